Context: an optimization exercise on an open-source flow, tuned for small area and few clock cycles. The choices shown serve that exercise and are no tape-out recipe.
The RTL was checked by simulation tests, not by an equivalence proof against the original design.
Runs are listed by start time; runs that overlapped did not see each other's results, and the first one shown may already differ from the original design.
The series may have gaps, and a smaller design here may also do less where the tests do not look.

### config.mk
export PLATFORM = sky130hd
export DESIGN_NAME = QR_Engine
export DESIGN_NICKNAME = QR_Engine
export VERILOG_FILES = /design/flow/design.v
export SDC_FILE = /design/flow/constraint.sdc
export NUM_CORES = 4
export LEC_CHECK = 0
export CAP_MARGIN = 20
export CORE_MARGIN = 10
export CORE_UTILIZATION = 30
export PLACE_DENSITY = 0.45
export SLEW_MARGIN = 20
### constraint.sdc
create_clock -name core_clock -period 10.0 [get_ports {i_clk}]
set_input_delay 2.0000 -clock core_clock [delete_from_list [all_inputs] [get_ports {i_clk}]]
set_output_delay 2.0000 -clock core_clock [all_outputs]
set_load 0.01 [all_outputs]
### design.v
module cordic_pass (
    input              clk,
    input      [11:0]  i_x,
    input      [11:0]  i_y,
    input              i_vec,
    input      [6:0]   i_dir,
    output reg [11:0]  o_x,
    output reg [11:0]  o_y,
    output reg [6:0]   o_dir
);
    wire        c0 = i_vec ? i_x[11] : i_dir[6];
    wire [11:0] x0 = (i_x ^ {12{c0}}) + {11'd0, c0};
    wire [11:0] y0 = (i_y ^ {12{c0}}) + {11'd0, c0};
    wire        d0 = i_vec ? y0[11] : i_dir[0];
    wire [11:0] x1 = x0 + (y0 ^ {12{d0}}) + {11'd0, d0};
    wire [11:0] y1 = y0 + (x0 ^ {12{~d0}}) + {11'd0, ~d0};
    wire        d1 = i_vec ? y1[11] : i_dir[1];
    wire [11:0] y1s = {y1[11], y1[11:1]};
    wire [11:0] x1s = {x1[11], x1[11:1]};
    wire [11:0] x2 = x1 + (y1s ^ {12{d1}}) + {11'd0, d1};
    wire [11:0] y2 = y1 + (x1s ^ {12{~d1}}) + {11'd0, ~d1};
    wire        d2 = i_vec ? y2[11] : i_dir[2];
    wire [11:0] y2s = {{2{y2[11]}}, y2[11:2]};
    wire [11:0] x2s = {{2{x2[11]}}, x2[11:2]};
    wire [11:0] x3 = x2 + (y2s ^ {12{d2}}) + {11'd0, d2};
    wire [11:0] y3 = y2 + (x2s ^ {12{~d2}}) + {11'd0, ~d2};
    reg  [11:0] m_x, m_y;
    reg         m_vec;
    reg  [2:0]  m_rdir;    
    reg  [3:0]  m_dir;     
    always @(posedge clk) begin
        m_x    <= x3;
        m_y    <= y3;
        m_vec  <= i_vec;
        m_rdir <= i_dir[5:3];
        m_dir  <= {c0, d2, d1, d0};
    end
    wire        d3 = m_vec ? m_y[11] : m_rdir[0];
    wire [11:0] y3s = {{3{m_y[11]}}, m_y[11:3]};
    wire [11:0] x3s = {{3{m_x[11]}}, m_x[11:3]};
    wire [11:0] x4 = m_x + (y3s ^ {12{d3}}) + {11'd0, d3};
    wire [11:0] y4 = m_y + (x3s ^ {12{~d3}}) + {11'd0, ~d3};
    wire        d4 = m_vec ? y4[11] : m_rdir[1];
    wire [11:0] y4s = {{4{y4[11]}}, y4[11:4]};
    wire [11:0] x4s = {{4{x4[11]}}, x4[11:4]};
    wire [11:0] x5 = x4 + (y4s ^ {12{d4}}) + {11'd0, d4};
    wire [11:0] y5 = y4 + (x4s ^ {12{~d4}}) + {11'd0, ~d4};
    wire        d5 = m_vec ? y5[11] : m_rdir[2];
    wire [11:0] y5s = {{5{y5[11]}}, y5[11:5]};
    wire [11:0] x5s = {{5{x5[11]}}, x5[11:5]};
    wire [11:0] x6 = x5 + (y5s ^ {12{d5}}) + {11'd0, d5};
    wire [11:0] y6 = y5 + (x5s ^ {12{~d5}}) + {11'd0, ~d5};
    wire [11:0] kx = {x6[11], x6[11:1]} + {{3{x6[11]}}, x6[11:3]};
    wire [11:0] ky = {y6[11], y6[11:1]} + {{3{y6[11]}}, y6[11:3]};
    always @(posedge clk) begin
        o_x   <= kx;
        o_y   <= ky;
        o_dir <= {m_dir[3], d5, d4, d3, m_dir[2:0]};
    end
endmodule
module pe_core #(
    parameter VPOS = 0
) (
    input             clk,
    input             rst,
    input      [1:0]  slot_n,   
    input             cv,       
    input      [2:0]  ck,
    input             pv,       
    input      [2:0]  pk,
    input      [11:0] xr, xi,   
    input      [11:0] yr, yi,   
    input             ovr,      
    input      [11:0] ovx, ovy,
    input             ovvec,
    input      [6:0]  ovdir,
    output reg [11:0] hxr, hyr, hyi,
    output reg        hvec,
    output     [11:0] uox, uoy,
    output     [6:0]  udir
);
    reg [3:0] sh;
    always @(posedge clk or posedge rst) begin
        if (rst) sh <= 4'b1000;
        else     sh <= 4'b0001 << slot_n;
    end
    wire cvec = cv & (ck == VPOS);
    wire pvec = pv & (pk == VPOS);
    reg [6:0]  t0x, t0y, t1;
    reg [11:0] h1xx, h1xy, h1yy;
    wire [11:0] ix = ({12{sh[0]}} & (ovr ? ovx : xr)) | ({12{sh[1]}} & yr)
                   | ({12{sh[2]}} & h1xy) | ({12{sh[3]}} & h1xx);
    wire [11:0] iy = ({12{sh[0]}} & (ovr ? ovy : xi)) | ({12{sh[1]}} & yi)
                   | ({12{sh[2]}} & h1yy) | ({12{sh[3]}} & uox);
    wire        ivec = (sh[0] & (ovr ? ovvec : cvec)) | ((sh[1] | sh[3]) & cvec);
    wire [6:0]  idir = ({7{sh[0]}} & (ovr ? ovdir : t0x)) | ({7{sh[1]}} & t0y)
                     | ({7{sh[2] | sh[3]}} & t1);
    cordic_pass u (.clk(clk), .i_x(ix), .i_y(iy), .i_vec(ivec), .i_dir(idir),
                   .o_x(uox), .o_y(uoy), .o_dir(udir));
    always @(posedge clk) begin
        h1xx <= uox;    
        hyi  <= uoy;    
    end
    always @(posedge clk) begin
        case (1'b1)
            sh[2]: begin
                h1xy <= uoy;
                if (cvec) t0x <= udir;
            end
            sh[3]: begin
                h1yy <= uoy;
                if (cvec) t0y <= udir;
            end
            sh[1]: begin
                hxr  <= uox;
                hyr  <= uoy;
                hvec <= pvec;
                if (pvec) t1 <= udir;
            end
            default: ;
        endcase
    end
endmodule
module QR_Engine (
    i_clk,
    i_rst,
    i_trig,
    i_data,
    o_rd_vld,
    o_last_data,
    o_y_hat,
    o_r
);
    input          i_clk;
    input          i_rst;
    input          i_trig;
    input  [ 47:0] i_data;
    output         o_rd_vld;
    output         o_last_data;
    output [159:0] o_y_hat;
    output [319:0] o_r;
    localparam [7:0] TAIL = 8'h96;
    localparam NT = 11;
    integer i;
    reg  [1:0] slot;
    reg  [4:0] wcnt;         
    reg        ld;
    reg        vld;
    reg        tv [0:NT-1];  
    reg  [2:0] tk [0:NT-1];
    wire busy  = tv[0] & (tk[0] != 3'd4);
    wire start = i_trig & (wcnt == 5'd4);
    reg  inflight;
    always @(*) begin
        inflight = 1'b0;
        for (i = 0; i < NT; i = i + 1) inflight = inflight | tv[i];
    end
    wire idle = ~inflight & ~i_trig;
    wire [1:0] slot_n = idle ? 2'd3 : slot + 2'd1;
    always @(posedge i_clk or posedge i_rst) begin
        if (i_rst) begin
            slot <= 2'd3;
            wcnt <= 5'd0;
            ld   <= 1'b0;
            vld  <= 1'b0;
            for (i = 0; i < NT; i = i + 1) begin
                tv[i] <= 1'b0;
                tk[i] <= 3'd0;
            end
        end else begin
            slot <= slot_n;
            ld   <= ~i_trig & (idle | (slot == 2'd1));
            if (i_trig) begin
                wcnt <= (wcnt == 5'd19) ? 5'd0 : wcnt + 5'd1;
            end else begin
                wcnt <= 5'd0;
            end
            if (slot == 2'd3) begin
                tv[0] <= busy | start;
                tk[0] <= busy ? tk[0] + 3'd1 : 3'd0;
                for (i = 1; i < NT; i = i + 1) begin
                    tv[i] <= tv[i-1];
                    tk[i] <= tk[i-1];
                end
            end
            vld <= (slot == 2'd1) & tv[10] & (tk[10] == 3'd4);
        end
    end
    assign o_last_data = ld;
    assign o_rd_vld    = vld;
    reg [15:0] dl [1:19];
    always @(posedge i_clk) begin
        dl[1] <= {i_data[47:40], i_data[23:16]};
        for (i = 2; i < 20; i = i + 1) dl[i] <= dl[i-1];
    end
    function [11:0] ext;
        input [7:0] b;
        ext = {{2{b[7]}}, b, 2'b01};
    endfunction
    function [15:0] tap;
        input [2:0]  k;
        input [15:0] a0, a1, a2, a3, a4;
        case (k)
            3'd0: tap = a0;
            3'd1: tap = a1;
            3'd2: tap = a2;
            3'd3: tap = a3;
            default: tap = a4;
        endcase
    endfunction
    wire [15:0] row0 = tap(tk[0], dl[5], dl[8],  dl[11], dl[14], dl[17]);
    wire [15:0] row1 = tap(tk[0], dl[1], dl[4],  dl[7],  dl[10], dl[13]);
    wire [15:0] row2 = tap(tk[2], dl[4], dl[7],  dl[10], dl[13], dl[16]);
    wire [15:0] row3 = tap(tk[4], dl[7], dl[10], dl[13], dl[16], dl[19]);
    wire [11:0] p0_hxr, p0_hyr, p0_hyi, p0_ox, p0_oy;
    wire [11:0] p1_hxr, p1_hyr, p1_hyi, p1_ox, p1_oy;
    wire [11:0] p2_hxr, p2_hyr, p2_hyi, p2_ox, p2_oy;
    wire [11:0] p3_hxr, p3_hyr, p3_hyi, p3_ox, p3_oy;
    wire [11:0] p4_hxr, p4_hyr, p4_hyi, p4_ox, p4_oy;
    wire [11:0] p5_hxr, p5_hyr, p5_hyi, p5_ox, p5_oy;
    wire        p0_hv, p1_hv, p2_hv, p3_hv, p4_hv, p5_hv;
    wire [6:0]  p0_d, p1_d, p2_d, p3_d, p4_d, p5_d;
    wire [11:0] p0_xi = p0_hv ? p0_hyr : p0_ox;
    wire [11:0] p1_xi = p1_hv ? p1_hyr : p1_ox;
    wire [11:0] p2_xi = p2_hv ? p2_hyr : p2_ox;
    wire [11:0] p3_xi = p3_hv ? p3_hyr : p3_ox;
    wire [11:0] p4_xi = p4_hv ? p4_hyr : p4_ox;
    wire [11:0] p5_xi = p5_hv ? p5_hyr : p5_ox;
    wire [11:0] p0_yi = p0_hv ? p0_hyr : p0_hyi;
    wire [11:0] p1_yi = p1_hv ? p1_hyr : p1_hyi;
    wire [11:0] p2_yi = p2_hv ? p2_hyr : p2_hyi;
    wire [11:0] p3_yi = p3_hv ? p3_hyr : p3_hyi;
    wire [11:0] p4_yi = p4_hv ? p4_hyr : p4_hyi;
    reg [23:0] du0a, du0b, du1a, du1b;
    always @(posedge i_clk) begin
        if (slot == 2'd1) begin
            du0a <= {p0_yi, p0_hyr};
            du0b <= du0a;
            du1a <= {p3_yi, p3_hyr};
            du1b <= du1a;
        end
    end
    wire       ru_on  = tv[10] & ((tk[10] == 3'd3) | (tk[10] == 3'd4));
    wire       ru_vec = tv[10] & (tk[10] == 3'd3);
    reg  [6:0] t_ru;
    pe_core #(.VPOS(0)) pe0 (.clk(i_clk), .rst(i_rst), .slot_n(slot_n), .cv(tv[0]), .ck(tk[0]), .pv(tv[1]), .pk(tk[1]),
        .xr(ext(row0[7:0])), .xi(ext(row0[15:8])), .yr(ext(row1[7:0])), .yi(ext(row1[15:8])),
        .ovr(1'b0), .ovx(12'd0), .ovy(12'd0), .ovvec(1'b0), .ovdir(7'd0),
        .hxr(p0_hxr), .hyr(p0_hyr), .hyi(p0_hyi), .hvec(p0_hv), .uox(p0_ox), .uoy(p0_oy), .udir(p0_d));
    pe_core #(.VPOS(0)) pe1 (.clk(i_clk), .rst(i_rst), .slot_n(slot_n), .cv(tv[2]), .ck(tk[2]), .pv(tv[3]), .pk(tk[3]),
        .xr(p0_hxr), .xi(p0_xi), .yr(ext(row2[7:0])), .yi(ext(row2[15:8])),
        .ovr(1'b0), .ovx(12'd0), .ovy(12'd0), .ovvec(1'b0), .ovdir(7'd0),
        .hxr(p1_hxr), .hyr(p1_hyr), .hyi(p1_hyi), .hvec(p1_hv), .uox(p1_ox), .uoy(p1_oy), .udir(p1_d));
    pe_core #(.VPOS(0)) pe2 (.clk(i_clk), .rst(i_rst), .slot_n(slot_n), .cv(tv[4]), .ck(tk[4]), .pv(tv[5]), .pk(tk[5]),
        .xr(p1_hxr), .xi(p1_xi), .yr(ext(row3[7:0])), .yi(ext(row3[15:8])),
        .ovr(1'b0), .ovx(12'd0), .ovy(12'd0), .ovvec(1'b0), .ovdir(7'd0),
        .hxr(p2_hxr), .hyr(p2_hyr), .hyi(p2_hyi), .hvec(p2_hv), .uox(p2_ox), .uoy(p2_oy), .udir(p2_d));
    pe_core #(.VPOS(1)) pe3 (.clk(i_clk), .rst(i_rst), .slot_n(slot_n), .cv(tv[4]), .ck(tk[4]), .pv(tv[5]), .pk(tk[5]),
        .xr(du0b[11:0]), .xi(du0b[23:12]), .yr(p1_hyr), .yi(p1_yi),
        .ovr(1'b0), .ovx(12'd0), .ovy(12'd0), .ovvec(1'b0), .ovdir(7'd0),
        .hxr(p3_hxr), .hyr(p3_hyr), .hyi(p3_hyi), .hvec(p3_hv), .uox(p3_ox), .uoy(p3_oy), .udir(p3_d));
    pe_core #(.VPOS(1)) pe4 (.clk(i_clk), .rst(i_rst), .slot_n(slot_n), .cv(tv[6]), .ck(tk[6]), .pv(tv[7]), .pk(tk[7]),
        .xr(p3_hxr), .xi(p3_xi), .yr(p2_hyr), .yi(p2_yi),
        .ovr(1'b0), .ovx(12'd0), .ovy(12'd0), .ovvec(1'b0), .ovdir(7'd0),
        .hxr(p4_hxr), .hyr(p4_hyr), .hyi(p4_hyi), .hvec(p4_hv), .uox(p4_ox), .uoy(p4_oy), .udir(p4_d));
    pe_core #(.VPOS(2)) pe5 (.clk(i_clk), .rst(i_rst), .slot_n(slot_n), .cv(tv[8]), .ck(tk[8]), .pv(tv[9]), .pk(tk[9]),
        .xr(du1b[11:0]), .xi(du1b[23:12]), .yr(p4_hyr), .yi(p4_yi),
        .ovr(ru_on), .ovx(p5_hyr), .ovy(p5_oy), .ovvec(ru_vec), .ovdir(t_ru),
        .hxr(p5_hxr), .hyr(p5_hyr), .hyi(p5_hyi), .hvec(p5_hv), .uox(p5_ox), .uoy(p5_oy), .udir(p5_d));
    reg [11:0] s_r11, s_r22;
    reg [23:0] s_r12, s_r13, s_r14;
    reg [11:0] f_r11, f_r22, f_r33, f_r44;
    reg [23:0] f_r12, f_r13, f_r14, f_r23, f_r24, f_r34;
    reg [23:0] f_y1, f_y2, f_y3;
    always @(posedge i_clk) begin
        if (slot == 2'd0) begin
            if (tv[6]) begin
                case (tk[6])
                    3'd0: s_r11 <= p2_hxr;
                    3'd1: s_r12 <= {p2_xi, p2_hxr};
                    3'd2: s_r13 <= {p2_xi, p2_hxr};
                    3'd3: s_r14 <= {p2_xi, p2_hxr};
                    3'd4: f_y1  <= {p2_xi, p2_hxr};
                    default: ;
                endcase
            end
            if (tv[8]) begin
                case (tk[8])
                    3'd1: s_r22 <= p4_hxr;
                    3'd2: f_r23 <= {p4_xi, p4_hxr};
                    3'd3: f_r24 <= {p4_xi, p4_hxr};
                    3'd4: f_y2  <= {p4_xi, p4_hxr};
                    default: ;
                endcase
            end
            if (tv[10]) begin
                case (tk[10])
                    3'd0: begin
                        f_r11 <= s_r11;
                        f_r12 <= s_r12;
                        f_r13 <= s_r13;
                        f_r14 <= s_r14;
                        f_r22 <= s_r22;
                    end
                    3'd2: f_r33 <= p5_hxr;
                    3'd3: f_r34 <= {p5_xi, p5_hxr};
                    3'd4: f_y3  <= {p5_xi, p5_hxr};
                    default: ;
                endcase
            end
        end
        if (slot == 2'd2 && ru_vec) begin
            t_ru  <= p5_d;
            f_r44 <= p5_ox;
        end
    end
    function [39:0] cpx;
        input [23:0] v;
        cpx = {v[23:12], TAIL, v[11:0], TAIL};
    endfunction
    assign o_r = {f_r44, TAIL, cpx(f_r34), cpx(f_r24), cpx(f_r14), f_r33, TAIL,
                  cpx(f_r23), cpx(f_r13), f_r22, TAIL, cpx(f_r12), f_r11, TAIL};
    assign o_y_hat = {p5_oy, TAIL, p5_ox, TAIL, cpx(f_y3), cpx(f_y2), cpx(f_y1)};
endmodule
### run.sh
#!/bin/bash
# synth_recipe.tcl (not shown) runs the flow's synth.tcl, then flattens the netlist and writes it again
# the make line also repeats each setting of config.mk as NAME=value (left out here)
make -C /OpenROAD-flow-scripts/flow DESIGN_CONFIG=/design/flow/config.mk WORK_HOME=/design/flow/orfs CLKGATE_MAP_FILE= SYNTH_SCRIPT=/design/flow/synth_recipe.tcl finish
==> metrics.md, run 1 <==
| Metric | Value |
|---|---|
| Htree depth | 4 |
| Total Nets Final | roughly 12000 |
| Unrepaired setup endpoints after global routing | true |
| Layout Area Growth over Synthesis | 19.7% |
| GRT Total Usage | 0.171 |
| Drt total wl | 335000 um |
| Vias in the first global route | 76500 |
| Die Wd | 609 um |
| Final worst path period need | between 9 and 10 ns |
| Core Rows | about 220 |
| Period Utilization, post-route | 0.960 |
| CTS Buffer Depth | 4 |
| FMAX | 104 MHz |
| Outcome | complete, no violations |
| Iter 0 DRT Violations | 5312 |
| CTS tree | yes |
| Crit. Startpoint | tk[0][0]$_DFFE_PP0N_ |
| Hold Fails Final Rpt | 0 |
| Avg Cell Area, Syn | approximately 11 sq um |
| Filler Cells Inserted | ~34000 |
| Cell count after synthesis | 9769 |
| Setup WS pre-CTS | -0.365 ns |
| Crit path DAT | roughly 10 ns |
| Worst min-delay path class | reg -> reg |
| Post-Route Utilization | 0.360 |
| Setup Crit Path Kind | reg -> reg |
| # IOs | 533 |
| Remaining global-route overflow | 0 |
| Top FF cell, synth | edfxtp_1 |
| Top reg by flops | dl |
| Post-synth cell types | 131 |
| Post-placement cell count | 15000 |
| CTS Root Cell | clkbuf_16 |
| Largest regs | dl: 304 flops, tk: 33 flops |
| Final setup fails | 0 |
| Per-cell routed wire length | 21.7 um |
| DR pass1 iterations | 7 |
| Max cap viols | 0 |
| TritonCTS buffer count | around 200 |
| Layout Skew | approximately 0.078 ns |
| Worst EP required | 10.74 ns |
| Placer Congestion | between 0.8 and 0.9 |
| Register area share after synthesis | 0.426 |
| Hold Path Origin | dl[3][9]$_DFF_P_ |
| Clk slew on worst S/H paths | 0.07 ns |
| Core area | 0.346 sq mm |
| Most numerous cell on the critical path | a21oi_2 |
| I/O Buffers | between 300 and 400 |
| Worst-Margin Slew | approximately 1.2 ns |
| CP Capture Type | flop |
| Hpwl dp | 266000 um |
| Routed Antenna Nets | 0 |
| RR Startpoint | tk[0][0]$_DFFE_PP0N_ |
| Ys async rst share | 0.0325 |
| Layout cells sized above 1 | 0.136 |
| Max reg flops | 304 |
| CP max stage delay | 0.52 ns |
| Fin cells | ~15000 |
| Number of synthesized flops with an enable pin | 883 |
| Synth warnings | 11 |
| Die height | 609 um |
| Largest net degree at the start of global routing | 94 |
| Worst skew pair latency | 0.90 ns |
| Hold-fix buffers, CTS | 0 |
| Initial Util | 0.301 |
| First-pass GRT wire length | 491000 um |
| Final WS setup | 0.404 ns |
| Register bit total from synthesis | 1754 |
| Die footprint | 0.370 sq mm |
| Crit-path max FO | 8 |
| Clock Sinks | 1754 |
| Slowest cell on crit path | or4_4 |
| Mapped cell area | between 0.1 and 0.15 sq mm |
| Final Max Tran Viols | 0 |
| Vias/cell | between 4 and 5 |
| Slew Limit Headroom | 0.218 |
| Initial antenna violation count | 15 |
| DRC | 0 |
| Vias | 75700 |
| CP startpoint kind | flop |
-- critical path: cells and delay by family (launching register included) --
kind / cells / cell delay [ns]
compound gates: 22 / 3.67
simple gates: 10 / 2.44
fa+ha+maj: 5 / 1.20
buf+inv: 9 / 1.19
xor+xnor: 4 / 0.50
flops: 1 / 0.44
-- cells in the mapped netlist (51+ instances only) --
cell,number,area [sq um]
nand2b_1,130,813
a222oi_1,125,1250
or3_1,59,369
o21ai_0,399,2000
a211oi_1,51,383
nor2_1,487,1830
fa_1,84,1680
o21bai_1,207,1550
o21a_1,66,495
xor2_1,467,4090
nand2_1,407,1530
buf_4,203,1520
a21oi_1,639,3200
nor2b_1,99,619
mux2i_1,116,1160
dfxtp_1,814,16300
dfrtp_1,54,1350
and3_1,76,475
clkbuf_1,113,424
edfxtp_1,883,26500
buf_2,56,280
xnor2_1,1175,10300
nor3_1,142,711
mux2_2,120,1350
inv_1,596,2240
nand3_1,135,676
ha_1,873,10900
a21o_1,264,1980
a22oi_1,98,736
buf_1,54,203
-- final cells by class --
cell class                      instances  area (sq um)  area share
Inverter                              610          2310      0.0186
Antenna cell                            5          12.5    0.000101
Multi-Input combinational cell       7157         56900       0.457
Clock buffer                          253          5400      0.0434
Clock inverter                        106          1110     0.00894
Timing Repair Buffer                  977          8690      0.0699
Tap cell                             4578          5730      0.0460
Sequential cell                      1754         44300       0.356
-- cells in the final DEF (no fill, tap or decap), types with 33 or more instances in the layout --
master / n
dfrtp_1: 48
mux2_2: 118
nor3_1: 137
mux2i_1: 111
buf_12: 33
xnor2_1: 1154
clkbuf_16: 205
o21bai_1: 206
clkbuf_1: 36
a21oi_2: 39
nand2b_1: 129
conb_1: 192
a222oi_1: 125
a211oi_1: 46
edfxtp_1: 883
a21oi_1: 601
nand3_1: 134
a31oi_1: 41
nand4_1: 37
buf_4: 608
clkinv_2: 40
ha_1: 854
clkdlybuf4s50_1: 308
a21o_1: 263
a22oi_1: 97
nor2_1: 480
nand2_1: 401
and2_1: 40
inv_1: 586
and3_1: 74
dfxtp_1: 811
xor2_1: 461
nor2b_1: 96
o21a_1: 64
fa_1: 82
or3_1: 57
o21ai_0: 361
o21ai_1: 47
-- per-stage QoR --
| step | TNS (ns) | instance area, sq um | hold WS (ns) |
|---|---|---|---|
| 2_1_floorplan | -0.0382 | 105000 | 0.310 |
| 3_3_place_gp | -0.690 | 116000 | 0.310 |
| 3_5_place_dp | -1.03 | 116000 | 0.312 |
| 4_1_cts | 0 | 123000 | 0.299 |
| 5_1_grt | -0.553 | 124000 | 0.313 |
| 6_report | 0 | 124000 | 0.302 |
-- path summary, 6_finish.rpt --
check                           cells past startpoint               endpoint  slack, ns
max in group asynchronous                           3    pe4.sh[1]$_DFF_PP0_       7.75
worst min-delay path                                0       dl[4][9]$_DFF_P_       0.30
worst max-delay path                               50  pe0.u.m_x[10]$_DFF_P_       0.40
worst min register to register                      0       dl[4][9]$_DFF_P_       0.30
worst max register to register                     50  pe0.u.m_x[10]$_DFF_P_       0.40
min in group asynchronous                           3   tk[8][0]$_DFFE_PP0N_       1.64
-- logic make-up after synthesis --
logic type / share of synthesized area
AOI/OAI and AO/OA: 0.151
and+or+nand+nor: 0.0848
DFF: 0.426
xor gates and xnor gates: 0.140
buffers and inverters: 0.0467
adders and majority gates: 0.122
muxes: 0.0305
other: 0.0000722
-- repair_timing --
item,4_1_cts,5_1_grt
resized for setup,13,249
buffers inserted,6,65
cloned,0,3
endpoints found under the setup margin,13,109
pin swaps,3,92
-- per-layer routing --
layer / GRT usage / vias up / routed length [um] / share of wire
met5: 0 / - / 0 / 0
met4: 0.0468 / 0 / 9580 / 0.029
met3: 0.0183 / 415 / 13200 / 0.039
met2: 0.305 / 1619 / 166000 / 0.49
met1: 0.219 / 37100 / 147000 / 0.44
li1: - / 36600 / - / -
Testbench counts, summed over its fixed seeds: cycles 10,104.
Power of run 1 is left out: the tool's default activity adds up to more than one toggle a clock period on the data nets, which glitch-free logic cannot reach.
==> inputs of run 2 (changes only) <==
--- a/config.mk
+++ b/config.mk
@@ -7,6 +7,6 @@
 export LEC_CHECK = 0
 export CAP_MARGIN = 20
-export CORE_MARGIN = 10
-export CORE_UTILIZATION = 30
-export PLACE_DENSITY = 0.45
+export CORE_MARGIN = 4
+export CORE_UTILIZATION = 50
+export PLACE_DENSITY = 0.62
 export SLEW_MARGIN = 20
==> run 2 against run 1 <==
  * Synthesized cell count unchanged
  * Routed wire length is 12% lower
  * Global-route usage is 9.0 points higher
  * Largest cell class unchanged
==> metrics.md, run 2 <==
| Metric | Value |
|---|---|
| Outcome | complete, no violations |
| Placer Congestion | 0.918 |
| Vias | 75200 |
| Core Rows | 167 |
| CTS Buffer Depth | 3 |
| CP Buf/Inv Count | 9 |
| RR Startpoint | tk[0][1]$_DFFE_PP0N_ |
| CP endpoint | pe0.u.m_x[10]$_DFF_P_ |
| Final setup fails | 0 |
| Critical path depth | 50 |
| GRT Total Usage | 0.261 |
| Reg2Reg Depth | 50 |
| Synth area leaders | edfxtp_1, dfxtp_1, ha_1 |
| Synth area leader | edfxtp_1 |
| Crit path DAT | 10.33 ns |
| Remaining global-route overflow | 0 |
| Vias/cell | 5.64 |
| Die Wd | about 460 um |
| Post-synth cell types | 131 |
| Setup Crit Path Kind | reg -> reg |
| CTS tree | yes |
| Die footprint | 0.215 sq mm |
| Layout Skew | 0.0746 ns |
| # IOs | 533 |
| Synth cell count leaders | xnor2_1, edfxtp_1, ha_1 |
| Cell count after synthesis | 9769 |
| Initial Util | 0.503 |
| Final WS setup | 0.391 ns |
| Initial antenna violation count | 17 |
| Final Max Tran Viols | 0 |
| CP startpoint kind | flop |
| Max cap viols | 0 |
| Avg Cell Area, Syn | 10.6 sq um |
| Ys async rst share | 0.0325 |
| Mapped cell area | 0.104 sq mm |
| Max reg flops | 304 |
| FMAX | between 100 and 150 MHz |
| Total Nets Final | between 10000 and 15000 |
| Core area | 0.207 sq mm |
| Top FF cell, synth | edfxtp_1 |
| Critical path's top delay family | compound AO/OA/AOI/OAI gates |
| Fin cells | around 13000 |
| Register area share after synthesis | 0.426 |
| Filler Cells Inserted | 17400 |
| Routed Antenna Nets | 0 |
| Worst min-delay path class | reg -> reg |
| Most frequent cell after synthesis | xnor2_1 |
| Hold Path Origin | pe2.u.m_dir[1]$_DFF_P_ |
| Die height | 464 um |
| First-pass GRT wire length | 437000 um |
| TritonCTS buffer count | 181 |
| Crit. Startpoint | tk[0][1]$_DFFE_PP0N_ |
| Layout Area Growth over Synthesis | 15.5% |
| Drt total wl | a little under 300000 um |
| Register bit total from synthesis | 1754 |
| Commonest non-fill, non-tap cell in the layout | xnor2_1 |
| Synth warnings | 11 |
| Worst EP required | approximately 11 ns |
| CP Capture Type | flop |
| Setup WS pre-CTS | -0.310 ns |
| Layout cells sized above 1 | 0.117 |
| FF-to-FF End | pe0.u.m_x[10]$_DFF_P_ |
| Slew Limit Headroom | 0.249 |
| Htree depth | 4 |
| Period Utilization, post-route | 0.961 |
| Vias in the first global route | approximately 74000 |
| Hold Fails Final Rpt | 0 |
| Number of synthesized flops with an enable pin | 883 |
| DRC | 0 |
| CTS Root Cell | clkbuf_16 |
| Largest regs | dl: 304 flops, tk: 33 flops |
| Most frequent cells in the layout | xnor2_1, edfxtp_1, ha_1 |
| DR pass1 iterations | 9 |
| Top reg by flops | dl |
| CP max stage delay | 0.55 ns |
| Hpwl dp | between 200000 and 250000 um |
| Worst-Margin Slew | roughly 1.1 ns |
| Crit-path max FO | 8 |
| Iter 0 DRT Violations | 6124 |
| Clock Sinks | 1754 |
| Synth top area share | 0.255 |
| Worst skew pair latency | about 0.85 ns |
| Final worst path period need | 9.61 ns |
| Reg2reg setup slack | 0.39 ns |
| Largest net degree at the start of global routing | 98 |
| Slowest cell on crit path | or4_4 |
| Clk slew on worst S/H paths | 0.07 ns |
| Per-cell routed wire length | 22.0 um |
| I/O Buffers | 308 |
| Post-placement cell count | ~13000 |
run 2: cells by family after synthesis:
| family | Yosys count | share of synthesized area |
|---|---|---|
| AO/OA/AOI/OAI | 2308 | 0.151 |
| AND/OR/NAND/NOR | 1778 | 0.0848 |
| flip-flops | 1754 | 0.426 |
| XOR/XNOR | 1650 | 0.140 |
| buffers and inverters | 1048 | 0.0467 |
| adder cells (fa/ha/maj) | 961 | 0.122 |
| multiplexers | 268 | 0.0305 |
| other | 2 | 0.0000722 |
run 2: worst min-delay path by stage:
stage                                   to  cells past startpoint
floorplan                dl[10][0]$_DFF_P_                      0
global placement        dl[16][11]$_DFF_P_                      0
detailed placement  pe4.u.o_dir[1]$_DFF_P_                      0
CTS                 pe2.u.o_dir[1]$_DFF_P_                      0
global route        pe2.u.o_dir[1]$_DFF_P_                      0
finish              pe2.u.o_dir[1]$_DFF_P_                      0
run 2: stage by stage:
stage          hold slack [ns]  setup TNS, ns  instance area (sq um)   util
4_1_cts                  0.270              0                 118000  0.572
3_5_place_dp             0.312         -0.787                 112000  0.542
6_report                 0.277              0                 120000  0.580
2_1_floorplan            0.310        -0.0382                 105000      -
5_1_grt                  0.277         -0.242                 120000  0.580
3_3_place_gp             0.309         -0.592                 112000  0.542
run 2: routing by layer:
metal / track usage / part of all wire / wire [um]
met5: 0 / 0.000051 / 15
met4: 0.0815 / 0.029 / 8650
met3: 0.0321 / 0.056 / 16300
met2: 0.457 / 0.50 / 146000
met1: 0.337 / 0.42 / 123000
run 2: layout make-up:
class                      instances  area, sq um  area share
inverter                         610         2310      0.0193
timing repair buffer             776         7050      0.0587
multi-input combinational       7157        56700       0.473
sequential                      1754        44300       0.369
clock inverter                   103         1240      0.0103
clock buffer                     237         5020      0.0419
tap                             2704         3380      0.0282
antenna                            7         17.5    0.000146
run 2: what timing repair did:
action / 4_1_cts / 5_1_grt
cloned: 0 / 4
gates resized for setup: 9 / 203
hold buffers: 0 / 0
pin swaps: 3 / 71
endpoints found under the setup margin: 17 / 108
buffers inserted: 6 / 84
Power of run 2 is left out for the same reason.
==> inputs of run 3 (changes only) <==
--- a/config.mk
+++ b/config.mk
@@ -9,4 +9,6 @@
 export CORE_MARGIN = 4
 export CORE_UTILIZATION = 50
+export CTS_CLUSTER_DIAMETER = 100
+export CTS_CLUSTER_SIZE = 30
 export PLACE_DENSITY = 0.62
 export SLEW_MARGIN = 20
==> run 3 against run 2 <==
  * Still clean on timing, DRC and antenna
  * Synthesized area unchanged
  * Synthesized cell count stayed put
  * Design area decreased by 3.1%
  * Setup slack worse by 0.098 ns
  * Critical endpoint is now pe0.u.m_y[9]$_DFF_P_
  * Largest cell class unchanged
==> metrics.md, run 3 <==
| Metric | Value |
|---|---|
| Layout cells sized above 1 | 0.100 |
| Core Rows | around 170 |
| Post-placement cell area | roughly 0.11 sq mm |
| Cell count after synthesis | 9769 |
| Setup Crit Path Kind | reg -> reg |
| GRT Total Usage | 0.258 |
| Largest net degree at the start of global routing | 98 |
| Hpwl dp | 229000 um |
| Mapped cell area | roughly 0.10 sq mm |
| Most numerous cell on the critical path | ha_1 |
| Max reg flops | 304 |
| Max cap viols | 0 |
| Synth area leader | edfxtp_1 |
| Most frequent cell after synthesis | xnor2_1 |
| Layout Area Growth over Synthesis | 11.9% |
| Initial antenna violation count | 13 |
| CP max stage delay | 0.63 ns |
| DR pass1 iterations | 9 |
| Drt total wl | 291000 um |
| CP startpoint kind | flop |
| CP Capture Type | flop |
| Outcome | complete, no violations |
| Ys async rst share | 0.0325 |
| Initial Util | 0.503 |
| Post-synth cell types | around 130 |
| Clock Sinks | 1754 |
| # IOs | between 500 and 600 |
| TritonCTS buffer count | 78 |
| Top FF cell, synth | edfxtp_1 |
| Vias | around 74000 |
| CTS Root Cell | clkbuf_16 |
| Synth warnings | 11 |
| Unrepaired setup endpoints after global routing | true |
| DRC | 0 |
| Vias/cell | between 5 and 6 |
| Hold-fix buffers, CTS | 0 |
| Core area | 0.207 sq mm |
| Final setup fails | 0 |
| Top reg by flops | dl |
| Total Nets Final | 11400 |
| Slew Limit Headroom | 0.218 |
| Filler Cells Inserted | 17800 |
| Worst-Margin Slew | 1.16 ns |
| Die height | 464 um |
| Synth cell count leaders | xnor2_1, edfxtp_1, ha_1 |
| Largest regs | dl: 304 flops, tk: 33 flops |
| Worst min-delay path class | reg -> reg |
| Layout Skew | 0.0511 ns |
| Final Instance Area | about 0.12 sq mm |
| Hold Fails Final Rpt | 0 |
| Worst skew pair latency | 0.76 ns |
| Die Wd | 464 um |
| Number of synthesized flops with an enable pin | ~880 |
| Routed Antenna Nets | 0 |
| Period Utilization, post-route | 0.971 |
| Post-Route Utilization | 0.562 |
| Worst EP required | 10.63 ns |
| CTS tree | yes |
| Register bit total from synthesis | 1754 |
| Final Max Tran Viols | 0 |
| Clk slew on worst S/H paths | ~0.11 ns |
| Seq. cell area | ~0.044 sq mm |
| Avg Cell Area, Syn | 10.6 sq um |
| I/O Buffers | 308 |
| Per-cell routed wire length | 22.1 um |
| Vias in the first global route | 72300 |
| Htree depth | 3 |
| Synth top area share | 0.255 |
| Remaining global-route overflow | 0 |
| Final worst path period need | 9.71 ns |
| Crit path DAT | 10.34 ns |
| Most frequent cells in the layout | xnor2_1, edfxtp_1, ha_1 |
| Commonest non-fill, non-tap cell in the layout | xnor2_1 |
| CTS Buffer Depth | 3 |
| Iter 0 DRT Violations | 6445 |
| Area of the multi-input gates | 0.0567 sq mm |
| Die footprint | 0.215 sq mm |
| Placer Congestion | 0.918 |
| FMAX | approximately 100 MHz |
| Crit-path max FO | 25 |
| Register area share after synthesis | 0.426 |
| First-pass GRT wire length | 432000 um |
| Synth area leaders | edfxtp_1, dfxtp_1, ha_1 |
| Slowest cell on crit path | a222oi_1 |
[run 3: layer usage]
layer / part of all wire / global-route usage / wire length [um] / vias to the layer above
met5: 0.000045 / 0 / 13 / -
met4: 0.029 / 0.0683 / 8520 / 2
met3: 0.052 / 0.0265 / 15100 / 356
met2: 0.50 / 0.455 / 144000 / 1925
met1: 0.42 / 0.339 / 123000 / 36200
li1: - / - / - / 35900
[run 3: cell families (layout without fill, tap and decap cells)]
logic type	after synthesis	in the layout	share of synthesized area
buf+inv	1048	1519	0.0467
xor+xnor	1650	1650	0.140
simple gates	1778	1778	0.0848
mux	268	268	0.0305
compound gates	2308	2308	0.151
fa+ha+maj	961	961	0.122
flops	1754	1754	0.426
other cells	2	196	0.0000722
[run 3: final cells by class]
class,count,share of cell area
Antenna cell,4,0.0000861
Clock buffer,112,0.0184
Clock inverter,27,0.00408
Inverter,610,0.0199
Multi-Input combinational cell,7157,0.487
Sequential cell,1754,0.381
Tap cell,2704,0.0291
Timing Repair Buffer,770,0.0603
[run 3: final timing paths]
| check | startpoint | end | slack [ns] | cells past startpoint |
|---|---|---|---|---|
| setup / recovery | tk[0][0]$_DFFE_PP0N_ | pe0.u.m_y[9]$_DFF_P_ | 0.29 | 44 |
| hold / removal | dl[6][13]$_DFF_P_ | dl[7][13]$_DFF_P_ | 0.32 | 0 |
| setup reg to reg | tk[0][0]$_DFFE_PP0N_ | pe0.u.m_y[9]$_DFF_P_ | 0.29 | 44 |
| max in group asynchronous | i_rst | pe4.sh[0]$_DFF_PP0_ | 7.63 | 3 |
| min in group asynchronous | i_rst | wcnt[3]$_DFF_PP0_ | 1.77 | 3 |
| hold reg to reg | dl[6][13]$_DFF_P_ | dl[7][13]$_DFF_P_ | 0.32 | 0 |
[run 3: worst max-delay path: cells and delay by family (launching register included)]
kind / cells / cell delay, ns
AO/OA/AOI/OAI: 15 / 3.25
AND/OR/NAND/NOR: 13 / 2.77
adder cells (fa/ha/maj): 5 / 1.39
buffers and inverters: 6 / 0.96
XOR/XNOR: 5 / 0.72
flip-flops: 1 / 0.47
[run 3: timing repair]
item	in CTS	in global routing
endpoints found under the setup margin	15	109
gates cloned	0	3
setup buffers	2	83
pin swaps	2	60
gates resized for setup	8	186
[run 3: metrics by stage]
step / hold WS, ns / TNS (ns) / std cells / setup slack [ns]
2_1_floorplan: 0.310 / -0.0382 / 9959 / -0.0267
3_3_place_gp: 0.309 / -0.592 / 12900 / -0.237
3_5_place_dp: 0.312 / -0.787 / 12900 / -0.310
4_1_cts: 0.327 / 0 / 13000 / 0.00165
5_1_grt: 0.339 / -0.797 / 13100 / -0.118
6_report: 0.323 / 0 / 13100 / 0.294
Power of run 3 is left out for the same reason.
==> inputs of run 4 (changes only) <==
--- a/config.mk
+++ b/config.mk
@@ -10,5 +10,5 @@
 export CORE_UTILIZATION = 50
 export CTS_CLUSTER_DIAMETER = 100
-export CTS_CLUSTER_SIZE = 30
+export CTS_CLUSTER_SIZE = 22
 export PLACE_DENSITY = 0.62
 export SLEW_MARGIN = 20
==> run 4 against run 3 <==
  * Synthesized cell count is the same
  * Still clean
  * Non-clock buffer count shrank 7
  * Fmax up 0.20%
  * Sequential cell count did not move
  * Via count grew 0.23%
  * Worst hold slack better by 0.0015 ns
  * Die area unchanged
  * First-iteration DRC count is 4.9% lower
  * Routed wire length rose by 0.19%
  * Global-route usage is 0.055 points higher
==> metrics.md, run 4 <==
| Metric | Value |
|---|---|
| Initial antenna violation count | 13 |
| Slowest cell on crit path | a222oi_1 |
| Commonest non-fill, non-tap cell in the layout | xnor2_1 |
| Htree depth | 3 |
| Clock Sinks | 1754 |
| Worst-Margin Slew | 1.14 ns |
| Layout Area Growth over Synthesis | 12.1% |
| Largest regs | dl: 304 flops, tk: 33 flops |
| # IOs | 533 |
| Post-placement cell count | roughly 13000 |
| Setup Crit Path Kind | reg -> reg |
| Crit-path max FO | 25 |
| Crit. Startpoint | tk[0][0]$_DFFE_PP0N_ |
| Synth area leader | edfxtp_1 |
| Worst min-delay path class | reg -> reg |
| Iter 0 DRT Violations | 6129 |
| CTS Root Cell | clkbuf_16 |
| Met2 wire len | 144000 um |
| FMAX | 103 MHz |
| Unrepaired setup endpoints after global routing | true |
| Worst EP required | 10.64 ns |
| Post-Route Utilization | 0.563 |
| Routed Antenna Nets | 0 |
| Drt total wl | 291000 um |
| Die Wd | 464 um |
| CTS Buffer Depth | 3 |
| Most frequent cells in the layout | xnor2_1, edfxtp_1, ha_1 |
| Vias/cell | 5.66 |
| Final setup fails | 0 |
| Core Rows | 167 |
| Avg Cell Area, Syn | 10.6 sq um |
| Top FF cell, synth | edfxtp_1 |
| Max reg flops | 304 |
| Total Nets Final | 11400 |
| Final worst path period need | 9.69 ns |
| RR Startpoint | tk[0][0]$_DFFE_PP0N_ |
| Vias in the first global route | 72600 |
| TritonCTS buffer count | 97 |
| Most numerous cell on the critical path | ha_1 |
| CTS tree | yes |
| DRC | 0 |
| I/O Buffers | 308 |
| Cell count after synthesis | 9769 |
| Fin cells | 13200 |
| Vias | 74500 |
| Die height | 464 um |
| Mapped cell area | 0.104 sq mm |
| Slew Limit Headroom | 0.231 |
| Largest net degree at the start of global routing | 98 |
| GRT Total Usage | 0.259 |
| Max cap viols | 0 |
| Die footprint | roughly 0.22 sq mm |
| Initial Util | 0.503 |
| Crit path DAT | 10.33 ns |
| Filler Cells Inserted | 17800 |
| Final hold slack | 0.325 ns |
| Placer Congestion | 0.918 |
| Top reg by flops | dl |
| Worst skew pair latency | 0.77 ns |
| Layout cells sized above 1 | 0.0998 |
| Number of synthesized flops with an enable pin | 883 |
| Per-cell routed wire length | around 22 um |
| Hold Path Origin | dl[15][1]$_DFF_P_ |
| CP startpoint kind | flop |
| Period Utilization, post-route | 0.969 |
| Synth top area share | 0.255 |
| Clk slew on worst S/H paths | 0.09 ns |
| Final Max Tran Viols | 0 |
| Highest routed layer | met5 |
| Layout Skew | 0.0294 ns |
| Ys async rst share | 0.0325 |
| Synth area leaders | edfxtp_1, dfxtp_1, ha_1 |
| Post-synth cell types | ~130 |
| Met3 routed WL | 14200 um |
| Hold Fails Final Rpt | 0 |
| Most frequent cell after synthesis | xnor2_1 |
| Post-Route Setup TNS | 0 ns |
| DR pass1 iterations | 9 |
| Synth cell count leaders | xnor2_1, edfxtp_1, ha_1 |
| CP Capture Type | flop |
| Core area | 0.207 sq mm |
| First-pass GRT wire length | 433000 um |
| CP max stage delay | 0.64 ns |
| Remaining global-route overflow | 0 |
| Outcome | complete, no violations |
| Register bit total from synthesis | about 1800 |
| WL met1 | 124000 um |
| Register area share after synthesis | 0.426 |
| Synth warnings | 11 |
| Hpwl dp | approximately 230000 um |
[run 4: cell counts after synthesis]
No cell type changed its count.
[run 4: metal layers]
| metal | vias up | track usage |
|---|---|---|
| li1 | 35900 | - |
| met3 | 386 | 0.0281 |
| met5 | - | 0 |
| met4 | 2 | 0.0657 |
| met2 | 1897 | 0.458 |
| met1 | 36300 | 0.338 |
[run 4: cells by family after synthesis]
| group | share of synthesized area |
|---|---|
| buffers and inverters | 0.0467 |
| xor gates and xnor gates | 0.140 |
| DFF | 0.426 |
| AOI/OAI and AO/OA | 0.151 |
| muxes | 0.0305 |
| adders and majority gates | 0.122 |
| and+or+nand+nor | 0.0848 |
| other | 0.0000722 |
[run 4: worst max-delay path, delay by kind of cell (launching register included)]
| family | cells | cell delay [ns] |
|---|---|---|
| simple gates | 13 | 2.78 |
| buf+inv | 6 | 0.95 |
| fa+ha+maj | 5 | 1.36 |
| flops | 1 | 0.46 |
| compound gates | 15 | 3.22 |
| xor+xnor | 5 | 0.77 |
[run 4: final cells by class]
cell class                      count  area, sq um  area share
Multi-Input combinational cell   7157        56600       0.486
Sequential cell                  1754        44300       0.380
Timing Repair Buffer              763         6900      0.0592
Tap cell                         2704         3380      0.0290
Clock buffer                      150         2650      0.0227
Inverter                          610         2310      0.0198
Clock inverter                     24          353     0.00303
Antenna cell                        4         10.0   0.0000859
[run 4: per-stage QoR]
stage / area [sq um] / setup WS [ns]
floorplan: 105000 / -0.0267
detailed placement: 112000 / -0.310
CTS: 115000 / 0.0161
global route: 117000 / -0.129
finish: 117000 / 0.313
global placement: 112000 / -0.237
[run 4: path summary, 6_finish.rpt]
| kind | end | slack (ns) | depth (start not counted) |
|---|---|---|---|
| setup reg to reg | pe0.u.m_y[9]$_DFF_P_ | 0.31 | 44 |
| max in group asynchronous | pe4.sh[1]$_DFF_PP0_ | 7.63 | 3 |
| setup / recovery | pe0.u.m_y[9]$_DFF_P_ | 0.31 | 44 |
| hold / removal | dl[16][1]$_DFF_P_ | 0.32 | 0 |
| hold reg to reg | dl[16][1]$_DFF_P_ | 0.32 | 0 |
| min in group asynchronous | wcnt[2]$_DFF_PP0_ | 1.76 | 3 |
[run 4: repair_timing]
item / in CTS / in global routing
endpoints found under the hold margin: 0 / 0
resized for setup: 7 / 172
setup buffers: 2 / 78
setup endpoints to repair: 14 / 107
pin swaps: 2 / 56
cloned: 0 / 2
hold buffers: 0 / 0
Power of run 4 is left out for the same reason.
==> inputs of run 5 (changes only) <==
--- a/design.v
+++ b/design.v
@@ -65,8 +65,6 @@
     input             rst,
     input      [1:0]  slot_n,   
-    input             cv,       
-    input      [2:0]  ck,
-    input             pv,       
-    input      [2:0]  pk,
+    input      [4:0]  cur,      
+    input      [4:0]  prv,      
     input      [11:0] xr, xi,   
     input      [11:0] yr, yi,   
@@ -85,6 +83,6 @@
         else     sh <= 4'b0001 << slot_n;
     end
-    wire cvec = cv & (ck == VPOS);
-    wire pvec = pv & (pk == VPOS);
+    wire cvec = cur[VPOS];
+    wire pvec = prv[VPOS];
     reg [6:0]  t0x, t0y, t1;
     reg [11:0] h1xx, h1xy, h1yy;
@@ -147,12 +145,11 @@
     reg        ld;
     reg        vld;
-    reg        tv [0:NT-1];  
-    reg  [2:0] tk [0:NT-1];
-    wire busy  = tv[0] & (tk[0] != 3'd4);
+    reg  [4:0] to [0:NT-1];  
+    wire busy  = |to[0][3:0];
     wire start = i_trig & (wcnt == 5'd4);
     reg  inflight;
     always @(*) begin
         inflight = 1'b0;
-        for (i = 0; i < NT; i = i + 1) inflight = inflight | tv[i];
+        for (i = 0; i < NT; i = i + 1) inflight = inflight | (|to[i]);
     end
     wire idle = ~inflight & ~i_trig;
@@ -165,6 +162,5 @@
             vld  <= 1'b0;
             for (i = 0; i < NT; i = i + 1) begin
-                tv[i] <= 1'b0;
-                tk[i] <= 3'd0;
+                to[i] <= 5'd0;
             end
         end else begin
@@ -177,12 +173,10 @@
             end
             if (slot == 2'd3) begin
-                tv[0] <= busy | start;
-                tk[0] <= busy ? tk[0] + 3'd1 : 3'd0;
+                to[0] <= busy ? {to[0][3:0], 1'b0} : {4'd0, start};
                 for (i = 1; i < NT; i = i + 1) begin
-                    tv[i] <= tv[i-1];
-                    tk[i] <= tk[i-1];
+                    to[i] <= to[i-1];
                 end
             end
-            vld <= (slot == 2'd1) & tv[10] & (tk[10] == 3'd4);
+            vld <= (slot == 2'd1) & to[10][4];
         end
     end
@@ -199,18 +193,13 @@
     endfunction
     function [15:0] tap;
-        input [2:0]  k;
+        input [4:0]  k;
         input [15:0] a0, a1, a2, a3, a4;
-        case (k)
-            3'd0: tap = a0;
-            3'd1: tap = a1;
-            3'd2: tap = a2;
-            3'd3: tap = a3;
-            default: tap = a4;
-        endcase
+        tap = ({16{k[0]}} & a0) | ({16{k[1]}} & a1) | ({16{k[2]}} & a2)
+            | ({16{k[3]}} & a3) | ({16{k[4]}} & a4);
     endfunction
-    wire [15:0] row0 = tap(tk[0], dl[5], dl[8],  dl[11], dl[14], dl[17]);
-    wire [15:0] row1 = tap(tk[0], dl[1], dl[4],  dl[7],  dl[10], dl[13]);
-    wire [15:0] row2 = tap(tk[2], dl[4], dl[7],  dl[10], dl[13], dl[16]);
-    wire [15:0] row3 = tap(tk[4], dl[7], dl[10], dl[13], dl[16], dl[19]);
+    wire [15:0] row0 = tap(to[0], dl[5], dl[8],  dl[11], dl[14], dl[17]);
+    wire [15:0] row1 = tap(to[0], dl[1], dl[4],  dl[7],  dl[10], dl[13]);
+    wire [15:0] row2 = tap(to[2], dl[4], dl[7],  dl[10], dl[13], dl[16]);
+    wire [15:0] row3 = tap(to[4], dl[7], dl[10], dl[13], dl[16], dl[19]);
     wire [11:0] p0_hxr, p0_hyr, p0_hyi, p0_ox, p0_oy;
     wire [11:0] p1_hxr, p1_hyr, p1_hyi, p1_ox, p1_oy;
@@ -241,28 +230,28 @@
         end
     end
-    wire       ru_on  = tv[10] & ((tk[10] == 3'd3) | (tk[10] == 3'd4));
-    wire       ru_vec = tv[10] & (tk[10] == 3'd3);
+    wire       ru_on  = to[10][3] | to[10][4];
+    wire       ru_vec = to[10][3];
     reg  [6:0] t_ru;
-    pe_core #(.VPOS(0)) pe0 (.clk(i_clk), .rst(i_rst), .slot_n(slot_n), .cv(tv[0]), .ck(tk[0]), .pv(tv[1]), .pk(tk[1]),
+    pe_core #(.VPOS(0)) pe0 (.clk(i_clk), .rst(i_rst), .slot_n(slot_n), .cur(to[0]), .prv(to[1]),
         .xr(ext(row0[7:0])), .xi(ext(row0[15:8])), .yr(ext(row1[7:0])), .yi(ext(row1[15:8])),
         .ovr(1'b0), .ovx(12'd0), .ovy(12'd0), .ovvec(1'b0), .ovdir(7'd0),
         .hxr(p0_hxr), .hyr(p0_hyr), .hyi(p0_hyi), .hvec(p0_hv), .uox(p0_ox), .uoy(p0_oy), .udir(p0_d));
-    pe_core #(.VPOS(0)) pe1 (.clk(i_clk), .rst(i_rst), .slot_n(slot_n), .cv(tv[2]), .ck(tk[2]), .pv(tv[3]), .pk(tk[3]),
+    pe_core #(.VPOS(0)) pe1 (.clk(i_clk), .rst(i_rst), .slot_n(slot_n), .cur(to[2]), .prv(to[3]),
         .xr(p0_hxr), .xi(p0_xi), .yr(ext(row2[7:0])), .yi(ext(row2[15:8])),
         .ovr(1'b0), .ovx(12'd0), .ovy(12'd0), .ovvec(1'b0), .ovdir(7'd0),
         .hxr(p1_hxr), .hyr(p1_hyr), .hyi(p1_hyi), .hvec(p1_hv), .uox(p1_ox), .uoy(p1_oy), .udir(p1_d));
-    pe_core #(.VPOS(0)) pe2 (.clk(i_clk), .rst(i_rst), .slot_n(slot_n), .cv(tv[4]), .ck(tk[4]), .pv(tv[5]), .pk(tk[5]),
+    pe_core #(.VPOS(0)) pe2 (.clk(i_clk), .rst(i_rst), .slot_n(slot_n), .cur(to[4]), .prv(to[5]),
         .xr(p1_hxr), .xi(p1_xi), .yr(ext(row3[7:0])), .yi(ext(row3[15:8])),
         .ovr(1'b0), .ovx(12'd0), .ovy(12'd0), .ovvec(1'b0), .ovdir(7'd0),
         .hxr(p2_hxr), .hyr(p2_hyr), .hyi(p2_hyi), .hvec(p2_hv), .uox(p2_ox), .uoy(p2_oy), .udir(p2_d));
-    pe_core #(.VPOS(1)) pe3 (.clk(i_clk), .rst(i_rst), .slot_n(slot_n), .cv(tv[4]), .ck(tk[4]), .pv(tv[5]), .pk(tk[5]),
+    pe_core #(.VPOS(1)) pe3 (.clk(i_clk), .rst(i_rst), .slot_n(slot_n), .cur(to[4]), .prv(to[5]),
         .xr(du0b[11:0]), .xi(du0b[23:12]), .yr(p1_hyr), .yi(p1_yi),
         .ovr(1'b0), .ovx(12'd0), .ovy(12'd0), .ovvec(1'b0), .ovdir(7'd0),
         .hxr(p3_hxr), .hyr(p3_hyr), .hyi(p3_hyi), .hvec(p3_hv), .uox(p3_ox), .uoy(p3_oy), .udir(p3_d));
-    pe_core #(.VPOS(1)) pe4 (.clk(i_clk), .rst(i_rst), .slot_n(slot_n), .cv(tv[6]), .ck(tk[6]), .pv(tv[7]), .pk(tk[7]),
+    pe_core #(.VPOS(1)) pe4 (.clk(i_clk), .rst(i_rst), .slot_n(slot_n), .cur(to[6]), .prv(to[7]),
         .xr(p3_hxr), .xi(p3_xi), .yr(p2_hyr), .yi(p2_yi),
         .ovr(1'b0), .ovx(12'd0), .ovy(12'd0), .ovvec(1'b0), .ovdir(7'd0),
         .hxr(p4_hxr), .hyr(p4_hyr), .hyi(p4_hyi), .hvec(p4_hv), .uox(p4_ox), .uoy(p4_oy), .udir(p4_d));
-    pe_core #(.VPOS(2)) pe5 (.clk(i_clk), .rst(i_rst), .slot_n(slot_n), .cv(tv[8]), .ck(tk[8]), .pv(tv[9]), .pk(tk[9]),
+    pe_core #(.VPOS(2)) pe5 (.clk(i_clk), .rst(i_rst), .slot_n(slot_n), .cur(to[8]), .prv(to[9]),
         .xr(du1b[11:0]), .xi(du1b[23:12]), .yr(p4_hyr), .yi(p4_yi),
         .ovr(ru_on), .ovx(p5_hyr), .ovy(p5_oy), .ovvec(ru_vec), .ovdir(t_ru),
@@ -275,38 +264,23 @@
     always @(posedge i_clk) begin
         if (slot == 2'd0) begin
-            if (tv[6]) begin
-                case (tk[6])
-                    3'd0: s_r11 <= p2_hxr;
-                    3'd1: s_r12 <= {p2_xi, p2_hxr};
-                    3'd2: s_r13 <= {p2_xi, p2_hxr};
-                    3'd3: s_r14 <= {p2_xi, p2_hxr};
-                    3'd4: f_y1  <= {p2_xi, p2_hxr};
-                    default: ;
-                endcase
-            end
-            if (tv[8]) begin
-                case (tk[8])
-                    3'd1: s_r22 <= p4_hxr;
-                    3'd2: f_r23 <= {p4_xi, p4_hxr};
-                    3'd3: f_r24 <= {p4_xi, p4_hxr};
-                    3'd4: f_y2  <= {p4_xi, p4_hxr};
-                    default: ;
-                endcase
-            end
-            if (tv[10]) begin
-                case (tk[10])
-                    3'd0: begin
-                        f_r11 <= s_r11;
-                        f_r12 <= s_r12;
-                        f_r13 <= s_r13;
-                        f_r14 <= s_r14;
-                        f_r22 <= s_r22;
-                    end
-                    3'd2: f_r33 <= p5_hxr;
-                    3'd3: f_r34 <= {p5_xi, p5_hxr};
-                    3'd4: f_y3  <= {p5_xi, p5_hxr};
-                    default: ;
-                endcase
-            end
+            if (to[6][0]) s_r11 <= p2_hxr;
+            if (to[6][1]) s_r12 <= {p2_xi, p2_hxr};
+            if (to[6][2]) s_r13 <= {p2_xi, p2_hxr};
+            if (to[6][3]) s_r14 <= {p2_xi, p2_hxr};
+            if (to[6][4]) f_y1  <= {p2_xi, p2_hxr};
+            if (to[8][1]) s_r22 <= p4_hxr;
+            if (to[8][2]) f_r23 <= {p4_xi, p4_hxr};
+            if (to[8][3]) f_r24 <= {p4_xi, p4_hxr};
+            if (to[8][4]) f_y2  <= {p4_xi, p4_hxr};
+            if (to[10][0]) begin
+                f_r11 <= s_r11;
+                f_r12 <= s_r12;
+                f_r13 <= s_r13;
+                f_r14 <= s_r14;
+                f_r22 <= s_r22;
+            end
+            if (to[10][2]) f_r33 <= p5_hxr;
+            if (to[10][3]) f_r34 <= {p5_xi, p5_hxr};
+            if (to[10][4]) f_y3  <= {p5_xi, p5_hxr};
         end
         if (slot == 2'd2 && ru_vec) begin
==> run 5 against run 4 <==
  * Clock skew is 0.024 ns higher
  * Die area is 0.65% lower
  * Final cell count fell by 0.68%
  * Non-clock buffer count shrank 6
  * Sequential share of layout area increased by 0.40 points
  * Synthesized cell count decreased by 0.83%
  * Register-to-register slack barely moved
  * Fmax is 0.14% lower
  * Still clean
  * Design area decreased by 0.44%
==> metrics.md, run 5 <==
| Metric | Value |
|---|---|
| Outcome | complete, no violations |
| Core area | about 0.2 sq mm |
| CP endpoint | pe1.u.m_x[11]$_DFF_P_ |
| CP Capture Type | flop |
| Number of synthesized flops with an enable pin | 883 |
| FMAX | 103 MHz |
| CP startpoint kind | flop |
| Per-cell routed wire length | 21.7 um |
| CTS tree | yes |
| TritonCTS buffer count | 99 |
| Register bit total from synthesis | 1765 |
| GRT Total Usage | 0.252 |
| Die height | 462 um |
| Setup WS pre-CTS | -0.0798 ns |
| Commonest non-fill, non-tap cell in the layout | xnor2_1 |
| Layout cells sized above 1 | 0.0984 |
| Most frequent cell after synthesis | xnor2_1 |
| CTS Buffer Depth | 3 |
| Core Rows | 166 |
| Initial Util | 0.504 |
| CP max stage delay | 0.56 ns |
| Crit-path max FO | 24 |
| Worst EP required | 10.63 ns |
| Largest net degree at the start of global routing | 85 |
| DRC | 0 |
| Ys async rst share | 0.0385 |
| Reg2Reg Depth | 46 |
| Unrepaired setup endpoints after global routing | true |
| First-pass GRT wire length | 425000 um |
| Max reg flops | 304 |
| Cell count after synthesis | 9688 |
| CTS Root Cell | clkbuf_16 |
| Hold-fix buffers, CTS | 0 |
| Synth cell count leaders | xnor2_1, edfxtp_1, ha_1 |
| Synth top area share | 0.257 |
| Synth warnings | 9 |
| Placer Congestion | between 0.9 and 1 |
| Worst min-delay path class | reg -> reg |
| Mapped cell area | 0.103 sq mm |
| FF-to-FF End | pe1.u.m_x[11]$_DFF_P_ |
| Avg Cell Area, Syn | 10.7 sq um |
| Most frequent cells in the layout | xnor2_1, edfxtp_1, ha_1 |
| RR Startpoint | pe4.sh[2]$_DFF_PP0_ |
| Register area share after synthesis | 0.431 |
| DR pass1 iterations | 9 |
| Top reg by flops | dl |
| Vias in the first global route | a little over 70000 |
| Remaining global-route overflow | 0 |
| Largest regs | dl: 304 flops, to: 55 flops |
| I/O Buffers | 308 |
| Max cap viols | 0 |
| Layout Skew | 0.0536 ns |
| Initial antenna violation count | 12 |
| Synth area leaders | edfxtp_1, dfxtp_1, ha_1 |
| Final setup fails | 0 |
| Die footprint | between 0.2 and 0.25 sq mm |
| Slowest cell on crit path | dfrtp_4 |
| Synth area leader | edfxtp_1 |
| Final WS setup | about 0.3 ns |
| Slew Limit Headroom | 0.276 |
| Reg2reg setup slack | around 0.3 ns |
| Setup Crit Path Kind | reg -> reg |
| Iter 0 DRT Violations | 6267 |
| Clk slew on worst S/H paths | 0.10 ns |
| Post-synth cell types | 120 |
| Clock Sinks | 1765 |
| Die Wd | ~460 um |
| Crit path DAT | 10.33 ns |
| Vias | 74100 |
| Top FF cell, synth | edfxtp_1 |
| Worst skew pair latency | ~0.78 ns |
| Layout Area Growth over Synthesis | 12.3% |
| Period Utilization, post-route | 0.970 |
| Crit. Startpoint | pe4.sh[2]$_DFF_PP0_ |
| Hold Fails Final Rpt | 0 |
| Hpwl dp | 223000 um |
| Worst-Margin Slew | 1.09 ns |
| Total Nets Final | between 10000 and 15000 |
| Final worst path period need | 9.70 ns |
| Vias/cell | approximately 5.7 |
| Final Max Tran Viols | 0 |
| Drt total wl | 284000 um |
| # IOs | 533 |
| Routed Antenna Nets | 0 |
| Filler Cells Inserted | 17500 |
| Htree depth | 3 |
[run 5: metal layers]
layer	wire length, um	GRT usage	part of all wire
met3	16500	0.0314	0.058
met2	136000	0.434	0.48
met4	9090	0.0781	0.032
met5	13	0	0.000046
met1	123000	0.332	0.43
[run 5: logic make-up (layout without fill, tap and decap cells)]
| family | Yosys count | after routing | synth area share |
|---|---|---|---|
| AO/OA/AOI/OAI | 2353 | 2353 | 0.154 |
| XOR/XNOR | 1628 | 1628 | 0.139 |
| adder cells (fa/ha/maj) | 952 | 952 | 0.121 |
| buffers and inverters | 1004 | 1509 | 0.0447 |
| flip-flops | 1765 | 1765 | 0.431 |
| multiplexers | 258 | 259 | 0.0270 |
| other | 2 | 197 | 0.0000727 |
| AND/OR/NAND/NOR | 1726 | 1726 | 0.0826 |
[run 5: critical path: cells and delay by family (launching register included)]
kind	cells	cell delay (ns)
AOI/OAI and AO/OA	17	4.03
xor gates and xnor gates	7	0.94
adders and majority gates	3	0.79
buffers and inverters	8	1.25
DFF	1	0.56
and+or+nand+nor	11	1.96
[run 5: timing repair]
item,CTS,global route
endpoints found under the hold margin,0,0
gates cloned,0,3
pin swaps,0,73
buffers inserted,10,106
gates resized for setup,6,172
endpoints found under the setup margin,6,104
[run 5: how the worst min path moves through the flow]
stage	slack, ns	cells after the start	to	start
after global routing	0.32	0	dl[16][2]$_DFF_P_	dl[15][2]$_DFF_P_
after CTS	0.31	0	pe5.u.o_dir[6]$_DFF_P_	pe5.u.m_dir[3]$_DFF_P_
after floorplan	0.31	0	dl[10][0]$_DFF_P_	dl[9][0]$_DFF_P_
after global placement	0.31	0	dl[7][9]$_DFF_P_	dl[6][9]$_DFF_P_
final	0.31	0	dl[16][2]$_DFF_P_	dl[15][2]$_DFF_P_
after detailed placement	0.31	0	dl[10][12]$_DFF_P_	dl[9][12]$_DFF_P_
[run 5: stage by stage]
step | instances | util | TNS (ns) | hold slack (ns) | area [sq um]
floorplan | 9878 | - | -0.795 | 0.310 | 105000
global placement | 12800 | 0.542 | -0.0392 | 0.310 | 111000
detailed placement | 12800 | 0.542 | -0.248 | 0.312 | 111000
CTS | 13000 | 0.558 | 0 | 0.306 | 114000
global route | 13100 | 0.566 | -0.933 | 0.319 | 116000
finish | 13100 | 0.566 | 0 | 0.307 | 116000
[run 5: layout make-up]
type                    count  area (sq um)  share of cell area
flip-flops and latches   1765         44500               0.384
multi-input cells        7110         56000               0.483
well taps                2688          3360              0.0290
diodes                      5          12.5            0.000108
repair buffers            757          6780              0.0584
clock buffers             162          2770              0.0238
clock inverters            25           384             0.00331
inverters                 565          2160              0.0187
Testbench counts for the RTL of run 5, summed over its fixed seeds: cycles 10,104.
Power of run 5 is left out for the same reason.
==> inputs of run 6 (changes only) <==
--- a/config.mk
+++ b/config.mk
@@ -6,4 +6,5 @@
 export NUM_CORES = 4
 export LEC_CHECK = 0
+export ABC_AREA = 1
 export CAP_MARGIN = 20
 export CORE_MARGIN = 4
==> run 6 against run 5 <==
  * Sequential cell count unchanged
  * Global-route usage grew 0.16 points
  * Synthesized cell count rose by 17%
  * Sequential share of layout area rose by 0.96 points
  * Worst hold slack worse by 0.00074 ns
  * Routed wire length is 0.73% lower
  * Die area up 0.96%
  * Largest cell class unchanged
  * Clock skew down 0.0061 ns
  * Final cell count rose by 11%
  * Design area shrank 2.4%
  * Critical endpoint is now pe2.u.m_x[11]$_DFF_P_
  * First-iteration DRC count decreased by 13%
  * Highest routed layer unchanged
==> metrics.md, run 6 <==
| Metric | Value |
|---|---|
| DRC | 0 |
| Core Rows | between 150 and 200 |
| Crit. Startpoint | pe4.sh[3]$_DFF_PP1_ |
| Reg2Reg Depth | 49 |
| Filler Cells Inserted | approximately 19000 |
| CP startpoint kind | flop |
| Layout Skew | 0.0474 ns |
| Remaining global-route overflow | 0 |
| Largest family of logic cells by synthesized area | simple AND/OR/NAND/NOR gates |
| Final Max Tran Viols | 0 |
| Max reg flops | roughly 300 |
| Layout cells sized above 1 | 0.0456 |
| # IOs | 533 |
| Vias | 76500 |
| CP Buf/Inv Count | 7 |
| Vias in the first global route | 74900 |
| Top reg by flops | dl |
| Layout Area Growth over Synthesis | 8.53% |
| Per-cell routed wire length | 19.4 um |
| Die Wd | 465 um |
| Synth area leader | edfxtp_1 |
| Die footprint | 0.216 sq mm |
| Core area | 0.207 sq mm |
| FF-to-FF End | pe2.u.m_x[11]$_DFF_P_ |
| Most numerous cell on the critical path | nand2_1 |
| Max cap viols | 0 |
| Clk slew on worst S/H paths | 0.09 ns |
| Synth warnings | 9 |
| Crit-path max FO | 21 |
| Worst-Margin Slew | between 1 and 1.5 ns |
| RR Startpoint | pe4.sh[3]$_DFF_PP1_ |
| Critical path depth | 49 |
| Period Utilization, post-route | 0.927 |
| Worst min-delay path class | reg -> reg |
| CTS Root Cell | clkbuf_16 |
| DR pass1 iterations | 6 |
| Critical path's top delay family | simple AND/OR/NAND/NOR gates |
| CP Capture Type | flop |
| Ys async rst share | 0.0385 |
| Synth cell count leaders | nand2_1, inv_1, xor2_1 |
| Final setup fails | 0 |
| Setup Crit Path Kind | reg -> reg |
| Crit path DAT | 9.93 ns |
| Iter 0 DRT Violations | 5476 |
| Most frequent cell after synthesis | nand2_1 |
| Worst skew pair latency | 0.78 ns |
| Avg Cell Area, Syn | 9.22 sq um |
| Register bit total from synthesis | 1765 |
| Synth area leaders | edfxtp_1, dfxtp_1, ha_1 |
| Synth Area in Compound Gates | 0.0994 |
| CP max stage delay | 0.79 ns |
| Largest net degree at the start of global routing | roughly 150 |
| Htree depth | 3 |
| Post-Synth Simple-Gate Area | 0.145 |
| Drt total wl | 282000 um |
| XOR/XNOR share of the synthesized area | 0.137 |
| GRT Total Usage | 0.254 |
| FMAX | 108 MHz |
| Clock Sinks | 1765 |
| Die height | 465 um |
| Hold Fails Final Rpt | 0 |
| Initial antenna violation count | 13 |
| Outcome | complete, no violations |
| Largest regs | dl: 304 flops, to: 55 flops |
| Hpwl dp | 223000 um |
| Most frequent cells in the layout | nand2_1, inv_1, xor2_1 |
| Vias/cell | 5.27 |
| Initial Util | 0.503 |
| Routed Antenna Nets | 0 |
| Reg2reg setup slack | slightly above 0.7 ns |
| CTS Buffer Depth | 3 |
| CP endpoint | pe2.u.m_x[11]$_DFF_P_ |
| I/O Buffers | 308 |
| Total Nets Final | 12600 |
| Area of the multi-input gates | between 0.05 and 0.06 sq mm |
| Worst EP required | 10.65 ns |
| Multiplexer area fraction after synthesis | 0.00127 |
| Number of synthesized flops with an enable pin | 883 |
| Slew Limit Headroom | 0.224 |
| Final worst path period need | 9.27 ns |
| Cell count after synthesis | 11300 |
| TritonCTS buffer count | 98 |
| Seq. cell area | 0.0445 sq mm |
| Post-Synth Adder-Cell Area | 0.120 |
| Placer Congestion | approximately 0.9 |
| CTS tree | yes |
| Slowest cell on crit path | dfstp_4 |
| Commonest non-fill, non-tap cell in the layout | nand2_1 |
| Post-synth cell types | 84 |
| Post-Route Setup TNS | 0 ns |
| Top FF cell, synth | edfxtp_1 |
| Synth top area share | 0.254 |
| Mapped cell area | 0.104 sq mm |
| Register area share after synthesis | 0.427 |
| First-pass GRT wire length | around 430000 um |
[run 6: kinds of logic (layout without fill, tap and decap cells)]
family,count (synthesis),after routing
simple gates,3597,3597
compound gates,1780,1780
flops,1765,1765
buf+inv,1605,1830
xor+xnor,1595,1595
fa+ha+maj,952,952
mux,12,12
other cells,2,200
[run 6: routing by layer]
metal / global-route usage / part of all wire / vias up
met3: 0.0253 / 0.049 / 410
met1: 0.325 / 0.42 / 36300
met2: 0.446 / 0.49 / 1928
met5: 0 / 0.000046 / -
li1: - / - / 37800
met4: 0.0928 / 0.040 / 2
[run 6: cell type report]
type                            instances  share of cell area
Multi-Input combinational cell       8128               0.471
Sequential cell                      1765               0.394
Inverter                             1208              0.0403
Timing Repair Buffer                  443              0.0371
Tap cell                             2788              0.0308
Clock buffer                          159              0.0241
Clock inverter                         20             0.00268
Antenna cell                            8            0.000177
[run 6: how the worst min path moves through the flow]
stage	startpoint	end	slack (ns)	cells past startpoint
6_report	dl[12][3]$_DFF_P_	dl[13][3]$_DFF_P_	0.31	0
5_1_grt	pe2.u.m_dir[1]$_DFF_P_	pe2.u.o_dir[1]$_DFF_P_	0.33	0
4_1_cts	pe2.u.m_dir[1]$_DFF_P_	pe2.u.o_dir[1]$_DFF_P_	0.32	0
3_5_place_dp	dl[9][3]$_DFF_P_	dl[10][3]$_DFF_P_	0.31	0
3_3_place_gp	dl[6][8]$_DFF_P_	dl[7][8]$_DFF_P_	0.31	0
2_1_floorplan	dl[9][0]$_DFF_P_	dl[10][0]$_DFF_P_	0.31	0
[run 6: timing repair]
item	in CTS	in global routing
gates resized for setup	0	13
endpoints found under the hold margin	0	0
setup endpoints to repair	0	17
buffers inserted	0	3
hold buffers	0	0
[run 6: through the flow]
stage / utilization / hold slack [ns] / instances / worst slack, ns / area, sq um
after CTS: 0.545 / 0.319 / 14500 / 0.427 / 113000
final: 0.546 / 0.307 / 14500 / 0.727 / 113000
after global placement: 0.531 / 0.310 / 14300 / 0.623 / 110000
after floorplan: - / 0.310 / 11500 / 0.591 / 105000
after global routing: 0.546 / 0.334 / 14500 / -0.000226 / 113000
after detailed placement: 0.531 / 0.312 / 14300 / 0.472 / 110000
[run 6: worst reg2reg max path, delay by kind of cell (launching register included)]
family | cells | cell delay (ns)
DFF | 1 | 0.79
buffers and inverters | 7 | 1.33
adders and majority gates | 4 | 1.31
and+or+nand+nor | 24 | 2.59
xor gates and xnor gates | 3 | 0.65
AOI/OAI and AO/OA | 11 | 2.49
Power of run 6 is left out for the same reason.
==> inputs of run 7 (changes only) <==
--- a/design.v
+++ b/design.v
@@ -10,19 +10,19 @@
 );
     wire        c0 = i_vec ? i_x[11] : i_dir[6];
-    wire [11:0] x0 = (i_x ^ {12{c0}}) + {11'd0, c0};
-    wire [11:0] y0 = (i_y ^ {12{c0}}) + {11'd0, c0};
+    wire [11:0] x0 = padd(12'd0, i_x ^ {12{c0}}, c0);
+    wire [11:0] y0 = padd(12'd0, i_y ^ {12{c0}}, c0);
     wire        d0 = i_vec ? y0[11] : i_dir[0];
-    wire [11:0] x1 = x0 + (y0 ^ {12{d0}}) + {11'd0, d0};
-    wire [11:0] y1 = y0 + (x0 ^ {12{~d0}}) + {11'd0, ~d0};
+    wire [11:0] x1 = padd(x0, y0 ^ {12{d0}}, d0);
+    wire [11:0] y1 = padd(y0, x0 ^ {12{~d0}}, ~d0);
     wire        d1 = i_vec ? y1[11] : i_dir[1];
     wire [11:0] y1s = {y1[11], y1[11:1]};
     wire [11:0] x1s = {x1[11], x1[11:1]};
-    wire [11:0] x2 = x1 + (y1s ^ {12{d1}}) + {11'd0, d1};
-    wire [11:0] y2 = y1 + (x1s ^ {12{~d1}}) + {11'd0, ~d1};
+    wire [11:0] x2 = padd(x1, y1s ^ {12{d1}}, d1);
+    wire [11:0] y2 = padd(y1, x1s ^ {12{~d1}}, ~d1);
     wire        d2 = i_vec ? y2[11] : i_dir[2];
     wire [11:0] y2s = {{2{y2[11]}}, y2[11:2]};
     wire [11:0] x2s = {{2{x2[11]}}, x2[11:2]};
-    wire [11:0] x3 = x2 + (y2s ^ {12{d2}}) + {11'd0, d2};
-    wire [11:0] y3 = y2 + (x2s ^ {12{~d2}}) + {11'd0, ~d2};
+    wire [11:0] x3 = padd(x2, y2s ^ {12{d2}}, d2);
+    wire [11:0] y3 = padd(y2, x2s ^ {12{~d2}}, ~d2);
     reg  [11:0] m_x, m_y;
     reg         m_vec;
@@ -39,18 +39,18 @@
     wire [11:0] y3s = {{3{m_y[11]}}, m_y[11:3]};
     wire [11:0] x3s = {{3{m_x[11]}}, m_x[11:3]};
-    wire [11:0] x4 = m_x + (y3s ^ {12{d3}}) + {11'd0, d3};
-    wire [11:0] y4 = m_y + (x3s ^ {12{~d3}}) + {11'd0, ~d3};
+    wire [11:0] x4 = padd(m_x, y3s ^ {12{d3}}, d3);
+    wire [11:0] y4 = padd(m_y, x3s ^ {12{~d3}}, ~d3);
     wire        d4 = m_vec ? y4[11] : m_rdir[1];
     wire [11:0] y4s = {{4{y4[11]}}, y4[11:4]};
     wire [11:0] x4s = {{4{x4[11]}}, x4[11:4]};
-    wire [11:0] x5 = x4 + (y4s ^ {12{d4}}) + {11'd0, d4};
-    wire [11:0] y5 = y4 + (x4s ^ {12{~d4}}) + {11'd0, ~d4};
+    wire [11:0] x5 = padd(x4, y4s ^ {12{d4}}, d4);
+    wire [11:0] y5 = padd(y4, x4s ^ {12{~d4}}, ~d4);
     wire        d5 = m_vec ? y5[11] : m_rdir[2];
     wire [11:0] y5s = {{5{y5[11]}}, y5[11:5]};
     wire [11:0] x5s = {{5{x5[11]}}, x5[11:5]};
-    wire [11:0] x6 = x5 + (y5s ^ {12{d5}}) + {11'd0, d5};
-    wire [11:0] y6 = y5 + (x5s ^ {12{~d5}}) + {11'd0, ~d5};
-    wire [11:0] kx = {x6[11], x6[11:1]} + {{3{x6[11]}}, x6[11:3]};
-    wire [11:0] ky = {y6[11], y6[11:1]} + {{3{y6[11]}}, y6[11:3]};
+    wire [11:0] x6 = padd(x5, y5s ^ {12{d5}}, d5);
+    wire [11:0] y6 = padd(y5, x5s ^ {12{~d5}}, ~d5);
+    wire [11:0] kx = padd({x6[11], x6[11:1]}, {{3{x6[11]}}, x6[11:3]}, 1'b0);
+    wire [11:0] ky = padd({y6[11], y6[11:1]}, {{3{y6[11]}}, y6[11:3]}, 1'b0);
     always @(posedge clk) begin
         o_x   <= kx;
@@ -58,4 +58,45 @@
         o_dir <= {m_dir[3], d5, d4, d3, m_dir[2:0]};
     end
+    function [11:0] padd;
+        input [11:0] a, b;
+        input        c;
+        reg [12:0] g, p, g2, p2;
+        begin
+            g = {a & b, c};
+            p = {a ^ b, 1'b0};
+            g2 = g; p2 = p;
+            g2[1] = g[1] | (p[1] & g[0]); p2[1] = p[1] & p[0];
+            g2[3] = g[3] | (p[3] & g[2]); p2[3] = p[3] & p[2];
+            g2[5] = g[5] | (p[5] & g[4]); p2[5] = p[5] & p[4];
+            g2[7] = g[7] | (p[7] & g[6]); p2[7] = p[7] & p[6];
+            g2[9] = g[9] | (p[9] & g[8]); p2[9] = p[9] & p[8];
+            g2[11] = g[11] | (p[11] & g[10]); p2[11] = p[11] & p[10];
+            g = g2; p = p2;
+            g2 = g; p2 = p;
+            g2[3] = g[3] | (p[3] & g[1]); p2[3] = p[3] & p[1];
+            g2[7] = g[7] | (p[7] & g[5]); p2[7] = p[7] & p[5];
+            g2[11] = g[11] | (p[11] & g[9]); p2[11] = p[11] & p[9];
+            g = g2; p = p2;
+            g2 = g; p2 = p;
+            g2[7] = g[7] | (p[7] & g[3]); p2[7] = p[7] & p[3];
+            g = g2; p = p2;
+            g2 = g; p2 = p;
+            g2[11] = g[11] | (p[11] & g[7]); p2[11] = p[11] & p[7];
+            g = g2; p = p2;
+            g2 = g; p2 = p;
+            g2[5] = g[5] | (p[5] & g[3]); p2[5] = p[5] & p[3];
+            g2[9] = g[9] | (p[9] & g[7]); p2[9] = p[9] & p[7];
+            g = g2; p = p2;
+            g2 = g; p2 = p;
+            g2[2] = g[2] | (p[2] & g[1]); p2[2] = p[2] & p[1];
+            g2[4] = g[4] | (p[4] & g[3]); p2[4] = p[4] & p[3];
+            g2[6] = g[6] | (p[6] & g[5]); p2[6] = p[6] & p[5];
+            g2[8] = g[8] | (p[8] & g[7]); p2[8] = p[8] & p[7];
+            g2[10] = g[10] | (p[10] & g[9]); p2[10] = p[10] & p[9];
+            g2[12] = g[12] | (p[12] & g[11]); p2[12] = p[12] & p[11];
+            g = g2; p = p2;
+            padd = (a ^ b) ^ g[11:0];
+        end
+    endfunction
 endmodule
 module pe_core #(
==> run 7 against run 6 <==
  * Still clean on timing, DRC and antenna
  * Worst hold slack lost 0.0061 ns
  * Utilization rose by 0.23 points
  * Critical path depth is 2 lower
  * Setup slack got worse by 0.034 ns
  * Die area down 2.1%
  * Register-to-register slack got worse by 0.03 ns
  * Synthesized area shrank 2.1%
  * Routed wire length down 6.3%
  * Count of clock-buffer cells in the layout increased by 2
  * Critical path type unchanged
==> metrics.md, run 7 <==
| Metric | Value |
|---|---|
| Register area share after synthesis | 0.436 |
| Reg2reg setup slack | just under 0.7 ns |
| Filler Cells Inserted | 17800 |
| Register bit total from synthesis | 1765 |
| Remaining global-route overflow | 0 |
| Worst-Margin Slew | 1.07 ns |
| Vias/cell | between 5 and 6 |
| Iter 0 DRT Violations | between 5000 and 6000 |
| Max reg flops | between 300 and 400 |
| Htree depth | 3 |
| Most frequent cell after synthesis | nand2_1 |
| Routed Antenna Nets | 0 |
| Cell count after synthesis | slightly above 10000 |
| GR Layer Usage met1 | 0.315 |
| CTS tree | yes |
| Core Rows | 165 |
| First-pass GRT wire length | 402000 um |
| GRT Total Usage | 0.246 |
| Worst EP required | around 11 ns |
| Die Wd | 460 um |
| Layout Area Growth over Synthesis | 8.77% |
| Mapped cell area | between 0.1 and 0.15 sq mm |
| Post-synth cell types | 64 |
| Synth area leader | edfxtp_1 |
| Clock Sinks | 1765 |
| Vias in the first global route | 69100 |
| I/O Buffers | 308 |
| DRC | 0 |
| Max cap viols | 0 |
| Initial Util | 0.504 |
| DR pass1 iterations | 6 |
| Final setup fails | 0 |
| Ys async rst share | 0.0385 |
| Layout Skew | 0.0532 ns |
| TritonCTS buffer count | 98 |
| Slew Limit Headroom | 0.281 |
| Crit path DAT | ~10 ns |
| CP Capture Type | flop |
| Placer Congestion | 0.914 |
| Largest regs | dl: 304 flops, to: 55 flops |
| Worst skew pair latency | 0.77 ns |
| Period Utilization, post-route | 0.931 |
| Area of the multi-input gates | 0.0507 sq mm |
| Crit-path max FO | 24 |
| Outcome | complete, no violations |
| Seq. cell area | 0.0445 sq mm |
| Layout cells sized above 1 | 0.0354 |
| CP startpoint kind | flop |
| Routing usage on met2 | 0.438 |
| Most Crowded Layer GR | met2 |
| Total Nets Final | 11900 |
| Core area | between 0.2 and 0.25 sq mm |
| Initial antenna violation count | 10 |
| Most numerous cell on the critical path | nand2_1 |
| Post-Route Setup TNS | 0 ns |
| Number of synthesized flops with an enable pin | 883 |
| Die height | 460 um |
| Hpwl dp | 209000 um |
| Hold Fails Final Rpt | 0 |
| Vias | 69200 |
| Slowest cell on crit path | dfrtp_4 |
| Drt total wl | 264000 um |
| Synth area leaders | edfxtp_1, dfxtp_1, ha_1 |
| CP max stage delay | 0.54 ns |
| Worst min-delay path class | reg -> reg |
| Commonest non-fill, non-tap cell in the layout | nand2_1 |
| CTS Root Cell | clkbuf_16 |
| GR Layer Usage met3 | 0.0266 |
| Synth warnings | 9 |
| Clk slew on worst S/H paths | 0.09 ns |
| Synth cell count leaders | nand2_1, inv_1, ha_1 |
| Most frequent cells in the layout | nand2_1, inv_1, ha_1 |
| Die footprint | 0.211 sq mm |
| Largest net degree at the start of global routing | 110 |
| Setup Crit Path Kind | reg -> reg |
| # IOs | 533 |
| Synth top area share | 0.260 |
| Per-cell routed wire length | 19.9 um |
| CTS Buffer Depth | 3 |
| CP Buf/Inv Count | 5 |
| Top reg by flops | dl |
| Avg Cell Area, Syn | ~10 sq um |
| FMAX | 107 MHz |
| Final Max Tran Viols | 0 |
| Final worst path period need | 9.31 ns |
| Top FF cell, synth | edfxtp_1 |
| Critical path's top delay family | simple AND/OR/NAND/NOR gates |
## run 7: final timing paths
check                                     from               endpoint  depth (start not counted)
max reg2reg                pe4.sh[0]$_DFF_PP0_  pe1.u.m_y[10]$_DFF_P_                         47
min in group asynchronous                i_rst           ld$_DFF_PP0_                          3
min                         dl[18][15]$_DFF_P_     dl[19][15]$_DFF_P_                          0
max                        pe4.sh[0]$_DFF_PP0_  pe1.u.m_y[10]$_DFF_P_                         47
min reg2reg                 dl[18][15]$_DFF_P_     dl[19][15]$_DFF_P_                          0
max in group asynchronous                i_rst    pe4.sh[2]$_DFF_PP0_                          3
## run 7: logic make-up (layout without fill, tap and decap cells)
group / count (synthesis) / in the layout / synth area share
AOI/OAI and AO/OA: 1106 / 1106 / 0.0681
muxes: 10 / 10 / 0.00110
DFF: 1765 / 1765 / 0.436
xor gates and xnor gates: 1237 / 1237 / 0.107
adders and majority gates: 1326 / 1326 / 0.193
other: 2 / 198 / 0.0000736
and+or+nand+nor: 2932 / 2932 / 0.119
buffers and inverters: 1814 / 2020 / 0.0758
## run 7: timing repair
item	in CTS	in global routing
endpoints found under the setup margin	0	73
hold buffers	0	0
gates resized for setup	0	28
buffers inserted	0	2
## run 7: area by class of cell
type,count,share of cell area
clock buffer,161,0.0245
timing repair buffer,418,0.0358
tap,2672,0.0301
multi-input combinational,6803,0.457
antenna,6,0.000135
clock inverter,24,0.00374
inverter,1417,0.0480
sequential,1765,0.401
## run 7: through the flow
stage	util	worst slack (ns)	hold slack, ns	area, sq um	cells
CTS	0.547	0.415	0.317	111000	13300
detailed placement	0.532	0.477	0.312	108000	13100
finish	0.548	0.693	0.300	111000	13300
floorplan	-	0.467	0.310	103000	10400
global placement	0.532	0.673	0.310	108000	13100
global route	0.548	-0.00265	0.318	111000	13300
## run 7: per-layer routing
layer / vias to the layer above / routed length (um)
met5: - / 26
met4: 4 / 8810
met3: 372 / 14400
met2: 1833 / 132000
met1: 33500 / 110000
li1: 33500 / -
Testbench counts for the RTL of run 7, summed over its fixed seeds: cycles 10,104.
Power of run 7 is left out for the same reason.
==> inputs of run 8 (changes only) <==
--- a/design.v
+++ b/design.v
@@ -51,6 +51,6 @@
     wire [11:0] x6 = padd(x5, y5s ^ {12{d5}}, d5);
     wire [11:0] y6 = padd(y5, x5s ^ {12{~d5}}, ~d5);
-    wire [11:0] kx = padd({x6[11], x6[11:1]}, {{3{x6[11]}}, x6[11:3]}, 1'b0);
-    wire [11:0] ky = padd({y6[11], y6[11:1]}, {{3{y6[11]}}, y6[11:3]}, 1'b0);
+    wire [11:0] kx = radd({x6[11], x6[11:1]}, {{3{x6[11]}}, x6[11:3]}, 1'b0);
+    wire [11:0] ky = radd({y6[11], y6[11:1]}, {{3{y6[11]}}, y6[11:3]}, 1'b0);
     always @(posedge clk) begin
         o_x   <= kx;
@@ -99,4 +99,17 @@
         end
     endfunction
+    function [11:0] radd;
+        input [11:0] a, b;
+        input        c;
+        integer k;
+        reg cc;
+        begin
+            cc = c;
+            for (k = 0; k < 12; k = k + 1) begin
+                radd[k] = a[k] ^ b[k] ^ cc;
+                cc = (a[k] & b[k]) | (cc & (a[k] ^ b[k]));
+            end
+        end
+    endfunction
 endmodule
 module pe_core #(
==> run 8 against run 7 <==
  * Setup slack lost 0.14 ns
  * First-iteration DRC count down 0.75%
  * Die area down 0.98%
  * Global-route usage rose by 0.12 points
  * Design area down 0.32%
  * Fmax shrank 1.5%
  * Worst hold slack better by 0.0078 ns
  * Critical endpoint is now pe4.u.o_x[9]$_DFF_P_
==> metrics.md, run 8 <==
| Metric | Value |
|---|---|
| Outcome | complete, no violations |
| CP startpoint kind | flop |
| Per-cell routed wire length | between 20 and 25 um |
| Synth area leaders | edfxtp_1, dfxtp_1, ha_1 |
| DR pass1 iterations | 6 |
| Register area share after synthesis | 0.440 |
| Placer Congestion | 0.897 |
| Reg2reg setup slack | between 0.5 and 0.6 ns |
| Final Max Tran Viols | 0 |
| Number of synthesized flops with an enable pin | 883 |
| Iter 0 DRT Violations | around 5100 |
| CTS Buffer Depth | 3 |
| Max reg flops | 304 |
| RR Startpoint | pe4.u.m_vec$_DFF_P_ |
| Crit path DAT | 10.15 ns |
| Largest net degree at the start of global routing | 77 |
| Worst EP required | 10.70 ns |
| Most frequent cell after synthesis | nand2_1 |
| CTS tree | yes |
| Max cap viols | 0 |
| Layout cells sized above 1 | 0.0479 |
| # IOs | 533 |
| I/O Buffers | 308 |
| Hold Fails Final Rpt | 0 |
| Final worst path period need | 9.45 ns |
| Synth area leader | edfxtp_1 |
| Slowest cell on crit path | fa_1 |
| TritonCTS buffer count | between 90 and 100 |
| Ys async rst share | 0.0385 |
| Final WS setup | 0.550 ns |
| Hold depth | 0 |
| Layout Skew | between 0.07 and 0.08 ns |
| Post-synth cell types | 67 |
| Crit-path max FO | 17 |
| Final Instance Area | 0.111 sq mm |
| Reg2Reg Depth | 44 |
| FMAX | between 100 and 150 MHz |
| Commonest non-fill, non-tap cell in the layout | nand2_1 |
| CTS Root Cell | clkbuf_16 |
| Synth top area share | 0.262 |
| Top reg by flops | dl |
| Top FF cell, synth | edfxtp_1 |
| Hold Path Sink | dl[16][6]$_DFF_P_ |
| Htree depth | 3 |
| Hold Path Origin | dl[15][6]$_DFF_P_ |
| Hpwl dp | 211000 um |
| Register bit total from synthesis | 1765 |
| Drt total wl | 265000 um |
| Initial Util | 0.504 |
| Die Wd | 458 um |
| Core Rows | 164 |
| Vias in the first global route | 67200 |
| Clk slew on worst S/H paths | 0.09 ns |
| DRC | 0 |
| Total Nets Final | 11800 |
| GRT Total Usage | 0.248 |
| CP max stage delay | 0.58 ns |
| Synth cell count leaders | nand2_1, inv_1, edfxtp_1 |
| Period Utilization, post-route | 0.945 |
| Most numerous cell on the critical path | fa_1 |
| Worst-Margin Slew | 1.17 ns |
| Final setup fails | 0 |
| CP Capture Type | flop |
| Unrepaired setup endpoints after global routing | true |
| Die footprint | 0.209 sq mm |
| Slew Limit Headroom | 0.217 |
| Cell count after synthesis | 10100 |
| Worst min-delay path class | reg -> reg |
| Core area | 0.200 sq mm |
| FF-to-FF End | pe4.u.o_x[9]$_DFF_P_ |
| Setup Crit Path Kind | reg -> reg |
| Worst skew pair latency | 0.79 ns |
| Avg Cell Area, Syn | 10.0 sq um |
| Layout Area Growth over Synthesis | 9.52% |
| Synth warnings | 9 |
| Initial antenna violation count | 16 |
| Most frequent cells in the layout | nand2_1, inv_1, edfxtp_1 |
| Routed Antenna Nets | 0 |
| Post-placement cell area | ~0.11 sq mm |
| Vias | between 60000 and 70000 |
| Die height | between 400 and 500 um |
| Remaining global-route overflow | 0 |
| Mapped cell area | 0.101 sq mm |
| Crit. Startpoint | pe4.u.m_vec$_DFF_P_ |
| Clock Sinks | 1765 |
| Setup WS pre-CTS | 0.122 ns |
| Largest regs | dl: 304 flops, to: 55 flops |
| First-pass GRT wire length | 399000 um |
| Vias/cell | 5.19 |
[run 8: cell count changes after synthesis, moves of 19 or more]
cell | before | now
inv_1 | 1400 | 1427
nand3_1 | 355 | 383
xnor2_1 | 453 | 426
a21o_1 | 98 | 69
ha_1 | 906 | 810
a31oi_1 | 96 | 77
a21oi_1 | 318 | 262
fa_1 | 420 | 468
xor2_1 | 775 | 751
[run 8: repair_timing]
| item | in CTS | in global routing |
|---|---|---|
| hold buffers | 0 | 0 |
| buffers inserted | 0 | 13 |
| setup endpoints to repair | 0 | 58 |
| gates resized for setup | 0 | 96 |
[run 8: how the worst max path moves through the flow]
stage / to / slack (ns)
3_5_place_dp: pe0.u.o_y[9]$_DFF_P_ / 0.12
6_report: pe4.u.o_x[9]$_DFF_P_ / 0.55
3_3_place_gp: pe0.u.o_y[9]$_DFF_P_ / 0.26
2_1_floorplan: pe1.u.m_x[10]$_DFF_P_ / 0.32
5_1_grt: pe4.u.o_x[9]$_DFF_P_ / -0.02
4_1_cts: pe0.u.o_y[9]$_DFF_P_ / 0.09
[run 8: layout make-up]
| type | instances | area [sq um] |
|---|---|---|
| well taps | 2656 | 3320 |
| repair buffers | 459 | 4340 |
| diodes | 6 | 15.0 |
| multi-input cells | 6650 | 49900 |
| clock inverters | 26 | 404 |
| clock buffers | 157 | 2700 |
| fillers | 17600 | 89800 |
| inverters | 1449 | 5450 |
| flip-flops and latches | 1765 | 44500 |
[run 8: through the flow]
stage	TNS, ns	util	instances	hold slack, ns
global route	-0.0614	0.552	13200	0.331
CTS	0	0.549	13100	0.315
finish	0	0.552	13200	0.308
global placement	0	0.533	13000	0.310
floorplan	0	-	10300	0.310
detailed placement	0	0.533	13000	0.312
[run 8: routing by layer]
layer	vias to the layer above	part of all wire	global-route usage
met3	323	0.056	0.0293
met2	1922	0.48	0.420
li1	32900	-	-
met4	4	0.034	0.0744
met5	-	0.00010	0
met1	33100	0.43	0.333
[run 8: worst max-delay path, delay by kind of cell, from the launching register on]
family | cells | cell delay [ns]
adder cells (fa/ha/maj) | 16 | 5.31
AND/OR/NAND/NOR | 6 | 0.65
XOR/XNOR | 4 | 0.80
buffers and inverters | 12 | 0.98
AO/OA/AOI/OAI | 6 | 1.22
flip-flops | 1 | 0.39
[run 8: logic make-up (layout without fill, tap and decap cells)]
family          Yosys count  count (layout)  synth area share
buf+inv                1841            2091            0.0773
xor+xnor               1182            1182             0.103
fa+ha+maj              1278            1278             0.193
flops                  1765            1765             0.440
other cells               2             198         0.0000743
mux                       9               9           0.00100
compound gates          978             978            0.0613
simple gates           3011            3011             0.124
Testbench counts for the RTL of run 8, summed over its fixed seeds: cycles 10,104.
Power of run 8 is left out for the same reason.
==> inputs of run 9 (changes only) <==
--- a/design.v
+++ b/design.v
@@ -49,6 +49,6 @@
     wire [11:0] y5s = {{5{y5[11]}}, y5[11:5]};
     wire [11:0] x5s = {{5{x5[11]}}, x5[11:5]};
-    wire [11:0] x6 = padd(x5, y5s ^ {12{d5}}, d5);
-    wire [11:0] y6 = padd(y5, x5s ^ {12{~d5}}, ~d5);
+    wire [11:0] x6 = radd(x5, y5s ^ {12{d5}}, d5);
+    wire [11:0] y6 = radd(y5, x5s ^ {12{~d5}}, ~d5);
     wire [11:0] kx = radd({x6[11], x6[11:1]}, {{3{x6[11]}}, x6[11:3]}, 1'b0);
     wire [11:0] ky = radd({y6[11], y6[11:1]}, {{3{y6[11]}}, y6[11:3]}, 1'b0);
==> run 9 against run 8 <==
  * Via count shrank 3.6%
  * Design area decreased by 0.11%
  * Clock skew fell by 0.026 ns
  * Die area down 2.4%
  * Register-to-register slack worse by 0.21 ns
  * Non-clock buffer count is 249 higher
  * Setup slack worse by 0.21 ns
  * Critical path depth down 5
  * Utilization up 1.3 points
  * Global-route usage decreased by 0.18 points
==> metrics.md, run 9 <==
| Metric | Value |
|---|---|
| Outcome | complete, no violations |
| Initial Util | 0.504 |
| Layout Area Growth over Synthesis | 12.1% |
| DR pass1 iterations | 6 |
| Seq. cell area | 0.0445 sq mm |
| Synth top area share | 0.269 |
| Per-cell routed wire length | 20.1 um |
| GRT Total Usage | 0.246 |
| TritonCTS buffer count | 95 |
| Die footprint | 0.204 sq mm |
| Max cap viols | 0 |
| Slew Limit Headroom | 0.285 |
| Vias in the first global route | 65500 |
| Top FF cell, synth | edfxtp_1 |
| Commonest non-fill, non-tap cell in the layout | nand2_1 |
| Largest regs | dl: 304 flops, to: 55 flops |
| Max reg flops | 304 |
| Unrepaired setup endpoints after global routing | true |
| CTS Buffer Depth | 3 |
| Die height | 452 um |
| First-pass GRT wire length | ~390000 um |
| Synth area leaders | edfxtp_1, dfxtp_1, fa_1 |
| Htree depth | 3 |
| Synth area leader | edfxtp_1 |
| Final setup fails | 0 |
| Cell count after synthesis | 9436 |
| Routed Antenna Nets | 0 |
| Layout cells sized above 1 | 0.0988 |
| CTS Root Cell | clkbuf_16 |
| Hpwl dp | 200000 um |
| Synth warnings | 9 |
| Layout Skew | between 0.04 and 0.05 ns |
| FMAX | 104 MHz |
| Avg Cell Area, Syn | 10.5 sq um |
| Die Wd | 452 um |
| Slowest cell on crit path | fa_2 |
| Hold-fix buffers, CTS | 0 |
| Total Nets Final | approximately 11000 |
| CP Buf/Inv Count | 6 |
| Largest net degree at the start of global routing | 152 |
| Vias/cell | 5.16 |
| Register bit total from synthesis | between 1500 and 2000 |
| DRC | 0 |
| Clk slew on worst S/H paths | roughly 0.09 ns |
| Most frequent cells in the layout | nand2_1, inv_1, edfxtp_1 |
| Placer Congestion | 0.911 |
| CTS tree | yes |
| Iter 0 DRT Violations | 4831 |
| Top reg by flops | dl |
| Number of synthesized flops with an enable pin | 883 |
| Crit-path max FO | 8 |
| Final Max Tran Viols | 0 |
| Area of the multi-input gates | just under 0.05 sq mm |
| Filler Cells Inserted | 16800 |
| Crit path DAT | 10.30 ns |
| Drt total wl | 256000 um |
| Hold Fails Final Rpt | 0 |
| Post-synth cell types | 75 |
| Clock Sinks | ~1800 |
| Worst EP required | 10.64 ns |
| Core Rows | 162 |
| Worst skew pair latency | roughly 0.77 ns |
| CP startpoint kind | flop |
| Register area share after synthesis | 0.451 |
| CP max stage delay | approximately 0.50 ns |
| Vias | ~66000 |
| Core area | 0.196 sq mm |
| Critical path's top delay family | adder cells |
| Final worst path period need | 9.66 ns |
| Post-Route Utilization | 0.565 |
| Synth cell count leaders | nand2_1, inv_1, edfxtp_1 |
| Worst-Margin Slew | 1.07 ns |
| Setup Crit Path Kind | reg -> reg |
| Period Utilization, post-route | 0.966 |
| Initial antenna violation count | 7 |
| Ys async rst share | 0.0385 |
| Most frequent cell after synthesis | nand2_1 |
| Mapped cell area | 0.0986 sq mm |
| Remaining global-route overflow | 0 |
| # IOs | 533 |
| I/O Buffers | 308 |
| Worst min-delay path class | reg -> reg |
| CP Capture Type | flop |
| Final hold slack | between 0.3 and 0.4 ns |
| Most numerous cell on the critical path | fa_2 |
[run 9: cell types whose count changed in the layout (fill, tap and decap cells not counted), sizes merged, moves of 60 or more]
cell / previous run / this run
ha: 810 / 690
nor2: 386 / 321
buf: 151 / 398
inv: 1462 / 1274
nand2: 2080 / 1891
fa: 468 / 528
[run 9: per-layer routing]
metal	track usage	vias to the layer above	wire [um]	part of all wire
li1	-	31400	-	-
met1	0.325	32200	108000	0.42
met2	0.424	1830	124000	0.48
met3	0.0279	360	13900	0.054
met4	0.0786	0	9520	0.037
met5	0	-	0	0
[run 9: per-stage QoR]
stage	setup TNS [ns]	setup WS, ns	instances	instance area [sq um]
6_report	0	0.340	12800	111000
5_1_grt	-0.765	-0.120	12700	111000
4_1_cts	0	0.00217	12700	109000
3_5_place_dp	-2.37	-0.221	12500	106000
3_3_place_gp	-0.110	-0.0449	12500	106000
2_1_floorplan	-0.0143	-0.0143	9626	99400
[run 9: kinds of logic after synthesis]
family / share of synthesized area
AOI/OAI and AO/OA: 0.0595
xor gates and xnor gates: 0.101
adders and majority gates: 0.195
buffers and inverters: 0.0732
DFF: 0.451
muxes: 0.000799
other: 0.0000761
and+or+nand+nor: 0.119
[run 9: worst paths after layout]
path,startpoint,slack [ns],cells after the start,end
max,pe5.u.m_y[11]$_DFF_P_,0.34,39,pe5.u.o_y[9]$_DFF_P_
min,dl[6][15]$_DFF_P_,0.33,0,dl[7][15]$_DFF_P_
max reg2reg,pe5.u.m_y[11]$_DFF_P_,0.34,39,pe5.u.o_y[9]$_DFF_P_
min reg2reg,dl[6][15]$_DFF_P_,0.33,0,dl[7][15]$_DFF_P_
max in group asynchronous,i_rst,7.40,3,pe4.sh[2]$_DFF_PP0_
min in group asynchronous,i_rst,1.86,3,ld$_DFF_PP0_
[run 9: timing repair]
action | in CTS | in global routing
gates resized for setup | 35 | 256
gates cloned | 0 | 6
pin swaps | 10 | 113
buffers inserted | 14 | 61
setup endpoints to repair | 22 | 48
[run 9: cell type report]
class	instances	share of cell area
flip-flops and latches	1765	0.403
inverters	1267	0.0432
well taps	2624	0.0297
clock buffers	156	0.0238
clock inverters	18	0.00250
repair buffers	708	0.0567
multi-input cells	6208	0.441
diodes	5	0.000113
Testbench counts for the RTL of run 9, summed over its fixed seeds: cycles 10,104.
Power of run 9 is left out for the same reason.
==> inputs of run 10 (changes only) <==
--- a/config.mk
+++ b/config.mk
@@ -9,7 +9,7 @@
 export CAP_MARGIN = 20
 export CORE_MARGIN = 4
-export CORE_UTILIZATION = 50
+export CORE_UTILIZATION = 55
 export CTS_CLUSTER_DIAMETER = 100
-export CTS_CLUSTER_SIZE = 22
-export PLACE_DENSITY = 0.62
+export CTS_CLUSTER_SIZE = 26
+export PLACE_DENSITY = 0.66
 export SLEW_MARGIN = 20
==> run 10 against run 9 <==
  * Count of clock-buffer cells in the layout down 22
  * Via count down 0.41%
  * Sequential cell count unchanged
  * First-iteration DRC count up 4.5%
  * Clock skew up 0.032 ns
  * Design area down 0.56%
  * Utilization up 5.1 points
  * Non-clock buffer count down 19
  * Die area down 8.9%
  * Global-route usage up 2.1 points
==> metrics.md, run 10 <==
| Metric | Value |
|---|---|
| Largest family of logic cells by synthesized area | adder cells |
| Initial Util | 0.553 |
| Avg Cell Area, Syn | 10.5 sq um |
| RR Startpoint | pe2.u.m_vec$_DFF_P_ |
| First-pass GRT wire length | 381000 um |
| Synth area leader | edfxtp_1 |
| CP startpoint kind | flop |
| Clk slew on worst S/H paths | 0.11 ns |
| CTS Buffer Depth | 3 |
| Htree depth | 3 |
| Core Rows | 155 |
| Final setup fails | 0 |
| Vias/cell | 5.27 |
| XOR/XNOR share of the synthesized area | 0.101 |
| Remaining global-route overflow | 0 |
| Post-synth cell types | 75 |
| Worst skew pair latency | approximately 0.76 ns |
| Top reg by flops | dl |
| FMAX | around 100 MHz |
| Layout cells sized above 1 | 0.0967 |
| Synth top area share | 0.269 |
| DR pass1 iterations | 7 |
| Post-placement cell count | 12200 |
| Layout Skew | 0.0763 ns |
| CTS Root Cell | clkbuf_16 |
| Die footprint | 0.186 sq mm |
| TritonCTS buffer count | 84 |
| Commonest non-fill, non-tap cell in the layout | nand2_1 |
| Synth Area in Compound Gates | 0.0595 |
| Die Wd | between 400 and 500 um |
| CTS tree | yes |
| Routed Antenna Nets | 0 |
| GRT Total Usage | 0.267 |
| Die height | around 430 um |
| Unrepaired setup endpoints after global routing | true |
| DRC | 0 |
| Per-cell routed wire length | 20.4 um |
| Layout Area Growth over Synthesis | 11.5% |
| Hold depth | 0 |
| Number of synthesized flops with an enable pin | 883 |
| Register bit total from synthesis | 1765 |
| Post-Route Utilization | 0.616 |
| Vias | 65500 |
| Post-Synth Simple-Gate Area | 0.119 |
| Max reg flops | 304 |
| Ys async rst share | 0.0385 |
| Slowest cell on crit path | fa_1 |
| Worst EP required | 10.65 ns |
| Filler Cells Inserted | 14700 |
| Reg2reg setup slack | 0.37 ns |
| Core area | 0.178 sq mm |
| Slew Limit Headroom | 0.239 |
| Hold Path Sink | pe4.u.o_dir[6]$_DFF_P_ |
| Total Nets Final | 11300 |
| FF-to-FF End | pe2.u.o_x[9]$_DFF_P_ |
| Placer Congestion | 0.918 |
| Most frequent cell after synthesis | nand2_1 |
| Drt total wl | about 250000 um |
| CP max stage delay | 0.53 ns |
| Hold-fix buffers, CTS | 0 |
| Post-placement cell area | approximately 0.11 sq mm |
| Vias in the first global route | 64700 |
| Setup Crit Path Kind | reg -> reg |
| Worst-Margin Slew | 1.14 ns |
| Worst min-delay path class | reg -> reg |
| Synth cell count leaders | nand2_1, inv_1, edfxtp_1 |
| I/O Buffers | 308 |
| Period Utilization, post-route | 0.963 |
| Top FF cell, synth | edfxtp_1 |
| Largest regs | dl: 304 flops, to: 55 flops |
| Crit path DAT | 10.28 ns |
| Synth area leaders | edfxtp_1, dfxtp_1, fa_1 |
| Register area share after synthesis | 0.451 |
| Final Instance Area | 0.110 sq mm |
| Largest net degree at the start of global routing | 152 |
| Reg2Reg Depth | 42 |
| Crit-path max FO | 5 |
| Initial antenna violation count | 4 |
| Fin cells | 12400 |
| Multiplexer area fraction after synthesis | 0.000799 |
| Max cap viols | 0 |
| Most numerous cell on the critical path | fa_2 |
| Clock Sinks | 1765 |
| # IOs | 533 |
| Hpwl dp | approximately 200000 um |
| Final worst path period need | 9.63 ns |
| Mapped cell area | 0.0986 sq mm |
| Outcome | complete, no violations |
| CP Capture Type | flop |
| Final Max Tran Viols | 0 |
| Most frequent cells in the layout | nand2_1, inv_1, edfxtp_1 |
| Cell count after synthesis | roughly 9400 |
| Iter 0 DRT Violations | ~5000 |
| Hold Fails Final Rpt | 0 |
| Synth warnings | 9 |
| Hold Path Origin | pe4.u.m_dir[3]$_DFF_P_ |
| Post-Synth Adder-Cell Area | 0.195 |
run 10: metrics by stage:
stage               worst slack, ns  TNS [ns]  hold slack, ns
finish                        0.369         0           0.316
global route                 -0.103    -0.502           0.314
CTS                         0.00185         0           0.311
detailed placement           -0.214     -2.92           0.312
global placement            -0.0165   -0.0245           0.310
floorplan                   -0.0143   -0.0143           0.310
run 10: worst max path at each step:
| stage | from | endpoint | slack (ns) |
|---|---|---|---|
| after floorplan | pe0.u.m_vec$_DFF_P_ | pe0.u.o_x[9]$_DFF_P_ | -0.01 |
| after global placement | pe1.u.m_y[11]$_DFF_P_ | pe1.u.o_y[9]$_DFF_P_ | -0.02 |
| after detailed placement | pe4.u.m_y[11]$_DFF_P_ | pe4.u.o_y[9]$_DFF_P_ | -0.21 |
| after CTS | pe4.u.m_vec$_DFF_P_ | pe4.u.o_y[9]$_DFF_P_ | 0.002 |
| after global routing | pe0.u.m_vec$_DFF_P_ | pe0.u.o_y[9]$_DFF_P_ | -0.10 |
| final | pe2.u.m_vec$_DFF_P_ | pe2.u.o_x[9]$_DFF_P_ | 0.37 |
run 10: timing repair:
| item | CTS | global route |
|---|---|---|
| pin swaps | 14 | 106 |
| resized for setup | 49 | 243 |
| buffers inserted | 20 | 63 |
| endpoints found under the setup margin | 22 | 50 |
| cloned | 0 | 2 |
run 10: cell families after synthesis:
group,after synthesis
AO/OA/AOI/OAI,930
XOR/XNOR,1128
adder cells (fa/ha/maj),1218
buffers and inverters,1658
flip-flops,1765
multiplexers,7
other,2
AND/OR/NAND/NOR,2728
run 10: final cells by class:
class,count,area [sq um],share of cell area
diodes,2,5.00,0.0000455
clock buffers,134,2350,0.0214
clock inverters,21,309,0.00281
inverters,1267,4780,0.0435
multi-input cells,6204,48800,0.444
flip-flops and latches,1765,44500,0.405
well taps,2355,2950,0.0268
repair buffers,689,6180,0.0562
run 10: routing by layer:
metal	vias to the layer above	track usage	share of wire
li1	31400	-	-
met5	-	0	0
met2	1867	0.459	0.49
met3	363	0.0278	0.056
met1	31900	0.352	0.42
met4	0	0.0974	0.040
run 10: worst max-delay path, delay by kind of cell (launching register included):
| kind | cells | cell delay [ns] |
|---|---|---|
| adder cells (fa/ha/maj) | 16 | 5.88 |
| XOR/XNOR | 4 | 0.76 |
| AO/OA/AOI/OAI | 9 | 1.17 |
| buffers and inverters | 9 | 1.00 |
| AND/OR/NAND/NOR | 4 | 0.35 |
| flip-flops | 1 | 0.36 |
Power of run 10 is left out for the same reason.

## what the ideal ports hide
How much do the figures lean on ideal ports? The routed layouts below were timed once more, with nothing changed but the port constraints.
Step 1 sets driving cells, clkbuf_16 on the clock port and buf_2 on the other inputs (assumed; they add their load-dependent delay and slew).
Step 2 adds t to the input delays and takes it off the output delays; t is the mean of the earliest and latest rising clock arrival at the registers after step 1. Input paths then give back, and output paths get back, about the clock's delay inside the block.
a / b / c = no drivers / after step 1 / after step 2; a / b = the first two.
run | t, ns | slack for setup (ns) | worst slew at a driven data input, ns
run 1 | 0.968 | 0.404 / 0.404 / 0.404 | 0.08
run 2 | 0.902 | 0.391 / 0.391 / 0.391 | 0.09
run 3 | 0.820 | 0.294 / 0.294 / 0.294 | 0.09
run 4 | 0.841 | 0.313 / 0.313 / 0.313 | 0.08
run 5 | 0.846 | 0.300 / 0.300 / 0.300 | 0.17
run 6 | 0.851 | 0.727 / 0.727 / 0.727 | 0.15
run 7 | 0.848 | 0.693 / 0.693 / 0.693 | 0.13
run 8 | 0.846 | 0.550 / 0.550 / 0.550 | 0.12
run 9 | 0.837 | 0.340 / 0.340 / 0.340 | 0.15
run 10 | 0.812 | 0.369 / 0.369 / 0.369 | 0.16
After both steps every run listed still meets setup and hold.
